Source: an optimization exercise on an open RTL-to-GDS flow (aim: small area). Production flows keep margins and buffers that such runs may drop. In this exercise RTL edits were held to simulation tests only and were not proved equivalent to the original. Runs are listed by start time; runs that overlapped did not see each other's results, and the first one shown may already differ from the original design. Not every run is shown, and edits may drop behaviour that the tests do not exercise.

### flow/run.sh
#!/bin/bash
# synth_recipe.tcl (not shown) runs the flow's synth.tcl, then flattens the netlist and writes it again
# the make line also repeats each setting of config.mk as NAME=value (left out here)
make -C /OpenROAD-flow-scripts/flow DESIGN_CONFIG=/design/flow/config.mk WORK_HOME=/design/flow/orfs CLKGATE_MAP_FILE= SYNTH_SCRIPT=/design/flow/synth_recipe.tcl finish
### flow/config.mk
export PLATFORM = sky130hd
export DESIGN_NAME = LCD_Driver
export DESIGN_NICKNAME = LCD_Driver
export VERILOG_FILES = /design/flow/design.v
export SDC_FILE = /design/flow/constraint.sdc
export NUM_CORES = 4
export LEC_CHECK = 0
export CAP_MARGIN = 20
export CORE_MARGIN = 2
export CORE_UTILIZATION = 40
export SLEW_MARGIN = 20
### flow/constraint.sdc
create_clock -name core_clock -period 20.0 [get_ports {clock}]
set_input_delay 4.0000 -clock core_clock [delete_from_list [all_inputs] [get_ports {clock}]]
set_output_delay 4.0000 -clock core_clock [all_outputs]
set_load 0.01 [all_outputs]
### flow/design.v
`timescale 1ns / 1ps
module LCD_Driver( output SF_CE0,			 
				   output LCD_RW,			 
				   output LCD_RS,			 
				   output [3:0] SF_D,		 
				   output LCD_E,			 
				   input clock,				 
				   input reset				 
				  );
	parameter 	INIT_IDLE		= 4'h1,
				WAITING_READY 	= 4'h2,
				WR_ENABLE_1		= 4'h3,
				WAITING_1		= 4'h4,
				WR_ENABLE_2		= 4'h5,
				WAITING_2		= 4'h6,
				WR_ENABLE_3		= 4'h7,
				WAITING_3		= 4'h8,
				WR_ENABLE_4		= 4'h9,
				WAITING_4		= 4'hA,
				INIT_DONE		= 4'hB;
	reg [3:0] init_state;
	reg [19:0] cnt_init;
	reg init_done;
	parameter	DISPLAY_INIT	= 4'h1,
				FUNCTION_SET	= 4'h2,
				ENTRY_MODE_SET	= 4'h3,
				DISPLAY_ON_OFF	= 4'h4,
				DISPLAY_CLEAR	= 4'h5,
				CLEAR_EXECUTION	= 4'h6,
				IDLE_2SEC 		= 4'h7,
				SET_DD_RAM_ADDR	= 4'h8,
				LCD_LINE_1		= 4'h9,
				SET_NEWLINE		= 4'hA,
				LCD_LINE_2		= 4'hB,
				DISPLAY_DONE    = 4'hC;
	reg [3:0] ctrl_state;
	reg [16:0] cnt_delay;	
	reg init_exec;
	reg [26:0] cnt_2sec;
	reg tx_ctrl;
	parameter 	TX_IDLE		= 8'H01,
				UPPER_SETUP	= 8'H02,
				UPPER_HOLD	= 8'H04,
				ONE_US		= 8'H08,
				LOWER_SETUP	= 8'H10,
				LOWER_HOLD	= 8'H20,
				FORTY_US	= 8'H40;
	reg [6:0] tx_state;
	reg [10:0] cnt_tx;
	reg select;
	reg [3:0] nibble; 
	reg [3:0] DB_init; 	
	reg enable;
	reg en_init;        
	reg mux;			 
	reg [7:0] tx_byte;
	reg [7:0] tx_Line1;
	reg [7:0] tx_Line2;
	reg [3:0] cnt_1;	 
	reg [3:0] cnt_2;	 
	assign SF_CE0 	= 1'b1; 	 
	assign LCD_RW 	= 1'b0;		 
	assign LCD_RS 	= select;
	assign SF_D 	= ( mux ) ? nibble : DB_init;	
	assign LCD_E 	= ( mux ) ? enable : en_init;
	always @(*)
	begin
		case ( ctrl_state )
			DISPLAY_INIT:		mux = 1'b0;	 
			FUNCTION_SET,
			ENTRY_MODE_SET,
			DISPLAY_ON_OFF,
			DISPLAY_CLEAR,
			IDLE_2SEC,
			CLEAR_EXECUTION,
			SET_DD_RAM_ADDR,
			LCD_LINE_1,
			SET_NEWLINE,
			LCD_LINE_2:			mux = 1'b1;
			default:			mux = 1'b0;
		endcase
	end
	always @( * ) begin
		case ( ctrl_state )
			FUNCTION_SET:		begin
									tx_byte = 8'b0010_1000;
									select = 1'b0;
								end
			ENTRY_MODE_SET:		begin
									tx_byte = 8'b0000_0110;
									select = 1'b0;
								end
			DISPLAY_ON_OFF:		begin
									tx_byte = 8'b0000_1100;
									select = 1'b0;
								end
			DISPLAY_CLEAR:		begin
									tx_byte = 8'b0000_0001;
									select = 1'b0;
								end
			SET_DD_RAM_ADDR:	begin
									tx_byte = 8'b1000_0000;
									select = 1'b0;
								end
			LCD_LINE_1:			begin
									tx_byte = tx_Line1;
									select = 1'b1;
								end
			SET_NEWLINE:		begin
									tx_byte = 8'b1100_0000;
									select = 1'b0;
								end			
			LCD_LINE_2:			begin
									tx_byte = tx_Line2;
									select = 1'b1;
								end
			default: 			begin
									tx_byte = 8'b0;
									select = 1'b0;
								end
		endcase
	end
	always @(*)
	begin
		case ( cnt_1 )  
			0:		tx_Line1 = 8'b0101_0011;		 
			1:		tx_Line1	= 8'b0111_0000;		 
			2:		tx_Line1 = 8'b0110_0001;		 
			3:		tx_Line1	= 8'b0110_0010;		 
			4:		tx_Line1	= 8'b0111_0100;		 
			5:		tx_Line1	= 8'b0110_0001;		 
			6:		tx_Line1	= 8'b0110_1110;		 
			7:		tx_Line1	= 8'b0010_1101;		 
			8:		tx_Line1	= 8'b0011_0011;		 
			9:		tx_Line1	= 8'b0100_0101;		 
			10: 	tx_Line1	= 8'b0010_0000;		 
			11:	tx_Line1	= 8'b0100_0110;		 
			12: 	tx_Line1 = 8'b0101_0000;		 
			13: 	tx_Line1 = 8'b0100_0111;		 
			14: 	tx_Line1 = 8'b0100_0001;		 
			default:tx_Line1 	= 8'b0;				 
		endcase
	end
	always @(*)
	begin
		case ( cnt_2 )  
			0:		tx_Line2 = 8'b0100_0110;		 
			1:		tx_Line2 = 8'b0101_0000;		 
			2:		tx_Line2 = 8'b0100_0111;		 
			3:		tx_Line2 = 8'b0100_0001;		 
			4:		tx_Line2 = 8'b0010_0000;		 
			5:		tx_Line2 = 8'b0101_0011;		 
			6:		tx_Line2 = 8'b0111_0100;		 
			7:		tx_Line2 = 8'b0110_0001;		 
			8:		tx_Line2 = 8'b0110_0010;		 
			9:		tx_Line2 = 8'b0111_0100;		 
			10:	tx_Line2 = 8'b0110_0101;		 
			11:	tx_Line2 = 8'b0110_0010;		 
			default:tx_Line2 	= 8'b0;				 
		endcase
	end
	always @( posedge clock )
	begin
		if( reset ) begin
			init_state <= INIT_IDLE;
			DB_init <= 4'b0;
			en_init <= 0;
			cnt_init <= 0;
			init_done <= 0;
		end
		else begin
			case ( init_state )
				INIT_IDLE:			begin
										en_init <= 0;
										if ( init_exec  )
											init_state <= WAITING_READY;
										else
											init_state <= INIT_IDLE;
									end
				WAITING_READY:		begin	 
										en_init <= 0;
										if ( cnt_init <= 750000 ) begin
											DB_init <= 4'h0;
											cnt_init <= cnt_init + 1;
											init_state <= WAITING_READY;
										end
										else begin
											cnt_init <= 0;
											init_state <= WR_ENABLE_1;
										end
									end
				WR_ENABLE_1:		begin
										DB_init <= 4'h3;			 
										en_init <= 1'b1;			 
										if ( cnt_init < 12 ) begin	 
											cnt_init <= cnt_init + 1;
											init_state <= WR_ENABLE_1;
										end
										else begin
											cnt_init <= 0;
											init_state <= WAITING_1;
										end
									end
				WAITING_1:			begin	 
										en_init <= 1'b0;			
										if ( cnt_init <= 205000 ) begin	 
											cnt_init <= cnt_init + 1;
											init_state <= WAITING_1;
									end
									else begin
											cnt_init <= 0;
											init_state <= WR_ENABLE_2;
										end
									end
				WR_ENABLE_2:		begin
										DB_init <= 4'h3;			 
										en_init <= 1'b1;			 
										if ( cnt_init < 12 ) begin	 
											cnt_init <= cnt_init + 1;
											init_state <= WR_ENABLE_2;
									end
									else begin
											cnt_init <= 0;
											init_state <= WAITING_2;
										end
									end
				WAITING_2:			begin
										en_init <= 1'b0;
										if ( cnt_init <= 5000 ) begin	 
											cnt_init <= cnt_init + 1;
											init_state <= WAITING_2;
										end
										else begin
											cnt_init <= 0;
											init_state <= WR_ENABLE_3;
										end
									end
				WR_ENABLE_3:		begin	 
										DB_init <= 4'h3;			 
										en_init <= 1'b1;			 
										if ( cnt_init < 12 ) begin	 
											cnt_init <= cnt_init + 1;
											init_state <= WR_ENABLE_3;
									end
									else begin
											cnt_init <= 0;
											init_state <= WAITING_3;
										end
									end
				WAITING_3:			begin	 
										en_init <= 1'b0;	
										if ( cnt_init <= 2000 ) begin	 
											cnt_init <= cnt_init + 1;
											init_state <= WAITING_3;
									end
									else begin
											cnt_init <= 0;
											init_state <= WR_ENABLE_4;
										end
									end
				WR_ENABLE_4:		begin	 
										DB_init <= 4'h2;			 
										en_init <= 1'b1;			 
										if ( cnt_init < 12 ) begin	 
											cnt_init <= cnt_init + 1;
											init_state <= WR_ENABLE_4;
									end
									else begin
											cnt_init <= 0;
											init_state <= WAITING_4;
										end
									end
				WAITING_4:			begin	 
										en_init <= 1'b0;										
										if ( cnt_init <= 2000 ) begin
											cnt_init <= cnt_init + 1;
											init_state <= WAITING_4;
										end
										else begin
											DB_init <= 4'h0;		 
											cnt_init <= 0;
											cnt_init <= 0;
											init_done <= 1'b1;
											init_state <= INIT_DONE;
										end
									end
				INIT_DONE:			begin
										init_state <= INIT_DONE;
										DB_init <= 4'h0;
										en_init <= 1'b0;
										cnt_init <= 0;
										init_done <= 1'b1;
									end
				default:			begin
										init_state <= INIT_IDLE;
										DB_init <= 4'b0;
										en_init <= 0;
										cnt_init <= 0;
										init_done <= 0;
									end
			endcase
		end
	end
	always @( * )
	begin
		case ( ctrl_state )
			DISPLAY_INIT:		tx_ctrl = 1'b0;
			FUNCTION_SET,
			ENTRY_MODE_SET,
			DISPLAY_ON_OFF,
			DISPLAY_CLEAR:		tx_ctrl = 1'b1;
			CLEAR_EXECUTION:	tx_ctrl = 1'b0;
			SET_DD_RAM_ADDR,
			LCD_LINE_1,
			SET_NEWLINE,
			LCD_LINE_2:			tx_ctrl = 1'b1;
			DISPLAY_DONE:		tx_ctrl = 1'b0;
			default:			tx_ctrl = 1'b0;
		endcase
	end		
	always @( posedge clock )
	begin
		if( reset ) begin
			ctrl_state <= DISPLAY_INIT;
			cnt_delay <= 0;
			cnt_1 <= 0;
			cnt_2 <= 0;
			cnt_2sec <= 0;
			init_exec <= 1'b1;
		end
		else begin
			case ( ctrl_state )
				DISPLAY_INIT:		begin	 
										init_exec <= 1;
										if ( init_done ) begin
											ctrl_state <= FUNCTION_SET;
											cnt_1 <= 0;
											cnt_2 <= 0;
										end
										else begin
											ctrl_state <= DISPLAY_INIT;
										end
									end
				FUNCTION_SET:		begin
										if ( cnt_tx <= 2000 ) begin
											ctrl_state <= FUNCTION_SET;
										end
										else begin
											ctrl_state <= ENTRY_MODE_SET;
										end		
									end
				ENTRY_MODE_SET:		begin
										if ( cnt_tx <= 2000 ) begin
											ctrl_state <= ENTRY_MODE_SET;
										end
										else begin
											ctrl_state <= DISPLAY_ON_OFF;
										end
									end
				DISPLAY_ON_OFF:		begin
										if ( cnt_tx <= 2000 ) begin
											ctrl_state <= DISPLAY_ON_OFF;
										end
										else begin
											ctrl_state <= DISPLAY_CLEAR;
										end
									end
				DISPLAY_CLEAR:		begin 
										if ( cnt_tx <= 2000 ) begin
											ctrl_state <= DISPLAY_CLEAR;
										end
										else begin
											ctrl_state <= CLEAR_EXECUTION;
											cnt_delay <= 0;
										end
									end
				CLEAR_EXECUTION:	begin
										if ( cnt_delay <= 82000 ) begin
											ctrl_state <= CLEAR_EXECUTION;
											cnt_delay <= cnt_delay + 1;
										end
										else begin
											ctrl_state <= IDLE_2SEC;
											cnt_delay <= 0;
											cnt_2sec <= 0;
										end
									end
				IDLE_2SEC:			begin  
										if ( cnt_2sec < 27'd1000000 ) begin  
											ctrl_state <= IDLE_2SEC;
											cnt_2sec <= cnt_2sec + 1;
										end
										else begin
											ctrl_state <= SET_DD_RAM_ADDR;
											cnt_delay <= 0;
										end										
									end
				SET_DD_RAM_ADDR:	begin   
										if ( cnt_tx <= 2000 ) begin
											ctrl_state <= SET_DD_RAM_ADDR;
										end
										else begin
											ctrl_state <= LCD_LINE_1;
											cnt_1 <= 0;
										end
									end
				LCD_LINE_1:			begin
										if ( cnt_tx <= 2000 ) begin
											ctrl_state <= LCD_LINE_1;
										end
										else if ( cnt_1 < 14 ) begin
												ctrl_state <= LCD_LINE_1;
												cnt_1 <= cnt_1 + 1;
											end
											else begin	
												ctrl_state <= SET_NEWLINE;
												cnt_1 <= 0;
											end
									end
				SET_NEWLINE:		begin
										if ( cnt_tx <= 2000 ) begin
											ctrl_state <= SET_NEWLINE;
										end
										else begin
											ctrl_state <= LCD_LINE_2;
											cnt_2 <= 0;
										end
									end	
				LCD_LINE_2:			begin
										if ( cnt_tx <= 2000 ) begin
											ctrl_state <= LCD_LINE_2;
										end
										else if ( cnt_2 < 11 ) begin
												ctrl_state <= LCD_LINE_2;
												cnt_2 <= cnt_2 + 1;
											end
											else begin	
												ctrl_state <= DISPLAY_DONE;
												cnt_2 <= 0;
											end
									end
				DISPLAY_DONE:		begin
										ctrl_state <= DISPLAY_DONE;
									end
				default:			begin
										ctrl_state <= DISPLAY_INIT;
										cnt_delay <= 0;
										cnt_1 <= 0;
										cnt_2 <= 0;
										cnt_2sec <= 0;
									end
			endcase
		end
	end	
	always @( posedge clock )
	begin
		if ( reset ) begin
			enable <= 1'b0;
			nibble <= 4'b0;
			tx_state <= TX_IDLE;
			cnt_tx <= 0;
		end
		else  begin
			case ( tx_state )
				TX_IDLE:			begin
										enable <= 1'b0;
										nibble <= 4'b0;
										cnt_tx <= 0;
										if ( tx_ctrl ) begin
											tx_state <= UPPER_SETUP;
										end
										else begin
											tx_state <= TX_IDLE;
										end
									end
				UPPER_SETUP:		begin	
										nibble <= tx_byte[7:4];
										if ( cnt_tx < 2 ) begin
											enable <= 1'b0;
											tx_state <= UPPER_SETUP;
											cnt_tx <= cnt_tx + 1;
										end
										else begin
											enable <= 1'b1;
											tx_state <= UPPER_HOLD;
											cnt_tx <= 0;
										end
									end
				UPPER_HOLD:			begin
										nibble <= tx_byte[7:4];
										if ( cnt_tx < 12 ) begin
											enable <= 1'b1;
											tx_state <= UPPER_HOLD;
											cnt_tx <= cnt_tx + 1;
										end
										else begin
											enable <= 1'b0;
											tx_state <= ONE_US;
											cnt_tx <= 0;
										end
									end
				ONE_US:				begin
										enable <= 1'b0;
										if ( cnt_tx <= 50 ) begin
											tx_state <= ONE_US;
											cnt_tx <= cnt_tx + 1;
										end
										else begin
											tx_state <= LOWER_SETUP;
											cnt_tx <= 0;
										end
									end
				LOWER_SETUP:		begin	
										nibble <= tx_byte[3:0];
										if ( cnt_tx < 2 ) begin
											enable <= 1'b0;
											tx_state <= LOWER_SETUP;
											cnt_tx <= cnt_tx + 1;
										end
										else begin
											enable <= 1'b1;
											tx_state <= LOWER_HOLD;
											cnt_tx <= 0;
										end
									end
				LOWER_HOLD:			begin
										nibble <= tx_byte[3:0];
										if ( cnt_tx < 12 ) begin
											enable <= 1'b1;
											tx_state <= LOWER_HOLD;
											cnt_tx <= cnt_tx + 1;
										end
										else begin
											enable <= 1'b0;
											tx_state <= FORTY_US;
											cnt_tx <= 0;
										end
									end
				FORTY_US:			begin
										enable <= 1'b0;
										if ( cnt_tx <= 2000 ) begin
											tx_state <= FORTY_US;
											cnt_tx <= cnt_tx + 1;
										end
										else begin
											tx_state <= TX_IDLE;
											cnt_tx <= 0;
										end
									end
				default:			begin
											enable <= 1'b0;
											nibble <= 4'b0;
											tx_state <= TX_IDLE;
											cnt_tx <= 0;
									end
			endcase
		end
	end
endmodule
==> qor.yml, run 1 <==
outcome:
  result_of_the_run: "complete, no violations"
setup_path:
  slowest_stage: "dfxtp_1"
  reg2reg_to: "tx_Line1[0]$_DFF_P_"
  crit_required_ns: 16.00
  cp_cell_sequence: "inv_1, nand2_1, nor2_1, clkdlybuf4s50_1"
  r2r_cells: 11
  type_of_element_capturing_the_critical_path: "output pin"
  crit_path_start_kind: "flip-flop"
  worst-setup-path-type: "reg -> out"
  r2r_setup_slack_ns: 16.25
  timing.critical_path.arrival_ns: 2.22
  critPathMaxFanout: 19
  r2r_start: "ctrl_state[1]$_SDFF_PP0_"
  critical-path-max-stage-delay_ns: 0.68
worst_hold_path:
  timing.hold.worst_endpoint: "cnt_2sec[21]$_SDFFE_PP0P_"
  hold_path_startpoint: "cnt_2sec[21]$_SDFFE_PP0P_"
  hold_path_depth: 1
  min_path_type: "reg -> reg"
synth:
  synth_mux_area_frac: 0.0257
  synth_warnings: 1
  ys_top_cells_by_area: "dfxtp_1 35%, nor2_1 5.1%, nand2_1 4.4%"
  synth_enable_flop_cells: 0
  synth_xor_xnor_area_share: 0.0450
  syn_avg_cell_area_um2: 8.03
  yosys.area_share.simple: 0.286
  synthFlopType: "dfxtp_1"
  synth_compound_gate_area_share: 0.195
  ys_top_cells_by_count: "122 x dfxtp_1, 96 x nor2_1, 83 x nand2_1"
  main_combinational_cell_family_by_area_after_synthesis: "simple AND/OR/NAND/NOR gates"
  syn-cell-area_mm2: 0.00700
  synth_area_leader_cell: "dfxtp_1"
  synth.top_cell.area_share: 0.349
  synthMostInstantiatedCell: "dfxtp_1"
  synth_fa_ha_area_frac: 0.0429
  netlist_instances: 872
  async_reset_ff_frac: 0
  ys_ff_latch: 122
  mappedNetlistNets: 898
  synth_cell_types: 86
  seq_area_frac_synth: 0.349
grt:
  gr_util_all_layers: 0.176
  gr-total-overflow: 0
  wire_length_of_the_first_global_routing_pass_mm: 26.5
  grt_max_degree: 39
  antenna_violations_before_repair: 0
  first_global_vias: 5518
clock_network:
  cts_hold_buf: 0
  cts-buffers-inserted: 17
  numClockSinks: 122
  cts.root.buffer_cell: "clkbuf_16"
  worst_skew_pair.late_latency_ns: 0.42
  post_cts_resized: 0
  postCtsSetupRepairBufs: 0
  cts_tree: "done"
  cts-root-to-sink-buffers: 2
  htree_levels: 4
  path_clk_slew_ns: 0.06
floorplan:
  dieHeight_um: 136
  fp.dieArea_mm2: 0.0186
  initial_core_utilization: 0.408
  placement_rows: 48
  die_span_x_um: 136
  pin_count: 10
  fp.coreArea_mm2: 0.0172
route:
  detail_route.wl_per_cell_um: 14.4
  vias_per_cell: 5.57
  route.vias.total: 6068
  drtIter0Drc: 434
  detail_route.first_pass.iterations: 5
  postRouteWirelength_mm: 15.7
  ant_nets: 0
  detail_route.drc_violations: 0
timing:
  timing.clock.skew_ns: 0.0105
  final_min_period_over_clock_period: 0.311
  slew-limit-headroom: 0.445
  timing.setup.tns_ns: 0
  period_needed_ns: 6.22
  slew_violations: 0
  max_freq_mhz: 161
  setup_repair_after_global_routing_missed_its_margin: "false"
  finalSetupViolCount: 0
  finalHoldViolCount: 0
  worstMarginPinSlew_ns: 0.831
final_layout:
  layout.core_utilization: 0.455
  syn_to_final_growth_pct: 11.6
  stdcell_count: 1090
  n_antenna_cell: 0
  final_layout_size_suffix_gt1_frac: 0.0809
  num-nets-final: 878
placed_design:
  placed_cells_incl_taps: 1058
  port-buffer-count: 7
  dp_hpwl_mm: 10.9
  final_replace_weighted_congestion: 0.891
run:
  cap_violations: 0
-- per-layer routing --
layer  up-vias  routed length [um]  global-route usage
li1       3109                   -                   -
met1      2824                7940               0.243
met2       117                6940               0.269
met3        18                 597              0.0414
met4         0                 236              0.0579
met5         -                   0                   0
-- logic make-up (layout without fill, tap and decap cells) --
logic type | Yosys count | count (layout)
simple gates | 390 | 390
fa+ha+maj | 24 | 24
mux | 17 | 17
flops | 122 | 122
other cells | 2 | 2
buf+inv | 86 | 79
compound gates | 195 | 195
xor+xnor | 36 | 36
-- state kept, by name, summed over array words and instances (netlist names), 2 cells and up --
register	cells
cnt_2	4
tx_Line2	6
cnt_init	20
tx_Line1	7
nibble	4
cnt_2sec	27
DB_init	2
cnt_tx	11
tx_state	7
cnt_delay	17
ctrl_state	4
cnt_1	4
init_state	4
-- cell usage in the layout (no fill, tap or decap), types with 14 or more instances in the layout --
cell type / count
dfxtp_1: 122
nor2_1: 95
nand2_1: 83
a21oi_1: 46
nand3_1: 43
o21ai_0: 39
inv_1: 37
nor3_1: 26
nand4_1: 24
ha_1: 24
xnor2_1: 19
or3_1: 19
xor2_1: 17
clkbuf_16: 17
and2_1: 16
a31oi_1: 14
-- area by class of cell --
class | count | area [um2]
fillers | 1725 | 9360
multi-input cells | 664 | 4170
flip-flops and latches | 122 | 2440
clock buffers | 17 | 425
well taps | 225 | 282
clock inverters | 15 | 260
inverters | 37 | 139
repair buffers | 10 | 92.6
-- worst max-delay path: cells and delay by family, from the launching register on --
family / cells / cell delay (ns)
buffers and inverters: 2 / 0.81
flip-flops: 1 / 0.68
AND/OR/NAND/NOR: 2 / 0.30
-- per-stage QoR --
step,area (um2),setup slack (ns),hold WS [ns]
floorplan,7000,14.28,0.427
global placement,7130,13.65,0.443
detailed placement,7130,13.59,0.446
CTS,7810,13.76,0.464
global route,7820,13.60,0.490
finish,7820,13.78,0.461
-- worst max-delay path by stage --
stage	from	end	slack [ns]	depth (start not counted)
6_report	ctrl_state[2]$_SDFF_PP0_	LCD_RS	13.78	4
3_5_place_dp	reset	tx_Line1[0]$_DFF_P_	13.59	10
3_3_place_gp	reset	tx_Line1[0]$_DFF_P_	13.65	10
4_1_cts	ctrl_state[0]$_SDFF_PP1_	LCD_RS	13.76	3
5_1_grt	ctrl_state[2]$_SDFF_PP0_	LCD_RS	13.60	4
2_1_floorplan	reset	tx_Line1[0]$_DFF_P_	14.28	10
Power of run 1 is not shown: the default activity estimate is doubtful for this run.
==> run 2, diff against run 1 <==
==> flow/design.v (replaced) <==
module LCD_Driver(
    output SF_CE0,
    output LCD_RW,
    output LCD_RS,
    output [3:0] SF_D,
    output LCD_E,
    input clock,
    input reset
);
    localparam [11:0] C0V = 12'd129;
    localparam [9:0]  K0V = 10'd54;
    reg [11:0] c;
    reg [9:0]  k;
    wire bslot = (~k[9] & ~k[8] & ~k[7] & ~k[6] & ~k[5] & k[4]) | (~k[9] & ~k[8] & ~k[7] & ~k[6] & k[5] & ~k[4]) | (k[9] & ~k[8] & ~k[7] & ~k[6] & ~k[5] & ~k[4] & ~k[3] & k[2]) | (~k[9] & ~k[8] & ~k[7] & ~k[6] & ~k[5] & k[3] & k[2] & k[1] & k[0]);
    wire rb0 = (k[3] & k[2] & k[1] & ~k[0]) | (~k[9] & ~k[3] & k[2] & k[0]) | (~k[4] & ~k[3] & k[1] & k[0]) | (k[4] & ~k[3] & ~k[2] & ~k[0]) | (~k[4] & ~k[2] & k[1] & ~k[0]) | (k[4] & k[3] & ~k[2] & ~k[1]) | (~k[9] & k[2] & ~k[1] & k[0]);
    wire rb1 = (~k[2] & ~k[1] & ~k[0]) | (k[4] & ~k[2] & k[1] & k[0]) | (~k[4] & k[2] & ~k[1] & k[0]) | (k[5] & k[3] & k[1] & k[0]) | (~k[4] & ~k[3] & ~k[2] & ~k[0]) | (k[3] & k[2] & ~k[1] & k[0]) | (k[4] & ~k[3] & k[2] & k[1] & ~k[0]);
    wire rb2 = (~k[4] & k[1] & ~k[0]) | (k[3] & ~k[1] & k[0]) | (k[4] & ~k[3] & k[2] & ~k[0]) | (k[9] & ~k[1] & k[0]) | (k[4] & k[3] & ~k[2] & k[0]) | (~k[4] & ~k[3] & ~k[2] & ~k[0]) | (k[4] & ~k[3] & k[2] & k[1]);
    wire rb3 = (k[9] & ~k[0]) | (k[4] & ~k[3] & k[2] & k[1]);
    wire rb4 = (k[4] & ~k[1] & ~k[0]) | (k[5] & ~k[1] & k[0]) | (k[4] & ~k[3] & ~k[2] & ~k[1]) | (k[5] & k[2] & k[1] & ~k[0]);
    wire rb5 = (k[5] & k[3]) | (k[4] & ~k[3] & k[1]) | (~k[3] & k[2] & ~k[1] & ~k[0]) | (k[5] & k[2] & k[1]) | (k[3] & ~k[2] & ~k[0]) | (k[4] & ~k[3] & k[0]);
    wire rb6 = (~k[4] & ~k[2]) | (~k[2] & k[0]) | (k[4] & ~k[3] & ~k[0]) | (k[4] & k[3] & k[2]) | (k[5] & k[1]) | (~k[9] & ~k[1] & k[0]);
    wire rb7 = (k[3] & k[2] & k[1] & k[0]);
    wire rtxt = (~k[2]) | (~k[9] & ~k[3]) | (~k[9] & ~k[1]) | (~k[9] & ~k[0]);
    wire rchg = (k[3] & k[2] & k[1]) | (k[5] & k[3] & k[1] & k[0]);
    wire kp1 = (~k[9] & k[8] & k[7] & ~k[6] & ~k[5] & k[4] & k[3] & k[2] & ~k[1] & k[0]);
    wire kp2 = (~k[9] & k[8] & k[7] & k[6] & k[5] & k[4] & k[3] & k[2] & k[1] & k[0]);
    wire kp3 = (k[9] & ~k[8] & ~k[7] & ~k[6] & ~k[5] & ~k[4] & ~k[3] & ~k[2] & k[1] & ~k[0]);
    wire kp4 = (k[9] & ~k[8] & ~k[7] & ~k[6] & ~k[5] & ~k[4] & ~k[3] & ~k[2] & k[1] & k[0]);
    wire kmid = (~k[9] & k[8] & k[7] & k[5]) | (~k[9] & k[8] & k[7] & k[6]) | (~k[9] & k[8] & k[7] & k[4] & k[3] & k[2] & k[1]) | (k[9] & ~k[8] & ~k[7] & ~k[6] & ~k[5] & ~k[4] & ~k[3] & ~k[2] & ~k[1]) | (k[9] & ~k[8] & ~k[7] & ~k[6] & ~k[5] & ~k[4] & ~k[3] & ~k[2] & ~k[0]);
    wire kdone = (~k[9] & ~k[8] & ~k[7] & ~k[6] & k[5] & ~k[4] & k[3] & k[1] & k[0]);
    wire kskip = (~k[8] & ~k[7] & ~k[6] & k[5] & ~k[4] & k[3] & k[2] & ~k[1] & ~k[0]);
    wire c_end = c[11] & c[5] & c[2] & c[1];
    wire cskip = c[3] & c[5] & c[7] & c[8] & c[9];
    wire c0 = (~c[11] & ~c[10] & ~c[9] & ~c[8] & ~c[7] & ~c[6] & ~c[5] & ~c[4] & ~c[3] & ~c[2] & ~c[1] & ~c[0]);
    wire lo = (c[9]) | (c[7]) | (c[8]) | (c[10]) | (c[11]) | (c[6] & c[3]) | (c[6] & c[5]) | (c[6] & c[4]) | (c[6] & c[2] & c[0]) | (c[6] & c[2] & c[1]);
    wire eu = (~c[11] & ~c[10] & ~c[9] & ~c[8] & ~c[7] & ~c[6] & ~c[5] & ~c[4] & c[2]) | (~c[11] & ~c[10] & ~c[9] & ~c[8] & ~c[7] & ~c[6] & ~c[5] & ~c[4] & c[3]) | (~c[11] & ~c[10] & ~c[9] & ~c[8] & ~c[7] & ~c[6] & ~c[5] & ~c[4] & c[1] & c[0]);
    wire el = (~c[10] & ~c[9] & ~c[8] & ~c[7] & c[6] & ~c[5] & ~c[4] & c[3]) | (~c[10] & ~c[9] & ~c[8] & ~c[7] & c[6] & ~c[5] & c[4] & ~c[3] & ~c[2]) | (~c[10] & ~c[9] & ~c[8] & ~c[7] & c[6] & ~c[5] & ~c[4] & c[2] & c[1] & c[0]);
    wire w1 = (~c[10] & c[9] & c[8] & c[7] & ~c[6] & ~c[5] & ~c[4] & c[3]) | (~c[10] & c[9] & c[8] & c[7] & ~c[6] & ~c[5] & ~c[4] & c[2]) | (~c[10] & c[9] & c[8] & c[7] & ~c[6] & ~c[5] & c[4] & ~c[3] & ~c[2] & ~c[1] & ~c[0]);
    wire w2 = (c[10] & ~c[9] & c[8] & ~c[7] & c[6] & c[5] & c[4] & ~c[3]) | (c[10] & ~c[9] & c[8] & ~c[7] & c[6] & c[5] & c[4] & ~c[2] & ~c[1]) | (c[10] & ~c[9] & c[8] & ~c[7] & c[6] & c[5] & ~c[4] & c[3] & c[2] & c[0]) | (c[10] & ~c[9] & c[8] & ~c[7] & c[6] & c[5] & ~c[4] & c[3] & c[2] & c[1]);
    wire w3 = (~c[10] & ~c[9] & ~c[8] & c[7] & ~c[6] & ~c[5] & c[4] & ~c[3]) | (~c[10] & ~c[9] & ~c[8] & c[7] & ~c[6] & ~c[5] & c[4] & ~c[2]) | (~c[10] & ~c[9] & ~c[8] & c[7] & ~c[6] & ~c[5] & ~c[4] & c[3] & c[2] & c[1] & c[0]);
    wire ge900 = (c[10]) | (c[11]) | (c[9] & c[8] & c[7] & c[6]) | (c[9] & c[8] & c[7] & c[5]) | (c[9] & c[8] & c[7] & c[4]) | (c[9] & c[8] & c[7] & c[2]) | (c[9] & c[8] & c[7] & c[3]);
    wire lt71 = (~c[11] & ~c[10] & ~c[9] & ~c[8] & ~c[7] & ~c[6]) | (~c[11] & ~c[10] & ~c[9] & ~c[8] & ~c[7] & ~c[5] & ~c[4] & ~c[3] & ~c[0]) | (~c[11] & ~c[10] & ~c[9] & ~c[8] & ~c[7] & ~c[5] & ~c[4] & ~c[3] & ~c[2]) | (~c[10] & ~c[9] & ~c[8] & ~c[7] & c[6] & ~c[5] & ~c[4] & ~c[3] & ~c[1]);
    wire lt2085 = (~c[11]) | (~c[5]) | (~c[2]) | (~c[1] & ~c[0]);
    wire skip = kskip & cskip;
    wire done = kdone & c_end;
    wire wrap = c_end | skip;
    wire clr  = reset | wrap;
    wire [12:0] cc;
    wire [10:0] kc;
    assign cc[0] = ~done;
    wire wrapn = wrap & ~done;
    assign kc[0] = wrapn;
    genvar i;
    generate for (i = 0; i < 12; i = i + 1) begin : gc
        assign cc[i+1] = cc[i] & c[i];
        always @(posedge clock)
            c[i] <= reset ? C0V[i] : (~wrapn & (c[i] ^ cc[i]));
    end endgenerate
    generate for (i = 0; i < 10; i = i + 1) begin : gk
        assign kc[i+1] = kc[i] & k[i];
        always @(posedge clock)
            k[i] <= reset ? K0V[i] : (k[i] ^ kc[i]);
    end endgenerate
    wire [3:0] hi_n = {rb7, rb6, rb5, rb4};
    wire [3:0] lo_n = {rb3, rb2, rb1, rb0};
    wire [3:0] db = c0 ? 4'd0 : lo ? lo_n : hi_n;
    wire ei = (kp1 & w1) | (kp2 & w2) | (kp3 & w3) | (kp4 & el);
    wire d3 = (kp1 & ge900) | kmid | (kp4 & lt71);
    wire d2 = kp4 & ~lt71 & lt2085;
    assign SF_CE0 = 1'b1;
    assign LCD_RW = 1'b0;
    assign LCD_E  = (bslot & (eu | el)) | ei;
    assign SF_D   = done ? 4'd0 : bslot ? db : {2'b00, d3 | d2, d3};
    assign LCD_RS = bslot & (rtxt ^ (c_end & rchg));
endmodule
==> run 2 against run 1 <==
Net effect: highest routed layer unchanged; via count is 73% lower; maximum frequency is 8.8% lower; still clean on timing, DRC and antenna; synthesized cell count is 73% lower; setup slack worse by 0.60 ns; flip-flop and latch count is 100 lower; clock-buffer cell count is 14 lower; synthesized area is 74% lower; non-clock buffer count is 3 lower; design area is 75% lower; critical path depth is 2 higher.
==> qor.yml, run 2 <==
outcome:
  result_of_the_run: "complete, no violations"
synth:
  synthFlopType: "dfxtp_1"
  netlist_instances: 235  # -73%
  seq_area_frac_synth: 0.240  # -0.109
  ys_top_cells_by_count: "22 x dfxtp_1, 20 x ha_1, 20 x nand2_1"
  syn-cell-area_mm2: 0.00184  # -74%
  synth_enable_flop_cells: 0  # unchanged
  synth_cell_types: 58  # -33%
  synth.top_cell.area_share: 0.240  # -0.109
  mappedNetlistNets: 257  # -71%
  ys_ff_latch: 22  # -82%
  ys_top_cells_by_area: "dfxtp_1 24%, ha_1 14%, and2_1 4.1%"
  async_reset_ff_frac: 0  # unchanged
  synth_warnings: 1  # unchanged
  synth_area_leader_cell: "dfxtp_1"
  syn_avg_cell_area_um2: 7.82  # -2.7%
  synthMostInstantiatedCell: "dfxtp_1"
worst_hold_path:
  hold_path_depth: 2  # +1
  hold_path_startpoint: "c[11]$_SDFF_PP0_"
  min_path_type: "reg -> reg"
  timing.hold.worst_endpoint: "c[11]$_SDFF_PP0_"
grt:
  gr_util_all_layers: 0.166  # -0.00935
  first_global_vias: 1419  # -74%
  global_route_met2_utilization: 0.251  # -0.0178
  grt_util_met1: 0.247  # +0.00383
  grt_max_degree: 24  # -38%
  busiest_layer: "met2"
  global_route_met3_usage: 0.0155  # -0.0259
  wire_length_of_the_first_global_routing_pass_mm: 6.87  # -74%
  gr-total-overflow: 0  # unchanged
  antenna_violations_before_repair: 0  # unchanged
clock_network:
  htree_levels: 1  # -3
  cts_hold_buf: 0  # unchanged
  post_cts_resized: 0  # unchanged
  cts-buffers-inserted: 3  # -14
  cts.root.buffer_cell: "clkbuf_8"
  worst_skew_pair.late_latency_ns: 0.26  # -0.16 ns
  path_clk_slew_ns: 0.08  # +0.02 ns
  numClockSinks: 22  # -82%
  postCtsSetupRepairBufs: 0  # unchanged
  cts_tree: "done"
  cts-root-to-sink-buffers: 2  # unchanged
setup_path:
  r2r_cells: 16  # +5
  type_of_element_capturing_the_critical_path: "output pin"
  r2r_start: "k[4]$_SDFF_PP1_"
  timing.critical_path.arrival_ns: 2.82  # +0.60 ns
  r2r_setup_slack_ns: 16.17  # -0.08 ns
  crit_required_ns: 16.00  # about the same
  critPathMaxFanout: 23  # +4
  worst-setup-path-type: "reg -> out"
  crit_path_start_kind: "flip-flop"
  reg2reg_to: "c[11]$_SDFF_PP0_"
final_layout:
  stdcell_count: 279  # -74%
  final_common_cell: "dfxtp_1"
  n_antenna_cell: 0  # unchanged
  layout.cells.most_common_list: "22 x dfxtp_1, 20 x nand2_1, 20 x ha_1"
  flip_flop_count_of_the_largest_register_after_layout: 12  # -56%
  largest_registers: "c: 12 flops, k: 10 flops"
  final_layout_size_suffix_gt1_frac: 0.0573  # -0.0237
  syn_to_final_growth_pct: 6.33
  number_of_fill_cells: 454  # -74%
  register_area_um2: 440  # -82%
  num-nets-final: 250  # -72%
  footprint_of_the_multi_input_gates_mm2: 0.00128  # -69%
  post_layout_inst_area_mm2: 0.00195  # -75%
  max_flop_register: "c"
timing:
  period_needed_ns: 6.82  # +0.599 ns
  timing.setup.tns_ns: 0  # unchanged
  timing.clock.skew_ns: 0.00610  # -0.00443 ns
  worstMarginPinSlew_ns: 0.721  # -0.110 ns
  setup_repair_after_global_routing_missed_its_margin: "false"
  final_min_period_over_clock_period: 0.341  # +0.0300
  max_freq_mhz: 147  # -8.8%
  finalSetupViolCount: 0  # unchanged
  slew_violations: 0  # unchanged
  finalHoldViolCount: 0  # unchanged
  slew-limit-headroom: 0.513  # +0.0680
  post-route-worst-setup-slack_ns: 13.18  # -0.599 ns
placed_design:
  port-buffer-count: 7  # unchanged
  placement.setup.worst_slack_ns: 13.50  # -0.0886 ns
  dp_hpwl_mm: 2.98  # -73%
  final_replace_weighted_congestion: 0.824  # -7.5%
  placed_cells_incl_taps: 275  # -74%
  dpl_cell_area_mm2: 0.00188  # -74%
route:
  detail_route.wl_per_cell_um: 14.3  # -0.56%
  detail_route.drc_violations: 0  # unchanged
  drtIter0Drc: 221  # -49%
  postRouteWirelength_mm: 4.00  # -75%
  route.vias.total: 1632  # -73%
  detail_route.first_pass.iterations: 4  # -1
  vias_per_cell: 5.85  # +5.1%
  ant_nets: 0  # unchanged
floorplan:
  placement_rows: 24  # -50%
  initial_core_utilization: 0.419  # +0.0113
  die_span_x_um: 71.8  # -47%
  dieHeight_um: 71.8  # -47%
  pin_count: 10  # unchanged
  fp.coreArea_mm2: 0.00438  # -74%
  fp.dieArea_mm2: 0.00515  # -72%
run:
  cap_violations: 0  # unchanged
run 2: cell types whose count changed in the layout (fill, tap and decap cells not counted), sizes merged, moves of 22 or more:
cell   previous run  this run
dfxtp           122        22
nor2             97        16
nand2            84        20
a21oi            48         5
inv              41         6
nand3            44        10
o21ai            41        10
nand4            24         2
run 2: worst max path at each step:
stage	from	to	cells after the start
6_report	k[3]$_SDFF_PP0_	SF_D[1]	6
3_3_place_gp	k[3]$_SDFF_PP0_	SF_D[1]	6
4_1_cts	k[3]$_SDFF_PP0_	SF_D[1]	6
5_1_grt	k[3]$_SDFF_PP0_	SF_D[1]	6
3_5_place_dp	k[3]$_SDFF_PP0_	SF_D[1]	6
2_1_floorplan	k[2]$_SDFF_PP1_	SF_D[1]	6
run 2: kinds of logic (layout without fill, tap and decap cells):
group / count (synthesis) / in the layout / share of synthesized area
AO/OA/AOI/OAI: 51 / 51 / 0.204
XOR/XNOR: 3 / 3 / 0.0143
adder cells (fa/ha/maj): 20 / 20 / 0.136
buffers and inverters: 25 / 17 / 0.0613
flip-flops: 22 / 22 / 0.240
other: 2 / 2 / 0.00409
AND/OR/NAND/NOR: 112 / 112 / 0.340
run 2: area by class of cell:
cell class,count,share of cell area
timing repair buffer,7,0.0359
multi-input combinational,188,0.657
inverter,6,0.0115
tap,52,0.0333
sequential,22,0.225
clock buffer,3,0.0211
clock inverter,1,0.0154
run 2: worst max-delay path: stages, from the launching register on:
cell and delay, ns:
dfxtp_1 0.77, nor2b_1 0.19, o2bb2ai_1 0.17, a21oi_1 0.32, nor4b_1 0.44, a22oi_1 0.16
clkdlybuf4s50_1 0.50
run 2: per-layer routing:
| metal | wire (um) | vias up |
|---|---|---|
| met2 | 1760 | 39 |
| met4 | 48 | 0 |
| met5 | 0 | - |
| li1 | - | 845 |
| met3 | 210 | 4 |
| met1 | 1980 | 744 |
run 2: per-stage QoR:
stage          utilization  hold slack [ns]
2_1_floorplan            -            0.533
3_3_place_gp         0.429            0.640
3_5_place_dp         0.429            0.644
4_1_cts              0.445            0.657
5_1_grt              0.445            0.715
6_report             0.445            0.658
Power of run 2 is not shown: the default activity estimate is doubtful for this run.
==> run 3, diff against run 2 <==
==> flow/flow/run.sh (new file) <==
#!/bin/bash
# Own layout flow: the standard ORFS flow, with two changes.
# 1. Synthesis: the standard synthesis script (synth_recipe.tcl -> ORFS synth.tcl) run against
#    a copy of ORFS's scripts in which the combinational mapping uses an area-oriented ABC
#    script and Yosys does not pre-extract half/full adders. Registers, their names and their
#    cell types are made exactly as in the standard synthesis (dfflibmap runs before ABC).
# 2. Layout: port buffers use buf_1, and CTS uses small clock buffers without dummy loads.
# Every tool's output goes to a log file in this folder.
set -euo pipefail
W=$(pwd)
cp -r "$FLOW_HOME/scripts" "$W/myscripts"
cp "$W/flow/abc_area_deep.script" "$W/myscripts/abc_speed.script"
python3 - "$W/myscripts/synth.tcl" <<'PY'
import sys
p = sys.argv[1]
s = open(p).read()
old = "if {\n  [env_var_exists_and_non_empty ADDER_MAP_FILE] &&"
assert old in s
s = s.replace(old, "if { 0 &&\n  [env_var_exists_and_non_empty ADDER_MAP_FILE] &&")
open(p, "w").write(s)
PY
bash standard.sh SCRIPTS_DIR="$W/myscripts" synth > "$W/log_synth.txt" 2>&1
export BUFFER_PORTS_ARGS="-buffer_cell sky130_fd_sc_hd__buf_1"
export CTS_ARGS="-sink_clustering_enable -repair_clock_nets -dont_use_dummy_load -buf_list {sky130_fd_sc_hd__clkbuf_2 sky130_fd_sc_hd__clkbuf_4} -root_buf sky130_fd_sc_hd__clkbuf_4"
bash standard.sh finish > "$W/log_layout.txt" 2>&1
==> flow/flow/abc_area_deep.script (new file) <==
&get -n
&st
&deepsyn -T 120
&dch -f
&nf -R 1000 -p
&put
topo
dnsize -c
==> flow/standard.sh (new file) <==
#!/bin/bash
# synth_recipe.tcl (not shown) runs the flow's synth.tcl, then flattens the netlist and writes it again
# the make line also repeats each setting of config.mk as NAME=value (left out here)
make -C /OpenROAD-flow-scripts/flow DESIGN_CONFIG=/design/flow/config.mk WORK_HOME=/design/flow/orfs CLKGATE_MAP_FILE= SYNTH_SCRIPT=/design/flow/synth_recipe.tcl "${@:-finish}"
removed: flow/run.sh
==> run 3 against run 2 <==
Net effect: die area is 20% lower; setup slack better by 0.018 ns; final cell count is 4.7% lower; non-clock buffer count stayed put; synthesized cell count is 9.8% lower; critical path depth is 2 higher; critical path type unchanged.
==> qor.yml, run 3 <==
timing:
  max_freq_mhz: 147  # +0.27%
  setup_repair_after_global_routing_missed_its_margin: "false"
  final_min_period_over_clock_period: 0.340  # -0.000905
  holdWs_ns: 0.527  # -0.131 ns
  worstMarginPinSlew_ns: 0.616  # -0.105 ns
  post-route-worst-setup-slack_ns: 13.20  # +0.0181 ns
  slew_violations: 0  # unchanged
  finalSetupViolCount: 0  # unchanged
  slew-limit-headroom: 0.578  # +0.0653
  timing.clock.skew_ns: 0.00249  # -0.00361 ns
  period_needed_ns: 6.80  # -0.0181 ns
  finalHoldViolCount: 0  # unchanged
  timing.setup.tns_ns: 0  # unchanged
final_layout:
  num-nets-final: 224  # -10%
  n_antenna_cell: 0  # unchanged
  flip_flop_count_of_the_largest_register_after_layout: 12  # unchanged
  max_flop_register: "c"
  stdcell_count: 266  # -4.7%
  syn_to_final_growth_pct: 6.29  # about the same
  final_common_cell: "nor2_1"
  layout.cells.most_common_list: "31 x nor2_1, 27 x nand2_1, 22 x a21oi_1, 22 x dfxtp_1, 21 x nor3_1"
  final_layout_size_suffix_gt1_frac: 0.0136  # -0.0436
  largest_registers: "c: 12 flops, k: 10 flops"
synth:
  netlist_instances: 212  # -9.8%
  synthMostInstantiatedCell: "nor2_1"
  synth_area_leader_cell: "dfxtp_1"
  synthFlopType: "dfxtp_1"
  synth_enable_flop_cells: 0  # unchanged
  async_reset_ff_frac: 0  # unchanged
  synth_warnings: 1  # unchanged
  synth.top_cell.area_share: 0.303  # +0.0637
  ys_ff_latch: 22  # unchanged
  synth_cell_types: 36  # -38%
  mappedNetlistNets: 214  # -17%
  seq_area_frac_synth: 0.303  # +0.0637
  syn_avg_cell_area_um2: 6.85  # -12%
  syn-cell-area_mm2: 0.00145  # -21%
  ys_top_cells_by_count: "31 x nor2_1, 27 x nand2_1, 22 x a21oi_1, 22 x dfxtp_1, 21 x nor3_1"
  ys_top_cells_by_area: "dfxtp_1 30%, nor2_1 8.0%, a21oi_1 7.6%"
placed_design:
  final_replace_weighted_congestion: 0.876  # +6.2%
  port-buffer-count: 7  # unchanged
  placed_cells_incl_taps: 263  # -4.4%
  dp_hpwl_mm: 2.77  # -6.9%
  placement.setup.worst_slack_ns: 13.57  # +0.0754 ns
floorplan:
  placement_rows: 21  # -13%
  dieHeight_um: 64.2  # -10%
  fp.dieArea_mm2: 0.00413  # -20%
  pin_count: 10  # unchanged
  initial_core_utilization: 0.425  # +0.00596
  fp.coreArea_mm2: 0.00342  # -22%
  die_span_x_um: 64.2  # -10%
clock_network:
  cts_tree: "done"
  numClockSinks: 22  # unchanged
  htree_levels: 1  # unchanged
  cts-buffers-inserted: 3  # unchanged
  worst_skew_pair.late_latency_ns: 0.29  # +0.03 ns
  post_cts_resized: 0  # unchanged
  path_clk_slew_ns: 0.11  # +0.03 ns
  cts.root.buffer_cell: "clkbuf_4"
  cts_hold_buf: 0  # unchanged
  cts-root-to-sink-buffers: 2  # unchanged
  postCtsSetupRepairBufs: 0  # unchanged
route:
  detail_route.wl_per_cell_um: 13.9  # -2.9%
  route.vias.total: 1589  # -2.6%
  detail_route.drc_violations: 0  # unchanged
  postRouteWirelength_mm: 3.70  # -7.4%
  detail_route.first_pass.iterations: 5  # +1
  vias_per_cell: 5.97  # +2.1%
  ant_nets: 0  # unchanged
  drtIter0Drc: 243  # +10%
grt:
  grt_max_degree: 19  # -21%
  gr-total-overflow: 0  # unchanged
  wire_length_of_the_first_global_routing_pass_mm: 6.33  # -7.8%
  first_global_vias: 1405  # -0.99%
  gr_util_all_layers: 0.190  # +0.0235
  antenna_violations_before_repair: 0  # unchanged
run:
  cap_violations: 0  # unchanged
worst_hold_path:
  min_path_type: "reg -> reg"
setup_path:
  crit_required_ns: 16.00  # about the same
  critPathMaxFanout: 12  # -48%
  crit_path_start_kind: "flip-flop"
  worst-setup-path-type: "reg -> out"
  type_of_element_capturing_the_critical_path: "output pin"
  r2r_setup_slack_ns: 17.26  # +1.09 ns
  timing.critical_path.arrival_ns: 2.80  # -0.02 ns
outcome:
  result_of_the_run: "complete, no violations"
run 3: logic make-up (layout without fill, tap and decap cells):
group | Yosys count | count (layout) | share of synthesized area
simple gates | 117 | 117 | 0.391
compound gates | 61 | 61 | 0.252
flops | 22 | 22 | 0.303
xor+xnor | 5 | 5 | 0.0302
buf+inv | 5 | 13 | 0.0181
other cells | 2 | 2 | 0.00517
run 3: area by class of cell:
type	count	area [um2]
fill	360	1870
tap	46	57.6
multi-input combinational	185	985
sequential	22	440
timing repair buffer	7	26.3
inverter	3	11.3
clock buffer	3	22.5
run 3: final timing paths:
check,from,to,depth (start not counted)
max,c[5]$_SDFF_PP0_,SF_D[1],8
min,k[8]$_SDFF_PP0_,k[8]$_SDFF_PP0_,2
max reg2reg,k[2]$_SDFF_PP1_,k[8]$_SDFF_PP0_,9
min reg2reg,k[8]$_SDFF_PP0_,k[8]$_SDFF_PP0_,2
run 3: metal layers:
metal	global-route usage	vias up	share of wire
met1	0.259	726	0.47
met5	0	-	0
met4	0.0399	0	0.0070
li1	-	802	-
met3	0.0264	4	0.052
met2	0.319	57	0.47
run 3: critical path, stage by stage, from the launching register on:
cell	delay, ns
dfxtp_1	0.57
or3_1	0.19
a21oi_1	0.04
or4_1	0.46
a21oi_1	0.19
o21ai_0	0.11
a2111oi_0	0.60
a22oi_1	0.18
buf_1	0.17
run 3: stage by stage:
step	instance area, um2	utilization
global route	1540	0.452
global placement	1520	0.445
finish	1540	0.452
floorplan	1450	-
CTS	1540	0.452
detailed placement	1520	0.445
Power of run 3 is not shown: the default activity estimate is doubtful for this run.
==> run 4, diff against run 3 <==
==> flow/design.v (replaced) <==
module LCD_Driver(
    output SF_CE0,
    output LCD_RW,
    output LCD_RS,
    output [3:0] SF_D,
    output LCD_E,
    input clock,
    input reset
);
    localparam [10:0] Q_RST  = 11'd1318;
    localparam [10:0] Q_WRAP = 11'd0;
    localparam [10:0] M_RST  = 11'd105;
    reg [10:0] q;
    reg [10:0] m;
    wire bslot = (~m[10] & ~m[9] & ~m[8] & ~m[7] & ~m[6] & m[5]) | (~m[10] & ~m[9] & ~m[8] & ~m[7] & m[6] & ~m[5]) | (m[10] & ~m[9] & ~m[8] & ~m[7] & ~m[6] & ~m[5] & ~m[4] & m[3]) | (~m[10] & ~m[9] & ~m[8] & ~m[7] & ~m[6] & m[4] & m[3] & m[2] & m[1]);
    wire rn0 = (m[5] & ~m[3] & ~m[2] & ~m[1]) | (~m[10] & ~m[4] & m[3] & m[1] & m[0]) | (m[6] & ~m[2] & m[1] & ~m[0]) | (m[5] & ~m[2] & ~m[1] & ~m[0]) | (~m[4] & ~m[3] & m[2] & ~m[1] & m[0]) | (m[5] & m[4] & ~m[2] & m[1] & m[0]) | (~m[5] & ~m[4] & m[2] & m[1] & m[0]) | (m[5] & ~m[4] & ~m[3] & ~m[2] & ~m[0]) | (m[6] & m[3] & m[2] & ~m[1] & ~m[0]) | (~m[5] & m[4] & m[2] & ~m[1] & m[0]) | (m[4] & m[3] & m[2] & ~m[1] & m[0]);
    wire rn1 = (~m[3] & ~m[2] & ~m[1] & m[0]) | (m[4] & m[3] & ~m[2] & m[1] & m[0]) | (m[6] & ~m[4] & ~m[3] & ~m[1] & m[0]) | (~m[5] & m[3] & ~m[2] & m[1] & m[0]) | (m[6] & m[3] & m[2] & ~m[0]) | (m[5] & ~m[4] & m[3] & m[2] & ~m[1]) | (m[4] & ~m[3] & ~m[1] & ~m[0]) | (m[5] & ~m[4] & m[1] & ~m[0]) | (m[6] & m[4] & ~m[0]) | (m[6] & m[4] & m[2] & m[1]) | (m[5] & ~m[3] & m[2] & m[1] & m[0]) | (~m[4] & m[3] & ~m[2] & ~m[1] & ~m[0]) | (m[5] & ~m[4] & m[2] & ~m[0]);
    wire rn2 = (m[4] & ~m[2] & m[1]) | (m[10] & ~m[2] & m[1] & m[0]) | (m[6] & ~m[4] & ~m[3] & ~m[1]) | (~m[4] & ~m[3] & ~m[0]) | (m[5] & ~m[4] & m[3] & ~m[1]) | (m[5] & ~m[4] & m[3] & m[2] & m[0]) | (~m[6] & m[4] & ~m[3] & m[1]) | (m[5] & m[4] & m[3] & ~m[0]) | (~m[10] & ~m[2] & m[1] & ~m[0]) | (~m[5] & m[2] & ~m[1] & m[0]) | (m[6] & m[2] & ~m[0]) | (~m[5] & ~m[3] & ~m[0]);
    wire rn3 = (m[10] & ~m[1] & m[0]) | (m[5] & ~m[4] & m[3] & m[2] & m[0]) | (m[4] & m[3] & m[2] & m[1] & ~m[0]);
    wire rtxt = (~m[3]) | (~m[10] & ~m[4]) | (~m[10] & ~m[1]) | (m[4] & ~m[2]);
    wire rchg = (m[4] & m[3] & m[2] & m[0]) | (m[6] & m[4] & m[2] & m[1] & m[0]);
    wire mp1 = (~m[10] & m[9] & m[8] & ~m[7] & ~m[6] & m[5] & m[4] & m[3] & ~m[2] & ~m[1] & m[0]);
    wire mp2 = (~m[10] & m[9] & m[8] & m[7] & m[6] & m[5] & m[4] & m[3] & m[2] & m[1] & m[0]);
    wire mp3 = (m[10] & ~m[9] & ~m[8] & ~m[7] & ~m[6] & ~m[5] & ~m[4] & ~m[3] & m[2] & ~m[1] & m[0]);
    wire mp4 = (m[10] & ~m[9] & ~m[8] & ~m[7] & ~m[6] & ~m[5] & ~m[4] & ~m[3] & m[2] & m[1] & m[0]);
    wire mdone = (~m[10] & ~m[9] & ~m[8] & ~m[7] & m[6] & ~m[5] & m[4] & m[2] & m[1] & m[0]);
    wire mskip = (~m[9] & ~m[8] & ~m[7] & m[6] & ~m[5] & m[4] & m[3] & ~m[2] & ~m[1] & m[0]);
    wire mmid = (~m[10] & m[9] & m[8] & m[7]) | (~m[10] & m[9] & m[8] & m[6]) | (~m[10] & m[9] & m[8] & m[5] & m[4] & m[3] & m[2]) | (m[10] & ~m[9] & ~m[8] & ~m[7] & ~m[6] & ~m[5] & ~m[4] & ~m[3] & ~m[1]) | (~m[10] & m[9] & m[8] & m[5] & m[4] & m[3] & m[1]) | (m[10] & ~m[9] & ~m[8] & ~m[7] & ~m[6] & ~m[5] & ~m[4] & ~m[3] & ~m[2]) | (m[10] & ~m[9] & ~m[8] & ~m[7] & ~m[6] & ~m[5] & ~m[4] & ~m[3] & ~m[0]);
    wire q_endu = q[0] & q[1] & q[6];    
    wire q_endl = q[1] & q[5] & q[6] & q[7] & q[8] & q[9] & q[10];    
    wire q_skip = q[2] & q[5] & q[6] & q[8] & q[9];
    wire q_done = q[0] & q[5] & q[6] & q[7] & q[8] & q[9] & q[10];
    wire q_end1 = q[2] & q[5] & q[7] & q[8];
    wire q_end2 = q[2] & q[8] & q[9];
    wire q_end3 = q[1] & q[3] & q[4] & q[7] & q[8] & q[9] & q[10];
    wire q_rs = (q[10] & q[9] & q[8] & q[7] & q[6] & q[5] & q[0]) | (q[10] & q[9] & q[8] & q[7] & q[6] & q[5] & q[1]);    
    wire ew = (~q[10] & ~q[9] & ~q[8] & ~q[7] & ~q[6] & ~q[5] & ~q[4] & ~q[3] & q[1]) | (~q[10] & ~q[9] & ~q[8] & ~q[7] & ~q[6] & ~q[5] & ~q[4] & q[2] & ~q[1]) | (~q[10] & ~q[9] & ~q[8] & ~q[7] & ~q[6] & ~q[5] & ~q[4] & q[3] & ~q[2]) | (~q[10] & ~q[9] & ~q[8] & ~q[7] & ~q[6] & ~q[5] & ~q[4] & q[1] & ~q[0]);
    wire lt2 = (~q[10] & ~q[9] & ~q[8] & ~q[7] & ~q[6] & ~q[5] & ~q[4] & ~q[3] & ~q[2] & ~q[1]);
    wire lt2016 = (~q[6]) | (~q[5]) | (~q[7]) | (~q[8]) | (~q[10]) | (~q[9]);
    wire done = mdone & q_done;
    wire wrap = (m[0] ? (q_endl | (mskip & q_skip) | (mp1 & q_end1) | (mp2 & q_end2) | (mp3 & q_end3)) : q_endu) & ~done;
    wire [11:0] qc;
    wire [11:0] mc;
    assign qc[0] = ~done;
    assign mc[0] = wrap;
    genvar i;
    generate for (i = 0; i < 11; i = i + 1) begin : gq
        assign qc[i+1] = qc[i] & q[i];
        always @(posedge clock)
            q[i] <= reset ? Q_RST[i] : (wrap ? Q_WRAP[i] : (q[i] ^ qc[i]));
    end endgenerate
    generate for (i = 0; i < 11; i = i + 1) begin : gm
        assign mc[i+1] = mc[i] & m[i];
        always @(posedge clock)
            m[i] <= reset ? M_RST[i] : (m[i] ^ mc[i]);
    end endgenerate
    wire mpw = mp1 | mp2 | mp3 | mp4;
    wire d3  = (mp1 & ~lt2) | mmid | (mp4 & lt2);
    wire di1 = d3 | (mp4 & ~lt2 & lt2016);
    wire di0 = d3;
    assign SF_CE0 = 1'b1;
    assign LCD_RW = 1'b0;
    assign LCD_E  = (bslot | mpw) & ew;
    assign SF_D   = bslot ? ((m[0] & q_endl) ? 4'd0 : {rn3, rn2, rn1 & ~done, rn0}) : {2'b00, di1, di0};
    assign LCD_RS = bslot & (rtxt ^ (m[0] & q_rs & rchg));
endmodule
--- a/flow/flow/run.sh
+++ b/flow/flow/run.sh
@@ -21,5 +21,5 @@
 PY
 bash standard.sh SCRIPTS_DIR="$W/myscripts" synth > "$W/log_synth.txt" 2>&1
 export BUFFER_PORTS_ARGS="-buffer_cell sky130_fd_sc_hd__buf_1"
-export CTS_ARGS="-sink_clustering_enable -repair_clock_nets -dont_use_dummy_load -buf_list {sky130_fd_sc_hd__clkbuf_2 sky130_fd_sc_hd__clkbuf_4} -root_buf sky130_fd_sc_hd__clkbuf_4"
+export CTS_ARGS="-sink_clustering_enable -repair_clock_nets -dont_use_dummy_load -buf_list {sky130_fd_sc_hd__clkbuf_8} -root_buf sky130_fd_sc_hd__clkbuf_8"
 bash standard.sh finish > "$W/log_layout.txt" 2>&1
==> flow/flow/abc_area_deep.script (replaced) <==
&get -n
&st
&deepsyn -T 300
&dch -f
&nf -R 1000 -p
&put
topo
dnsize -c
==> run 4 against run 3 <==
Net effect: still clean on timing, DRC and antenna; final cell count shrank 11%; clock-buffer cell count is the same; worst hold slack gained 0.018 ns; setup slack gained 0.34 ns; critical path type unchanged; critical endpoint is now LCD_E.
==> qor.yml, run 4 <==
timing:
  finalHoldViolCount: 0  # unchanged
  timing.setup.tns_ns: 0  # unchanged
  timing.clock.skew_ns: 0.00863  # +0.00614 ns
  period_needed_ns: 6.47  # -0.336 ns
  worstMarginPinSlew_ns: 0.619  # +0.00230 ns
  finalSetupViolCount: 0  # unchanged
  final_min_period_over_clock_period: 0.323  # -0.0168
  slew-limit-headroom: 0.583  # +0.00473
  max_freq_mhz: 155  # +5.2%
  setup_repair_after_global_routing_missed_its_margin: "false"
  slew_violations: 0  # unchanged
grt:
  first_global_vias: 1170  # -17%
  grt_max_degree: 17  # -2
  gr-total-overflow: 0  # unchanged
  wire_length_of_the_first_global_routing_pass_mm: 5.42  # -14%
  antenna_violations_before_repair: 0  # unchanged
  gr_util_all_layers: 0.190  # +0.000335
clock_network:
  cts-root-to-sink-buffers: 2  # unchanged
  htree_levels: 1  # unchanged
  cts_tree: "done"
  postCtsSetupRepairBufs: 0  # unchanged
  cts.root.buffer_cell: "clkbuf_8"
  path_clk_slew_ns: 0.07  # -0.04 ns
  cts_hold_buf: 0  # unchanged
  cts-buffers-inserted: 3  # unchanged
  post_cts_resized: 0  # unchanged
  numClockSinks: 22  # unchanged
  worst_skew_pair.late_latency_ns: 0.26  # -0.03 ns
floorplan:
  fp.coreArea_mm2: 0.00310  # -9.2%
  initial_core_utilization: 0.430  # +0.00533
  pin_count: 10  # unchanged
  fp.dieArea_mm2: 0.00382  # -7.5%
  placement_rows: 20  # -4.8%
  die_span_x_um: 61.8  # -3.8%
  dieHeight_um: 61.8  # -3.8%
route:
  ant_nets: 0  # unchanged
  vias_per_cell: 5.77  # -3.4%
  detail_route.first_pass.iterations: 4  # -1
  postRouteWirelength_mm: 3.36  # -9.2%
  detail_route.wl_per_cell_um: 14.2  # +1.9%
  route.vias.total: 1368  # -14%
  detail_route.drc_violations: 0  # unchanged
  drtIter0Drc: 114  # -53%
setup_path:
  worst-setup-path-type: "reg -> out"
  timing.critical_path.arrival_ns: 2.46  # -0.34 ns
  crit_buf_inv: 1  # unchanged
  type_of_element_capturing_the_critical_path: "output pin"
  crit_path_start_kind: "flip-flop"
  cp_cell_sequence: "or3_1, a211oi_1, or3b_1, nand4_1, nor2b_1, nor4_1, buf_1"
  crit_required_ns: 16.00  # about the same
  critPathMaxFanout: 7  # -5
  slowest_stage: "or3b_1"
  critical-path-max-stage-delay_ns: 0.48  # -0.12 ns
  critPathTopFamily: "simple AND/OR/NAND/NOR gates"
run:
  cap_violations: 0  # unchanged
final_layout:
  layout.cells.most_common_list: "23 x nor2_1, 22 x nand2_1, 22 x dfxtp_1"
  largest_registers: "m: 11 flops, q: 11 flops"
  syn_to_final_growth_pct: 8.06
  num-nets-final: 197  # -12%
  layout.core_utilization: 0.465  # +0.0133
  n_antenna_cell: 0  # unchanged
  final_common_cell: "nor2_1"
  final_layout_size_suffix_gt1_frac: 0.0155  # +0.00191
synth:
  synthMostInstantiatedCell: "nor2_1"
  ys_top_cells_by_count: "23 x nor2_1, 22 x dfxtp_1, 22 x nand2_1"
  async_reset_ff_frac: 0  # unchanged
  synth.top_cell.area_share: 0.330  # +0.0264
  syn_avg_cell_area_um2: 7.22  # +5.4%
  mappedNetlistNets: 187  # -13%
  syn-cell-area_mm2: 0.00134  # -8.0%
  ys_ff_latch: 22  # unchanged
  synth_enable_flop_cells: 0  # unchanged
  seq_area_frac_synth: 0.330  # +0.0264
  ys_top_cells_by_area: "dfxtp_1 33%, o21ai_0 7.1%, nor2_1 6.5%"
  synth_warnings: 1  # unchanged
  netlist_instances: 185  # -13%
  synth_area_leader_cell: "dfxtp_1"
  synth_cell_types: 39  # +8.3%
  synthFlopType: "dfxtp_1"
placed_design:
  final_replace_weighted_congestion: 0.834  # -4.8%
  dp_hpwl_mm: 2.48  # -11%
  port-buffer-count: 7  # unchanged
outcome:
  result_of_the_run: "complete, no violations"
worst_hold_path:
  min_path_type: "reg -> reg"
==> run 4: changes by cell type in the layout (fill, tap and decap cells not counted), sizes merged, moves of 4 or more <==
cell   previous run  this run
a21oi            22        11
nor2             31        23
nor3             21        10
nor2b             1         9
or4               4         0
nand2            27        22
==> run 4: worst paths after layout <==
check / startpoint / cells after the start / slack (ns) / endpoint
worst max-delay path: m[7]$_SDFF_PP0_ / 7 / 13.54 / LCD_E
worst min-delay path: m[8]$_SDFF_PP0_ / 1 / 0.55 / m[8]$_SDFF_PP0_
worst max register to register: m[7]$_SDFF_PP0_ / 13 / 16.47 / m[10]$_SDFF_PP0_
worst min register to register: m[8]$_SDFF_PP0_ / 1 / 0.55 / m[8]$_SDFF_PP0_
==> run 4: final cells by class <==
class / count / area (um2)
clock buffer: 3 / 41.3
multi-input combinational: 158 / 868
timing repair buffer: 7 / 26.3
inverter: 3 / 11.3
tap: 44 / 55.1
sequential: 22 / 440
fill: 353 / 1660
==> run 4: cells by family (layout without fill, tap and decap cells) <==
family	count (synthesis)	in the layout	share of synthesized area
flip-flops	22	22	0.330
AO/OA/AOI/OAI	54	54	0.253
buffers and inverters	5	13	0.0197
AND/OR/NAND/NOR	97	97	0.359
XOR/XNOR	5	5	0.0328
other	2	2	0.00563
==> run 4: per-layer routing <==
metal,track usage,share of wire,up-vias
li1,-,-,704
met1,0.272,0.50,629
met2,0.295,0.45,29
met3,0.0311,0.040,6
met4,0.0578,0.013,0
met5,0,0,-
==> run 4: per-stage QoR <==
stage,std cells,worst slack (ns),hold WS [ns],cell area [um2]
after detailed placement,234,13.86,0.527,1400
final,237,13.54,0.545,1440
after global placement,234,13.89,0.513,1400
after global routing,237,13.38,0.558,1440
after floorplan,185,13.98,0.482,1340
after CTS,237,13.57,0.544,1440
Power of run 4 is not shown: the default activity estimate is doubtful for this run.
==> run 5, diff against run 4 <==
--- a/flow/flow/run.sh
+++ b/flow/flow/run.sh
@@ -21,5 +21,5 @@
 PY
 bash standard.sh SCRIPTS_DIR="$W/myscripts" synth > "$W/log_synth.txt" 2>&1
 export BUFFER_PORTS_ARGS="-buffer_cell sky130_fd_sc_hd__buf_1"
-export CTS_ARGS="-sink_clustering_enable -repair_clock_nets -dont_use_dummy_load -buf_list {sky130_fd_sc_hd__clkbuf_8} -root_buf sky130_fd_sc_hd__clkbuf_8"
+export CTS_ARGS="-sink_clustering_enable -sink_clustering_size 30 -sink_clustering_max_diameter 300 -repair_clock_nets -dont_use_dummy_load -buf_list {sky130_fd_sc_hd__clkbuf_16} -root_buf sky130_fd_sc_hd__clkbuf_16"
 bash standard.sh finish > "$W/log_layout.txt" 2>&1
==> run 5 against run 4 <==
Net effect: still clean; clock skew decreased by 0.0040 ns; die area did not move; design area rose by 2.3%; flip-flop and latch count unchanged; sequential share of layout area shrank 0.70 points; non-clock buffer count unchanged; critical path type unchanged.
==> qor.yml, run 5 <==
floorplan:
  fp.dieArea_mm2: 0.00382  # unchanged
  die_span_x_um: 61.8  # unchanged
  placement_rows: 20  # unchanged
  dieHeight_um: 61.8  # unchanged
  fp.coreArea_mm2: 0.00310  # unchanged
  initial_core_utilization: 0.430  # unchanged
  pin_count: 10  # unchanged
final_layout:
  final_common_cell: "nor2_1"
  final_layout_size_suffix_gt1_frac: 0.0155  # unchanged
  number_of_fill_cells: 349  # -1.1%
  post_layout_inst_area_mm2: 0.00148  # +2.3%
  footprint_of_the_multi_input_gates_um2: 868  # unchanged
  n_antenna_cell: 0  # unchanged
  syn_to_final_growth_pct: 10.6
  stdcell_count: 237  # unchanged
  largest_registers: "m: 11 flops, q: 11 flops"
  layout.cells.most_common_list: "23 x nor2_1, 22 x nand2_1, 22 x dfxtp_1"
  register_area_um2: 440  # unchanged
  num-nets-final: 197  # unchanged
clock_network:
  postCtsSetupRepairBufs: 0  # unchanged
  cts-buffers-inserted: 3  # unchanged
  htree_levels: 1  # unchanged
  post_cts_resized: 0  # unchanged
  path_clk_slew_ns: 0.05  # -0.02 ns
  worst_skew_pair.late_latency_ns: 0.25  # about the same
  cts_tree: "done"
  cts.root.buffer_cell: "clkbuf_16"
  cts-root-to-sink-buffers: 2  # unchanged
  cts_hold_buf: 0  # unchanged
  numClockSinks: 22  # unchanged
route:
  detailroute.wirelength.met3_um: 169  # +26%
  topmost_layer_with_routed_signal_wires: "met4"
  vias_per_cell: 5.88  # +1.8%
  ant_nets: 0  # unchanged
  detail_route.wl_per_cell_um: 14.2  # +0.48%
  drtIter0Drc: 123  # +7.9%
  detail_route.drc_violations: 0  # unchanged
  route.layer.met1.wl_mm: 1.64  # -1.7%
  postRouteWirelength_mm: 3.38  # +0.48%
  met2RoutedLength_mm: 1.52  # +0.66%
  route.vias.total: 1393  # +1.8%
  detail_route.first_pass.iterations: 4  # unchanged
timing:
  worstMarginPinSlew_ns: 0.630  # +0.0108 ns
  setup_repair_after_global_routing_missed_its_margin: "false"
  timing.clock.skew_ns: 0.00465  # -0.00397 ns
  holdWs_ns: 0.539  # -0.00614 ns
  timing.setup.tns_ns: 0  # unchanged
  slew_violations: 0  # unchanged
  max_freq_mhz: 155  # +0.23%
  period_needed_ns: 6.45  # -0.0146 ns
  finalSetupViolCount: 0  # unchanged
  final_min_period_over_clock_period: 0.323  # -0.000730
  finalHoldViolCount: 0  # unchanged
  slew-limit-headroom: 0.576  # -0.00731
synth:
  synth_warnings: 1  # unchanged
  synth_cell_types: 39  # unchanged
  ys_ff_latch: 22  # unchanged
  netlist_instances: 185  # unchanged
  syn_avg_cell_area_um2: 7.22  # unchanged
  async_reset_ff_frac: 0  # unchanged
  syn-cell-area_mm2: 0.00134  # unchanged
  mappedNetlistNets: 187  # unchanged
  synthFlopType: "dfxtp_1"
  ys_top_cells_by_area: "dfxtp_1 33%, o21ai_0 7.1%, nor2_1 6.5%"
  synth_enable_flop_cells: 0  # unchanged
  synthMostInstantiatedCell: "nor2_1"
  synth_area_leader_cell: "dfxtp_1"
  synth.top_cell.area_share: 0.330  # unchanged
  seq_area_frac_synth: 0.330  # unchanged
  ys_top_cells_by_count: "23 x nor2_1, 22 x dfxtp_1, 22 x nand2_1"
setup_path:
  r2r_start: "m[8]$_SDFF_PP0_"
  r2r_setup_slack_ns: 16.45  # -0.02 ns
  critical-path-max-stage-delay_ns: 0.48  # about the same
  timing.critical_path.arrival_ns: 2.45  # about the same
  type_of_element_capturing_the_critical_path: "output pin"
  crit_path_start_kind: "flip-flop"
  slowest_stage: "or3b_1"
  worst-setup-path-type: "reg -> out"
  critPathMaxFanout: 5  # -2
  crit_required_ns: 16.00  # about the same
  reg2reg_to: "m[10]$_SDFF_PP0_"
  r2r_cells: 13  # unchanged
  critPathTopFamily: "simple AND/OR/NAND/NOR gates"
  crit_buf_inv: 1  # unchanged
  cp_cell_sequence: "or3_1, a211oi_1, or3b_1, nand4_1, nor2b_1, nor4_1, buf_1"
outcome:
  result_of_the_run: "complete, no violations"
placed_design:
  dp_hpwl_mm: 2.48  # unchanged
  final_replace_weighted_congestion: 0.834  # unchanged
  placed_cells_incl_taps: 234  # unchanged
  dpl_cell_area_mm2: 0.00140  # unchanged
  port-buffer-count: 7  # unchanged
grt:
  gr-total-overflow: 0  # unchanged
  wire_length_of_the_first_global_routing_pass_mm: 5.44  # +0.26%
  gr_util_all_layers: 0.191  # +0.000428
  grt_max_degree: 17  # unchanged
  first_global_vias: 1170  # unchanged
  antenna_violations_before_repair: 0  # unchanged
run:
  cap_violations: 0  # unchanged
worst_hold_path:
  hold_path_depth: 1  # unchanged
  hold_path_startpoint: "m[8]$_SDFF_PP0_"
  min_path_type: "reg -> reg"
  timing.hold.worst_endpoint: "m[8]$_SDFF_PP0_"
-- run 5: final cells by class --
| type | instances | area share |
|---|---|---|
| Multi-Input combinational cell | 158 | 0.588 |
| Sequential cell | 22 | 0.298 |
| Clock buffer | 3 | 0.0508 |
| Tap cell | 44 | 0.0373 |
| Timing Repair Buffer | 7 | 0.0178 |
| Inverter | 3 | 0.00763 |
-- run 5: worst max path at each step --
stage,endpoint,slack [ns],cells after the start,from
final,LCD_E,13.55,7,m[8]$_SDFF_PP0_
after global routing,SF_D[3],13.40,7,m[7]$_SDFF_PP0_
after CTS,LCD_E,13.58,7,m[8]$_SDFF_PP0_
after detailed placement,LCD_E,13.86,7,m[9]$_SDFF_PP0_
after global placement,LCD_E,13.89,7,m[8]$_SDFF_PP0_
after floorplan,LCD_E,13.98,6,m[8]$_SDFF_PP0_
-- run 5: metrics by stage --
| stage | util | setup slack (ns) |
|---|---|---|
| 4_1_cts | 0.476 | 13.58 |
| 6_report | 0.476 | 13.55 |
| 3_5_place_dp | 0.452 | 13.86 |
| 3_3_place_gp | 0.452 | 13.89 |
| 5_1_grt | 0.476 | 13.40 |
| 2_1_floorplan | - | 13.98 |
-- run 5: cell families after synthesis --
logic type / count (synthesis) / share of synthesized area
compound gates: 54 / 0.253
xor+xnor: 5 / 0.0328
buf+inv: 5 / 0.0197
flops: 22 / 0.330
other cells: 2 / 0.00563
simple gates: 97 / 0.359
-- run 5: layer usage --
metal	vias up	GRT usage
met2	48	0.296
met3	6	0.0311
li1	698	-
met5	-	0
met1	641	0.272
met4	0	0.0578
Power of run 5 is not shown: the default activity estimate is doubtful for this run.
==> run 6, diff against run 5 <==
==> flow/design.v (replaced) <==
module LCD_Driver(
    output SF_CE0,
    output LCD_RW,
    output LCD_RS,
    output [3:0] SF_D,
    output LCD_E,
    input clock,
    input reset
);
    localparam [10:0] Q_RST  = 11'd1318;
    localparam [10:0] Q_WRAP = 11'd0;
    localparam [10:0] M_RST  = 11'd107;
    reg [10:0] q;
    reg [10:0] m;
    wire bslot = (~m[10] & ~m[9] & ~m[8] & ~m[7] & ~m[6] & m[5]) | (~m[10] & ~m[9] & ~m[8] & ~m[7] & m[6] & ~m[5]) | (m[10] & ~m[9] & ~m[8] & ~m[7] & ~m[6] & ~m[5] & ~m[4] & m[3] & m[2]) | (m[10] & ~m[9] & ~m[8] & ~m[7] & ~m[6] & ~m[5] & ~m[4] & m[3] & m[1]) | (m[10] & ~m[9] & ~m[8] & ~m[7] & ~m[6] & ~m[5] & m[4] & ~m[3] & ~m[2] & ~m[1]);
    wire rn0 = (~m[6] & ~m[3] & ~m[2] & m[1]) | (m[6] & m[2] & ~m[1] & ~m[0]) | (~m[6] & m[4] & ~m[3] & ~m[1] & m[0]) | (~m[10] & m[3] & m[2] & ~m[1] & m[0]) | (m[5] & ~m[2] & m[1] & ~m[0]) | (~m[5] & ~m[3] & m[2] & m[1] & m[0]) | (m[4] & m[3] & m[2] & m[0]) | (m[6] & m[3] & m[2] & ~m[0]) | (~m[4] & ~m[3] & m[2] & m[1] & m[0]) | (m[6] & ~m[4] & m[3] & ~m[1] & m[0]) | (~m[4] & ~m[3] & m[2] & ~m[1] & ~m[0]) | (m[4] & ~m[3] & ~m[2] & ~m[1] & m[0]);
    wire rn1 = (m[6] & m[4] & ~m[0]) | (m[5] & ~m[4] & m[2] & ~m[0]) | (~m[3] & ~m[2] & m[1] & m[0]) | (m[4] & m[3] & ~m[1] & m[0]) | (~m[6] & ~m[4] & m[3] & ~m[2] & ~m[0]) | (m[6] & m[3] & m[1] & ~m[0]) | (m[4] & ~m[3] & m[1] & ~m[0]) | (~m[5] & m[3] & m[2] & ~m[1] & m[0]) | (~m[5] & ~m[4] & ~m[3] & m[1] & m[0]) | (m[5] & ~m[4] & m[3] & ~m[2] & ~m[1]) | (~m[10] & m[4] & ~m[3] & ~m[2] & ~m[0]) | (m[5] & ~m[4] & m[3] & m[2] & m[1]);
    wire rn2 = (m[5] & m[3] & ~m[0]) | (m[6] & ~m[3] & ~m[0]) | (m[6] & m[2] & m[1]) | (m[4] & m[2] & ~m[1]) | (m[6] & ~m[1] & ~m[0]) | (m[10] & m[2] & m[0]) | (~m[4] & ~m[3] & m[1] & ~m[0]) | (m[5] & ~m[4] & m[3] & m[1]) | (m[5] & m[4] & ~m[1] & m[0]) | (m[5] & ~m[4] & m[2] & ~m[0]) | (m[6] & ~m[4] & ~m[3] & m[1]);
    wire rn3 = (m[10] & m[1] & m[0]) | (~m[4] & ~m[3] & ~m[2] & ~m[1] & ~m[0]) | (m[5] & ~m[4] & m[3] & m[2] & m[1] & m[0]) | (m[5] & m[4] & ~m[3] & ~m[2] & ~m[1] & m[0]);
    wire rtxt = (~m[10] & m[1]) | (~m[10] & m[2]) | (~m[10] & m[4]) | (~m[10] & m[3]);
    wire rchg = (~m[4] & ~m[3] & ~m[2] & ~m[1] & m[0]) | (m[6] & m[4] & m[3] & m[0]) | (m[4] & m[3] & m[2] & m[1] & m[0]);
    wire mp1 = (~m[10] & m[9] & m[8] & ~m[7] & ~m[6] & m[5] & m[4] & m[3] & ~m[2] & m[1] & m[0]);
    wire mp2 = (m[10] & ~m[9] & ~m[8] & ~m[7] & ~m[6] & ~m[5] & ~m[4] & ~m[3] & ~m[2] & ~m[1] & m[0]);
    wire mp3 = (m[10] & ~m[9] & ~m[8] & ~m[7] & ~m[6] & ~m[5] & ~m[4] & ~m[3] & m[2] & m[1] & m[0]);
    wire mp4 = (m[10] & ~m[9] & ~m[8] & ~m[7] & ~m[6] & ~m[5] & ~m[4] & m[3] & ~m[2] & ~m[1] & m[0]);
    wire mdone = (~m[10] & ~m[9] & ~m[8] & ~m[7] & m[6] & ~m[5] & m[4] & m[3] & m[0]);
    wire mskip = (~m[9] & ~m[8] & ~m[7] & m[6] & ~m[5] & m[4] & m[3] & ~m[2] & m[1] & m[0]);
    wire mmid = (~m[10] & m[9] & m[8] & m[7]) | (~m[10] & m[9] & m[8] & m[6]) | (m[10] & ~m[9] & ~m[8] & ~m[7] & ~m[6] & ~m[5] & ~m[4] & ~m[3]) | (~m[10] & m[9] & m[8] & m[5] & m[4] & m[3] & m[2]) | (m[10] & ~m[9] & ~m[8] & ~m[7] & ~m[6] & ~m[5] & ~m[4] & ~m[2] & ~m[1] & ~m[0]);
    wire q_endu = q[0] & q[1] & q[6];    
    wire q_endl = q[1] & q[5] & q[6] & q[7] & q[8] & q[9] & q[10];    
    wire q_skip = q[2] & q[5] & q[6] & q[8] & q[9];
    wire q_done = q[0] & q[5] & q[6] & q[7] & q[8] & q[9] & q[10];
    wire q_end1 = q[2] & q[5] & q[7] & q[8];
    wire q_end2 = q[2] & q[8] & q[9];
    wire q_end3 = q[1] & q[3] & q[4] & q[7] & q[8] & q[9] & q[10];
    wire q_rs = (q[10] & q[9] & q[8] & q[7] & q[6] & q[5] & q[0]) | (q[10] & q[9] & q[8] & q[7] & q[6] & q[5] & q[1]);    
    wire ew = (~q[10] & ~q[9] & ~q[8] & ~q[7] & ~q[6] & ~q[5] & ~q[4] & ~q[3] & q[1]) | (~q[10] & ~q[9] & ~q[8] & ~q[7] & ~q[6] & ~q[5] & ~q[4] & q[2] & ~q[1]) | (~q[10] & ~q[9] & ~q[8] & ~q[7] & ~q[6] & ~q[5] & ~q[4] & q[3] & ~q[2]) | (~q[10] & ~q[9] & ~q[8] & ~q[7] & ~q[6] & ~q[5] & ~q[4] & q[1] & ~q[0]);
    wire lt2 = (~q[10] & ~q[9] & ~q[8] & ~q[7] & ~q[6] & ~q[5] & ~q[4] & ~q[3] & ~q[2] & ~q[1]);
    wire lt2016 = (~q[6]) | (~q[5]) | (~q[7]) | (~q[8]) | (~q[10]) | (~q[9]);
    wire done = mdone & q_done;
    wire wrap = (m[0] ? (q_endl | (mskip & q_skip) | (mp1 & q_end1) | (mp2 & q_end2) | (mp3 & q_end3)) : q_endu) & ~done;
    wire [11:0] qc;
    wire [11:0] mc;
    assign qc[0] = ~done;
    assign mc[0] = wrap;
    genvar i;
    generate for (i = 0; i < 11; i = i + 1) begin : gq
        assign qc[i+1] = qc[i] & q[i];
        always @(posedge clock)
            q[i] <= reset ? Q_RST[i] : (wrap ? Q_WRAP[i] : (q[i] ^ qc[i]));
    end endgenerate
    generate for (i = 0; i < 11; i = i + 1) begin : gm
        assign mc[i+1] = mc[i] & m[i];
        always @(posedge clock)
            m[i] <= reset ? M_RST[i] : (m[i] ^ mc[i]);
    end endgenerate
    wire mpw = mp1 | mp2 | mp3 | mp4;
    wire d3  = (mp1 & ~lt2) | mmid | (mp4 & lt2);
    wire di1 = d3 | (mp4 & ~lt2 & lt2016);
    wire di0 = d3;
    assign SF_CE0 = 1'b1;
    assign LCD_RW = 1'b0;
    assign LCD_E  = (bslot | mpw) & ew;
    assign SF_D   = bslot ? ((m[0] & q_endl) ? 4'd0 : {rn3, rn2, rn1 & ~done, rn0}) : {2'b00, di1, di0};
    assign LCD_RS = bslot & (rtxt ^ (m[0] & q_rs & rchg));
endmodule
--- a/flow/flow/run.sh
+++ b/flow/flow/run.sh
@@ -21,5 +21,5 @@
 PY
 bash standard.sh SCRIPTS_DIR="$W/myscripts" synth > "$W/log_synth.txt" 2>&1
 export BUFFER_PORTS_ARGS="-buffer_cell sky130_fd_sc_hd__buf_1"
-export CTS_ARGS="-sink_clustering_enable -sink_clustering_size 30 -sink_clustering_max_diameter 300 -repair_clock_nets -dont_use_dummy_load -buf_list {sky130_fd_sc_hd__clkbuf_16} -root_buf sky130_fd_sc_hd__clkbuf_16"
+export CTS_ARGS="-sink_clustering_enable -repair_clock_nets -dont_use_dummy_load -buf_list {sky130_fd_sc_hd__clkbuf_8} -root_buf sky130_fd_sc_hd__clkbuf_8"
 bash standard.sh finish > "$W/log_layout.txt" 2>&1
==> flow/flow/abc_area_deep.script (replaced) <==
&get -n
&st
&deepsyn -T 120
&dch -f
&nf -R 1000 -p
&put
topo
dnsize -c
==> run 6 against run 5 <==
Net effect: via count shrank 0.93%; routed wire length shrank 4.4%; critical path depth up 3; maximum frequency shrank 4.1%; sequential share of layout area grew 0.97 points; still clean; final cell count grew 3.0%; non-clock buffer count stayed put; global-route usage up 0.66 points; worst hold slack worse by 0.026 ns; first-iteration DRC count is 66% higher.
==> qor.yml, run 6 <==
final_layout:
  num-nets-final: 204  # +3.6%
  footprint_of_the_multi_input_gates_um2: 848  # -2.3%
  number_of_fill_cells: 340  # -2.6%
  final_common_cell: "nand2_1"
  post_layout_inst_area_mm2: 0.00143  # -3.1%
  n_antenna_cell: 0  # unchanged
  largest_registers: "m: 11 flops, q: 11 flops"
  final_layout_size_suffix_gt1_frac: 0.0150  # -0.000544
  layout.cells.most_common_list: "26 x nand2_1, 25 x nor2_1, 22 x dfxtp_1"
  syn_to_final_growth_pct: 8.14
  register_area_um2: 440  # unchanged
grt:
  gr-total-overflow: 0  # unchanged
  first_global_vias: 1234  # +5.5%
  gr_util_all_layers: 0.197  # +0.00659
  wire_length_of_the_first_global_routing_pass_mm: 5.62  # +3.3%
  antenna_violations_before_repair: 0  # unchanged
  grt_max_degree: 16  # -1
clock_network:
  cts.root.buffer_cell: "clkbuf_8"
  cts-buffers-inserted: 3  # unchanged
  cts-root-to-sink-buffers: 2  # unchanged
  path_clk_slew_ns: 0.08  # +0.03 ns
  worst_skew_pair.late_latency_ns: 0.26  # about the same
  htree_levels: 1  # unchanged
  post_cts_resized: 0  # unchanged
  postCtsSetupRepairBufs: 0  # unchanged
  numClockSinks: 22  # unchanged
  cts_hold_buf: 0  # unchanged
  cts_tree: "done"
synth:
  async_reset_ff_frac: 0  # unchanged
  syn_avg_cell_area_um2: 6.89  # -4.5%
  synth_enable_flop_cells: 0  # unchanged
  ys_top_cells_by_count: "26 x nand2_1, 25 x nor2_1, 22 x dfxtp_1"
  synthFlopType: "dfxtp_1"
  mappedNetlistNets: 194  # +3.7%
  yosys.area_share.simple: 0.382  # +0.0233
  synth_area_leader_cell: "dfxtp_1"
  synth_warnings: 1  # unchanged
  synth_compound_gate_area_share: 0.220  # -0.0326
  synth_fa_ha_area_frac: 0  # unchanged
  synth_mux_area_frac: 0  # unchanged
  ys_ff_latch: 22  # unchanged
  main_combinational_cell_family_by_area_after_synthesis: "simple AND/OR/NAND/NOR gates"
  seq_area_frac_synth: 0.333  # +0.00312
  synthMostInstantiatedCell: "nand2_1"
  ys_top_cells_by_area: "dfxtp_1 33%, a21oi_1 7.6%, nand2_1 7.4%"
  synth_xor_xnor_area_share: 0.0331  # +0.000310
  netlist_instances: 192  # +3.8%
  syn-cell-area_mm2: 0.00132  # -0.94%
  synth.top_cell.area_share: 0.333  # +0.00312
  synth_cell_types: 33  # -15%
route:
  drtIter0Drc: 204  # +66%
  met2RoutedLength_mm: 1.48  # -2.4%
  detail_route.wl_per_cell_um: 13.2  # -7.2%
  topmost_layer_with_routed_signal_wires: "met4"
  route.layer.met1.wl_mm: 1.53  # -6.9%
  detail_route.first_pass.iterations: 5  # +1
  ant_nets: 0  # unchanged
  vias_per_cell: 5.66  # -3.8%
  detail_route.drc_violations: 0  # unchanged
  detailroute.wirelength.met3_um: 189  # +12%
  route.vias.total: 1380  # -0.93%
  postRouteWirelength_mm: 3.23  # -4.4%
setup_path:
  crit_path_start_kind: "flip-flop"
  timing.critical_path.arrival_ns: 2.72  # +0.27 ns
  crit_required_ns: 16.00  # about the same
  type_of_element_capturing_the_critical_path: "output pin"
  critPathMaxFanout: 7  # +2
  worst-setup-path-type: "reg -> out"
timing:
  max_freq_mhz: 149  # -4.1%
  finalSetupViolCount: 0  # unchanged
  finalHoldViolCount: 0  # unchanged
  timing.clock.skew_ns: 0.00629  # +0.00163 ns
  timing.setup.tns_ns: 0  # unchanged
  setup_repair_after_global_routing_missed_its_margin: "false"
  slew_violations: 0  # unchanged
  final_min_period_over_clock_period: 0.336  # +0.0137
  period_needed_ns: 6.72  # +0.274 ns
floorplan:
  placement_rows: 20  # unchanged
  pin_count: 10  # unchanged
  fp.dieArea_mm2: 0.00378  # -0.87%
  die_span_x_um: 61.5  # -0.44%
  fp.coreArea_mm2: 0.00310  # unchanged
  dieHeight_um: 61.5  # -0.44%
  initial_core_utilization: 0.426  # -0.00403
outcome:
  result_of_the_run: "complete, no violations"
placed_design:
  dpl_cell_area_mm2: 0.00139  # -0.89%
  dp_hpwl_mm: 2.44  # -1.6%
  port-buffer-count: 7  # unchanged
  final_replace_weighted_congestion: 0.929  # +11%
worst_hold_path:
  min_path_type: "reg -> reg"
run:
  cap_violations: 0  # unchanged
==> run 6: changes by cell type after synthesis, sizes merged, moves of 3 or more <==
cell	before	now
nor2b	9	3
nor3	10	18
a21oi	11	20
nand2	22	26
o21ai	19	16
==> run 6: worst paths after layout <==
path | start | to | slack, ns | depth (start not counted)
max | q[8]$_SDFF_PP1_ | LCD_E | 13.28 | 10
min | m[9]$_SDFF_PP0_ | m[9]$_SDFF_PP0_ | 0.51 | 2
max reg2reg | m[4]$_SDFF_PP0_ | m[10]$_SDFF_PP0_ | 16.35 | 12
min reg2reg | m[9]$_SDFF_PP0_ | m[9]$_SDFF_PP0_ | 0.51 | 2
==> run 6: cell families after synthesis <==
family                    count (synthesis)
xor gates and xnor gates                  5
other                                     2
DFF                                      22
buffers and inverters                     7
AOI/OAI and AO/OA                        51
and+or+nand+nor                         105
==> run 6: final cells by class <==
class | count | area share
Clock buffer | 3 | 0.0289
Inverter | 5 | 0.0131
Multi-Input combinational cell | 163 | 0.593
Sequential cell | 22 | 0.308
Tap cell | 44 | 0.0385
Timing Repair Buffer | 7 | 0.0184
==> run 6: metrics by stage <==
stage	setup WS [ns]	utilization	hold WS (ns)	std cells
after detailed placement	13.59	0.448	0.496	241
after global placement	13.61	0.448	0.487	241
after CTS	13.26	0.461	0.514	244
final	13.28	0.461	0.513	244
after floorplan	13.90	-	0.459	192
after global routing	13.04	0.461	0.535	244
==> run 6: critical path, cell delays in order (launching register included) <==
cell,delay (ns)
dfxtp_1,0.43
nand4_1,0.16
nor2_1,0.22
nand3_1,0.12
or3_1,0.36
or2_0,0.29
nand3_1,0.15
clkinv_1,0.11
and3_1,0.23
nor3_1,0.21
buf_1,0.17
==> run 6: metal layers <==
layer  global-route usage  vias to the layer above
li1                     -                      709
met1                0.268                      618
met2                0.319                       49
met3               0.0441                        4
met4               0.0456                        0
met5                    0                        -
Power of run 6 is not shown: the default activity estimate is doubtful for this run.
==> run 7, diff against run 6 <==
--- a/flow/flow/run.sh
+++ b/flow/flow/run.sh
@@ -21,5 +21,5 @@
 PY
 bash standard.sh SCRIPTS_DIR="$W/myscripts" synth > "$W/log_synth.txt" 2>&1
 export BUFFER_PORTS_ARGS="-buffer_cell sky130_fd_sc_hd__buf_1"
-export CTS_ARGS="-sink_clustering_enable -repair_clock_nets -dont_use_dummy_load -buf_list {sky130_fd_sc_hd__clkbuf_8} -root_buf sky130_fd_sc_hd__clkbuf_8"
+export CTS_ARGS="-sink_clustering_enable -sink_clustering_size 8 -repair_clock_nets -dont_use_dummy_load -buf_list {sky130_fd_sc_hd__clkbuf_4} -root_buf sky130_fd_sc_hd__clkbuf_4"
 bash standard.sh finish > "$W/log_layout.txt" 2>&1
==> run 7 against run 6 <==
Net effect: routed wire length is 0.43% higher; via count is 0.29% lower; largest cell class unchanged; setup slack worse by 0.069 ns; critical path type unchanged; still clean; synthesized cell count stayed put.
==> qor.yml, run 7 <==
clock_network:
  numClockSinks: 22  # unchanged
  cts-root-to-sink-buffers: 2  # unchanged
  path_clk_slew_ns: 0.12  # +0.04 ns
  postCtsSetupRepairBufs: 0  # unchanged
  cts.root.buffer_cell: "clkbuf_4"
  cts-buffers-inserted: 3  # unchanged
  worst_skew_pair.late_latency_ns: 0.30  # +0.04 ns
  cts_tree: "done"
  cts_hold_buf: 0  # unchanged
  htree_levels: 1  # unchanged
  post_cts_resized: 0  # unchanged
setup_path:
  crit_required_ns: 16.00  # about the same
  critPathMaxFanout: 7  # unchanged
  crit_path_start_kind: "flip-flop"
  worst-setup-path-type: "reg -> out"
  type_of_element_capturing_the_critical_path: "output pin"
  timing.critical_path.arrival_ns: 2.79  # +0.07 ns
timing:
  finalSetupViolCount: 0  # unchanged
  period_needed_ns: 6.79  # +0.0690 ns
  post-route-worst-setup-slack_ns: 13.21  # -0.0690 ns
  max_freq_mhz: 147  # -1.0%
  timing.clock.skew_ns: 0.00911  # +0.00282 ns
  final_min_period_over_clock_period: 0.340  # +0.00345
  timing.setup.tns_ns: 0  # unchanged
  finalHoldViolCount: 0  # unchanged
  setup_repair_after_global_routing_missed_its_margin: "false"
  slew_violations: 0  # unchanged
route:
  drtIter0Drc: 191  # -6.4%
  detail_route.first_pass.iterations: 4  # -1
  detail_route.drc_violations: 0  # unchanged
  ant_nets: 0  # unchanged
  vias_per_cell: 5.64  # -0.29%
  postRouteWirelength_mm: 3.24  # +0.43%
  route.vias.total: 1376  # -0.29%
  detail_route.wl_per_cell_um: 13.3  # +0.43%
grt:
  grt_max_degree: 16  # unchanged
  wire_length_of_the_first_global_routing_pass_mm: 5.61  # -0.12%
  first_global_vias: 1236  # +0.16%
  gr-total-overflow: 0  # unchanged
  antenna_violations_before_repair: 0  # unchanged
  gr_util_all_layers: 0.195  # -0.00215
final_layout:
  num-nets-final: 204  # unchanged
  final_common_cell: "nand2_1"
  layout.cells.most_common_list: "26 x nand2_1, 25 x nor2_1, 22 x dfxtp_1"
  final_layout_size_suffix_gt1_frac: 0.0150  # unchanged
  n_antenna_cell: 0  # unchanged
  largest_registers: "m: 11 flops, q: 11 flops"
  number_of_fill_cells: 339  # -0.29%
  footprint_of_the_multi_input_gates_um2: 848  # unchanged
  register_area_um2: 440  # unchanged
  syn_to_final_growth_pct: 6.72
  layout.core_utilization: 0.455  # -0.00605
floorplan:
  pin_count: 10  # unchanged
  initial_core_utilization: 0.426  # unchanged
  dieHeight_um: 61.5  # unchanged
  die_span_x_um: 61.5  # unchanged
  fp.coreArea_mm2: 0.00310  # unchanged
  fp.dieArea_mm2: 0.00378  # unchanged
  placement_rows: 20  # unchanged
synth:
  synth_enable_flop_cells: 0  # unchanged
  synth_area_leader_cell: "dfxtp_1"
  synthFlopType: "dfxtp_1"
  ys_top_cells_by_area: "dfxtp_1 33%, a21oi_1 7.6%, nand2_1 7.4%"
  synthMostInstantiatedCell: "nand2_1"
  syn-cell-area_mm2: 0.00132  # unchanged
  synth.top_cell.area_share: 0.333  # unchanged
  mappedNetlistNets: 194  # unchanged
  ys_ff_latch: 22  # unchanged
  async_reset_ff_frac: 0  # unchanged
  ys_top_cells_by_count: "26 x nand2_1, 25 x nor2_1, 22 x dfxtp_1"
  syn_avg_cell_area_um2: 6.89  # unchanged
  netlist_instances: 192  # unchanged
  synth_warnings: 1  # unchanged
  synth_cell_types: 33  # unchanged
  seq_area_frac_synth: 0.333  # unchanged
placed_design:
  dp_hpwl_mm: 2.44  # unchanged
  placement.setup.worst_slack_ns: 13.59  # unchanged
  port-buffer-count: 7  # unchanged
  final_replace_weighted_congestion: 0.929  # unchanged
run:
  cap_violations: 0  # unchanged
outcome:
  result_of_the_run: "complete, no violations"
worst_hold_path:
  min_path_type: "reg -> reg"
[run 7: per-layer routing]
| metal | track usage | wire [um] | vias up |
|---|---|---|---|
| li1 | - | - | 708 |
| met1 | 0.269 | 1580 | 623 |
| met2 | 0.319 | 1470 | 41 |
| met3 | 0.0441 | 165 | 4 |
| met4 | 0.0274 | 19 | 0 |
| met5 | 0 | 0 | - |
[run 7: path summary, 6_finish.rpt]
path                    from               end  slack, ns  cells after the start
max          q[8]$_SDFF_PP1_             LCD_E      13.21                     10
min          m[9]$_SDFF_PP0_   m[9]$_SDFF_PP0_       0.52                      2
max reg2reg  m[4]$_SDFF_PP0_  m[10]$_SDFF_PP0_      16.34                     12
min reg2reg  m[9]$_SDFF_PP0_   m[9]$_SDFF_PP0_       0.52                      2
[run 7: critical path, stage by stage (launching register included)]
cell and delay, ns:
dfxtp_1 0.45, nand4_1 0.16, nor2_1 0.22, nand3_1 0.12, or3_1 0.37, or2_0 0.29
nand3_1 0.15, clkinv_1 0.11, and3_1 0.23, nor3_1 0.21, buf_1 0.17
[run 7: kinds of logic after synthesis]
| kind of cell | after synthesis | synth area share |
|---|---|---|
| compound gates | 51 | 0.220 |
| xor+xnor | 5 | 0.0331 |
| buf+inv | 7 | 0.0255 |
| flops | 22 | 0.333 |
| other cells | 2 | 0.00568 |
| simple gates | 105 | 0.382 |
[run 7: cell type report]
| class | instances | share of cell area |
|---|---|---|
| inverter | 5 | 0.0133 |
| sequential | 22 | 0.312 |
| multi-input combinational | 163 | 0.601 |
| clock buffer | 3 | 0.0160 |
| timing repair buffer | 7 | 0.0186 |
| tap | 44 | 0.0390 |
[run 7: stage by stage]
stage | cell area (um2) | hold slack [ns] | std cells
4_1_cts | 1410 | 0.521 | 244
3_3_place_gp | 1390 | 0.487 | 241
2_1_floorplan | 1320 | 0.459 | 192
5_1_grt | 1410 | 0.545 | 244
6_report | 1410 | 0.520 | 244
3_5_place_dp | 1390 | 0.496 | 241
Power of run 7 is not shown: the default activity estimate is doubtful for this run.

==> separate check: timing with driven ports <==
The results above use ideal ports. As a check the final layouts listed here were re-extracted and re-timed, cells and wires unchanged. Step 1: set_driving_cell puts a clkbuf_16 on clock and a buf_2 on each other input, an assumption about the parent block. Step 2 also shifts input and output timing later by t, the mid clock arrival at the registers, as if the neighbouring blocks saw the same clock. Three values: ideal ports, drivers, drivers and shift; two values: the first two.
| run | shift t [ns] | setup slack, ns | worst data-port slew with drivers (ns) |
|---|---|---|---|
| run 1 | 0.462 | 13.780 / 13.738 / 13.524 | 0.03 |
| run 2 | 0.280 | 13.181 / 13.158 / 13.438 | 0.03 |
| run 3 | 0.316 | 13.199 / 13.175 / 13.491 | 0.03 |
| run 4 | 0.279 | 13.535 / 13.512 / 13.792 | 0.03 |
| run 5 | 0.278 | 13.550 / 13.522 / 13.800 | 0.03 |
| run 6 | 0.279 | 13.275 / 13.250 / 13.530 | 0.03 |
| run 7 | 0.320 | 13.206 / 13.186 / 13.506 | 0.03 |
After both steps setup and hold are still met in every run listed. The setup slack of run 1, which loses most, moves by -0.042 ns with the drivers and by -0.256 ns with both steps.
